Source: an optimization exercise on an open RTL-to-GDS flow (aim: small area). Production flows keep margins and buffers that such runs may drop. Where RTL was checked, it was by simulation tests only, not by an equivalence proof against the original. Order is by start time. A run may have started before the one above it ended, and the first run may already hold edits. Some runs may be left out. An edit can pass the tests and still lose a function that they never use. For run 2, only the layout was checked, not whether the RTL still works.

## run.sh

```bash
#!/bin/bash
# synth_recipe.tcl (not shown) runs the flow's synth.tcl, then flattens the netlist and writes it again
# the make line also repeats each setting of config.mk as NAME=value (left out here)
make -C /OpenROAD-flow-scripts/flow DESIGN_CONFIG=/design/flow/config.mk WORK_HOME=/design/flow/orfs CLKGATE_MAP_FILE= SYNTH_SCRIPT=/design/flow/synth_recipe.tcl finish
```

## config.mk

```make
export PLATFORM = sky130hd
export DESIGN_NAME = card_driver
export DESIGN_NICKNAME = card_driver
export VERILOG_FILES = /design/flow/design.v
export SDC_FILE = /design/flow/constraint.sdc
export NUM_CORES = 4
export LEC_CHECK = 0
export ABC_AREA = 1
export CAP_MARGIN = 20
export CORE_MARGIN = 2
export CORE_UTILIZATION = 40
export SLEW_MARGIN = 20
```

## constraint.sdc

```tcl
create_clock -name core_clock -period 6.0 [get_ports {CLK}]
set_input_delay 1.2000 -clock core_clock [delete_from_list [all_inputs] [get_ports {CLK}]]
set_output_delay 1.2000 -clock core_clock [all_outputs]
set_load 0.01 [all_outputs]
```

## design.v

```verilog
`timescale 1 ns / 1 ns
`default_nettype none
module SPI_cont(
    input  wire       CLK,
    input  wire       RST,
    input  wire       TICK,
    input  wire       W_STB,
    input  wire [7:0] W_DATA,
    output wire       W_READY,
    output reg        R_STB,
    output reg  [7:0] R_DATA,
    output reg        MOSI,
    input  wire       MISO,
    output wire       SCLK    
);
reg receiving;
reg sending;
reg [3:0] period;
reg [7:0] WR_DATA;
reg [7:0] RD_DATA;
reg INT_SCLK;
always @(posedge CLK or posedge RST) if (RST) INT_SCLK <= 0; else INT_SCLK <= (W_STB) ? 1 : INT_SCLK ^ TICK;
assign SCLK = INT_SCLK & receiving;
assign W_READY = !sending;
always@(posedge CLK or posedge RST)
if(RST) begin       
  MOSI <= 1;
  receiving <= 0;   
  sending <= 0;
  WR_DATA <= 0;
  RD_DATA <= 0;
  R_STB <= 0;   
  R_DATA <= 0;
  period <= 0;
end else begin  
  R_STB <= 0;   
  R_DATA <= 0;
  if (W_STB) begin
    WR_DATA <= W_DATA;
    sending <= 1;
    period <= (8-1);    
  end else if (sending && TICK && (INT_SCLK==1)) begin  
    WR_DATA <= WR_DATA << 1; 
    period <= period - 1;    
    if(period[3]) begin  
      receiving <= 0;
      sending <= 0;
      MOSI <= 1;
      R_DATA <= RD_DATA;
      R_STB  <= 1;
    end else begin      
      receiving <= 1;
      MOSI <= WR_DATA[7];                                           
    end
  end else if (receiving && TICK && (INT_SCLK==0)) begin  
    RD_DATA <= { RD_DATA, MISO};
  end       
end
endmodule 
`timescale 1 ns / 1 ns
`default_nettype none
module card_driver
#(
  parameter ADDR_WIDTH=32,
  parameter LEN_WIDTH=24
  )
(
    input wire CLK,
    input wire RST,
    input  wire        WR_STB,
    input  wire [ADDR_WIDTH-1:0] WR_ADDR,
    input  wire [LEN_WIDTH-1:0] WR_LENGTH,
    output reg         WR_ACK,
    input  wire        WD_STB,
    input  wire  [7:0] WD_DATA,
    output reg         WD_ACK,
    input  wire        RD_STB,
    input  wire [ADDR_WIDTH-1:0] RD_ADDR,
    input  wire [LEN_WIDTH-1:0] RD_LENGTH,
       output reg         RD_ACK,
    output reg       RES_STB,
	output reg       RES_DEBUG,
    output reg [7:0] RES_DATA,
    input  wire      RES_BUSY,       
    output wire MOSI,
    input  wire MISO,
    output wire SCLK,
    output reg  CS
);        
parameter START_DIVIDER = 255;
parameter TRANSMISSION_DIVIDER = 0;  
localparam DIVIDER_WIDTH = 9; 
reg [DIVIDER_WIDTH-1:0] tickcounter;
wire TICK = tickcounter[DIVIDER_WIDTH-1];
reg [DIVIDER_WIDTH-1:0] divider_m1;
always @(posedge CLK or posedge RST) 
    if (RST) tickcounter <= START_DIVIDER-1; else tickcounter <= (TICK) ? divider_m1 : tickcounter-1;
reg [7:0] state;
reg W_STB;
reg [7:0] W_DATA; 
wire W_READY;
wire R_STB;
wire [7:0] R_DATA;
reg RES_DATA_IS_00;
reg RES_DATA_IS_01;
reg RES_DATA_IS_AA;
reg RES_DATA_IS_FF;
localparam SC_SIZE = 11;
reg [SC_SIZE:0] statecnt;  
reg [SC_SIZE:0] statecnt_wr;
reg [SC_SIZE:0] statecnt_rd;
reg [ADDR_WIDTH-1:0] shreg;
reg [LEN_WIDTH-1:0] len_counter;
always@(posedge CLK or posedge RST)    
if (RST) begin
    state <= 0;
    CS <= 1;
    W_STB <= 0;
    W_DATA <= 0; 
    RES_STB <= 0;
	RES_DEBUG <= 1;	
    RES_DATA <= 0;
    statecnt <= 0;
    statecnt_wr <= 0;    
    statecnt_rd <= 0;
    shreg <= 0;
	WR_ACK <= 0; 
	WD_ACK <= 0; 
	RD_ACK <= 0; 
    len_counter <= 0;
    divider_m1 <= START_DIVIDER-1;
    RES_DATA_IS_00 <= 0;
    RES_DATA_IS_01 <= 0;
    RES_DATA_IS_AA <= 0;
    RES_DATA_IS_FF <= 0;	
end else begin  
	CS <= 0; 
    W_STB <= 0;
    W_DATA <= 0; 
    RES_STB <= 0;
    RES_DATA <= 0;
	WR_ACK <= 0; 
	WD_ACK <= 0; 
	RD_ACK <= 0; 
	W_DATA <= 8'b11111111;
	RES_DEBUG <= 1;
	RES_DATA <= R_DATA;
	if (R_STB) begin  
	RES_DATA_IS_00 <= R_DATA==8'h00;
    RES_DATA_IS_01 <= R_DATA==8'h01;
    RES_DATA_IS_AA <= R_DATA==8'hAA;
    RES_DATA_IS_FF <= R_DATA==8'hFF;
	end
case(state)
  0:  begin                                                                                 CS<=1;  if (RES_BUSY==0) state <= 1; end
  1:  begin                                statecnt <= 15;  RES_STB <= 1; RES_DATA <= "S";  CS<=1;                   state <= 2; end
  2:  begin                        W_STB <= W_READY && !R_STB;                                  CS<=1;   if (R_STB)   state <=  3; end
  3:  begin                        W_STB <= W_READY && !R_STB;                                  CS<=1;   if (R_STB)   state <=  4; end
  4:  begin                        W_STB <= W_READY && !R_STB;                                  CS<=1;   if (R_STB)   state <=  5; end
  5:  begin                        W_STB <= W_READY && !R_STB;                                  CS<=1;   if (R_STB)   state <=  6; end
  6:  begin                        W_STB <= W_READY && !R_STB;                                  CS<=1;   if (R_STB)   state <=  7; end
  7:  begin                        W_STB <= W_READY && !R_STB;                                  CS<=1;   if (R_STB)   state <=  8; end
  8:  begin                        W_STB <= W_READY && !R_STB;                                  CS<=1;   if (R_STB)   state <=  9; end
  9:  begin                        W_STB <= W_READY && !R_STB;                                  CS<=1;   if (R_STB)   state <=  10; end
  10: begin                        W_STB <= W_READY && !R_STB;                                  CS<=1;   if (R_STB)   state <=  11; end
  11: begin                        W_STB <= W_READY && !R_STB;                                  CS<=1;   if (R_STB)   state <=  12; end
  12: begin W_DATA <= 8'b01000000; W_STB <= W_READY && !R_STB;                                           if (R_STB)   state <= 13; end  
  13: begin W_DATA <= 8'b00000000; W_STB <= W_READY && !R_STB;                                           if (R_STB)   state <= 14; end
  14: begin W_DATA <= 8'b00000000; W_STB <= W_READY && !R_STB;                                           if (R_STB)   state <= 15; end
  15: begin W_DATA <= 8'b00000000; W_STB <= W_READY && !R_STB;                                           if (R_STB)   state <= 16; end
  16: begin W_DATA <= 8'b00000000; W_STB <= W_READY && !R_STB;                                           if (R_STB)   state <= 17; end
  17: begin W_DATA <= 8'b10010101; W_STB <= W_READY && !R_STB;                                           if (R_STB)   state <= 19; end  
  18: begin                        W_STB <= W_READY && !R_STB;  RES_STB <= R_STB;    RES_DATA <= R_DATA; if (R_STB)   state <= 19; end
  19: begin statecnt <= statecnt-1;                                              if (RES_DATA_IS_01) state <= 20; else if (statecnt[SC_SIZE]) state <= 0 ; else state <= 18; end
  20: begin                        W_STB <= W_READY && !R_STB;  RES_STB <= R_STB;    RES_DATA <= R_DATA; if (R_STB)   state <= 21; end
  21:  begin statecnt <= 15;                                        if (RES_BUSY==0) state <= 23; end
  23: begin W_DATA <= 8'b01001000; W_STB <= W_READY && !R_STB;                                           if (R_STB)   state <= 24; end  
  24: begin W_DATA <= 8'b00000000; W_STB <= W_READY && !R_STB;                                           if (R_STB)   state <= 25; end
  25: begin W_DATA <= 8'b00000000; W_STB <= W_READY && !R_STB;                                           if (R_STB)   state <= 26; end
  26: begin W_DATA <= 8'b00000001; W_STB <= W_READY && !R_STB;                                           if (R_STB)   state <= 27; end
  27: begin W_DATA <= 8'b10101010; W_STB <= W_READY && !R_STB;                                           if (R_STB)   state <= 28; end  
  28: begin W_DATA <= 8'b10000111; W_STB <= W_READY && !R_STB;                                           if (R_STB)   state <= 29; end  
  29: begin                        W_STB <= W_READY && !R_STB;  RES_STB <= R_STB;    RES_DATA <= R_DATA; if (R_STB)   state <= 30; end
  30: begin statecnt <= statecnt-1;                                                if (RES_DATA_IS_01) state <= 31; else if (statecnt[SC_SIZE]) state <= 21 ; else state <= 29; end 
  31: begin                        W_STB <= W_READY && !R_STB;  RES_STB <= R_STB;    RES_DATA <= R_DATA; if (R_STB)   state <= 32; end 
  32: begin statecnt <= statecnt-1;                                                if (RES_DATA_IS_00) state <= 33; else if (statecnt[SC_SIZE]) state <= 21 ; else state <= 31; end 
  33: begin                        W_STB <= W_READY && !R_STB;  RES_STB <= R_STB;    RES_DATA <= R_DATA; if (R_STB)   state <= 34; end  
  34: begin statecnt <= statecnt-1;                                                if (RES_DATA_IS_00) state <= 35; else if (statecnt[SC_SIZE]) state <= 21 ; else state <= 33; end 
  35: begin                        W_STB <= W_READY && !R_STB;  RES_STB <= R_STB;    RES_DATA <= R_DATA; if (R_STB)   state <= 36; end 
  36: begin statecnt <= statecnt-1;                                                if (RES_DATA_IS_01) state <= 37; else if (statecnt[SC_SIZE]) state <= 21 ; else state <= 35; end 
  37: begin                        W_STB <= W_READY && !R_STB;  RES_STB <= R_STB;    RES_DATA <= R_DATA; if (R_STB)   state <= 38; end
  38: begin statecnt <= statecnt-1;                                                if (RES_DATA_IS_AA) state <= 39; else if (statecnt[SC_SIZE]) state <= 21 ; else state <= 37; end 
  39: begin CS<=1;                 W_STB <= W_READY && !R_STB;  RES_STB <= R_STB;    RES_DATA <= R_DATA; CS<=1; if (R_STB)   state <= 40; end
  40: begin statecnt <= 5;                                     if (RES_BUSY==0) state <= 42; end
  42: begin W_DATA <= 8'b01110111; W_STB <= W_READY && !R_STB;                                           if (R_STB)   state <= 43; end  
  43: begin W_DATA <= 8'b00000000; W_STB <= W_READY && !R_STB;                                           if (R_STB)   state <= 44; end
  44: begin W_DATA <= 8'b00000000; W_STB <= W_READY && !R_STB;                                           if (R_STB)   state <= 45; end
  45: begin W_DATA <= 8'b00000000; W_STB <= W_READY && !R_STB;                                           if (R_STB)   state <= 46; end
  46: begin W_DATA <= 8'b00000000; W_STB <= W_READY && !R_STB;                                           if (R_STB)   state <= 47; end
  47: begin                        W_STB <= W_READY && !R_STB;                                           if (R_STB)   state <= 48; end  
  48: begin                        W_STB <= W_READY && !R_STB;  RES_STB <= R_STB;    RES_DATA <= R_DATA; if (R_STB)   state <= 50; end
  50: begin statecnt <= statecnt-1;                                               if (RES_DATA_IS_01) state <= 51; else if (statecnt[SC_SIZE]) state <= 40 ; else if (RES_BUSY==0) state <= 48; end
  51: begin                        W_STB <= W_READY && !R_STB;  RES_STB <= R_STB;    RES_DATA <= R_DATA; if (R_STB)   state <= 52; end
  52: begin W_DATA <= 8'b01101001; W_STB <= W_READY && !R_STB;                                           if (R_STB)   state <= 53; end  
  53: begin W_DATA <= 8'b01000000; W_STB <= W_READY && !R_STB;                                           if (R_STB)   state <= 54; end
  54: begin W_DATA <= 8'b00000000; W_STB <= W_READY && !R_STB;                                           if (R_STB)   state <= 55; end
  55: begin W_DATA <= 8'b00000000; W_STB <= W_READY && !R_STB;                                           if (R_STB)   state <= 56; end
  56: begin W_DATA <= 8'b00000000; W_STB <= W_READY && !R_STB;                                           if (R_STB)   state <= 57; end
  57: begin                        W_STB <= W_READY && !R_STB;                                           if (R_STB)   state <= 58; end
  58: begin                        W_STB <= W_READY && !R_STB;  RES_STB <= R_STB;    RES_DATA <= R_DATA; if (R_STB)   state <= 59; end  
  59: begin statecnt <= statecnt-1 ;                                               if (RES_DATA_IS_00) state <= 60; else if (statecnt[SC_SIZE]) state <= 40; else if (RES_BUSY==0) state <= 58; end
  60: begin                        W_STB <= W_READY && !R_STB;  RES_STB <= R_STB;    RES_DATA <= R_DATA; CS<=1; if (R_STB)   state <= 61; end
  61: begin statecnt <= 5;                                                            if (RES_BUSY==0) state <= 62; end
  62: begin W_DATA <= 8'b01111011;         W_STB <= W_READY && !R_STB;                                           if (R_STB)   state <= 63; end   
  63: begin W_DATA <= 8'b00000000;         W_STB <= W_READY && !R_STB;                                           if (R_STB)   begin state <= 64; shreg <= shreg<<8;end end
  64: begin W_DATA <= 8'b00000000;         W_STB <= W_READY && !R_STB;                                           if (R_STB)   begin state <= 65; shreg <= shreg<<8;end end
  65: begin W_DATA <= 8'b00000000;         W_STB <= W_READY && !R_STB;                                           if (R_STB)   begin state <= 66; shreg <= shreg<<8;end end
  66: begin W_DATA <= 8'b00000000;         W_STB <= W_READY && !R_STB;                                           if (R_STB)   state <= 67; end
  67: begin W_DATA <= 8'b00000000;         W_STB <= W_READY && !R_STB;                                           if (R_STB)   state <= 68; end
  68: begin                                W_STB <= W_READY && !R_STB;  RES_STB <= R_STB;    RES_DATA <= R_DATA; if (R_STB)   state <= 69; end
  69: begin statecnt <= statecnt-1;                                                if (RES_DATA_IS_00) state <= 70; else if (statecnt[SC_SIZE]) state <= 61 ; else state <= 68; end
  70: begin                                W_STB <= W_READY && !R_STB;  RES_STB <= R_STB;    RES_DATA <= R_DATA; if (R_STB)   state <= 71; end
  71: begin CS<=1; divider_m1 <= TRANSMISSION_DIVIDER-1;       if (TICK) state <= 72; end
  72: begin CS<=1; if (WR_STB) state <= 80; else if (RD_STB) state <= 158; end
  80: begin                                                      RES_STB <= 1;        RES_DATA <= "z";     state <= 81; end   
  81: begin statecnt <= 15;  len_counter <= WR_LENGTH;                                                    if (RES_BUSY==0) state <= 82;  end
  82: begin                                W_STB <= W_READY && !R_STB;                       RES_DATA <= R_DATA; if (R_STB)   state <= 83; end
  83: begin                                                                              if (RES_DATA_IS_FF) state <= 110; else state <= 82; end
  110: begin statecnt <= 15; if (RES_BUSY==0) state <= 111; end
  111: begin W_DATA <= 8'b01011001;  W_STB <= W_READY && !R_STB;                                           if (R_STB)   state <= 112;  shreg <= WR_ADDR;  end  
  112: begin W_DATA <= shreg[31:24]; W_STB <= W_READY && !R_STB;                                           if (R_STB)   begin state <= 113; shreg <= shreg<<8;end end
  113: begin W_DATA <= shreg[31:24]; W_STB <= W_READY && !R_STB;                                           if (R_STB)   begin state <= 114; shreg <= shreg<<8;end end
  114: begin W_DATA <= shreg[31:24]; W_STB <= W_READY && !R_STB;                                           if (R_STB)   begin state <= 115; shreg <= shreg<<8;end end
  115: begin W_DATA <= shreg[31:24]; W_STB <= W_READY && !R_STB;                                           if (R_STB)   state <= 116; end
  116: begin                         W_STB <= W_READY && !R_STB;                                           if (R_STB)   begin state <= 117; len_counter <= len_counter-1; end; end
  117: begin                         W_STB <= W_READY && !R_STB;  RES_STB <= R_STB;    RES_DATA <= R_DATA; if (R_STB)   state <= 118; end
  118: begin statecnt <= statecnt-1;                                               if (RES_DATA_IS_00) state <= 119; else if (statecnt[SC_SIZE]) state <= 81 ; else state <= 117; end
  119: begin                         W_STB <= W_READY && !R_STB;  RES_STB <= R_STB;    RES_DATA <= R_DATA; if (R_STB)   state <= 124; end
  124:  begin                        W_STB <= W_READY && !R_STB;  RES_STB <= R_STB;    RES_DATA <= R_DATA; if (R_STB)   state <= 125; end
  125:  begin statecnt_wr <= 510;    W_STB <= W_READY && !R_STB;  RES_STB <= R_STB;    RES_DATA <= R_DATA; if (R_STB)   state <= 126; end       
  126:  begin                                                                      if (RES_DATA_IS_FF) state <= 131; else state <= 125; end  
  131: begin   W_DATA <= 8'b11111100; W_STB <= W_READY && !R_STB;  RES_STB <= R_STB;    RES_DATA <= R_DATA; if (R_STB)   state <= 132; end     
  132: begin shreg[31:24] <= WD_DATA;                             WD_ACK <= WD_STB;                      if (WD_STB)  state <= 133; end
  133: begin W_DATA <= shreg[31:24];  W_STB <= W_READY && !R_STB;                                        if (R_STB)   state <= 134; end
  134: begin statecnt_wr <=statecnt_wr-1;                      if (statecnt_wr[SC_SIZE]) state <= 135; else state <= 132; end 
  135: begin                         W_STB <= W_READY && !R_STB;  RES_STB <= R_STB;    RES_DATA <= R_DATA; if (R_STB)   state <= 136; end      
  136: begin                         W_STB <= W_READY && !R_STB;  RES_STB <= R_STB;    RES_DATA <= R_DATA; if (R_STB)   state <= 137; end          
  137: begin                         W_STB <= W_READY && !R_STB;  RES_STB <= R_STB;    RES_DATA <= R_DATA; if (R_STB)   state <= 138; end
  138: begin                         W_STB <= W_READY && !R_STB;  RES_STB <= R_STB;    RES_DATA <= R_DATA; if (R_STB)   begin state <= 139; len_counter <= len_counter -1; end; end    
  139: begin if (len_counter[LEN_WIDTH-1]) state <= 140; else state <= 125; end       
  140: begin                         W_STB <= W_READY && !R_STB;                       RES_DATA <= R_DATA; if (R_STB)   state <= 141; end
  141: begin                                                                       if (RES_DATA_IS_FF) state <= 145; else state <= 140; end
  145: begin W_DATA <= 8'b11111101; W_STB <= W_READY && !R_STB;  RES_STB <= R_STB;    RES_DATA <= R_DATA; if (R_STB)   state <= 146; end  
  146: begin statecnt <= 15;        W_STB <= W_READY && !R_STB;  RES_STB <= R_STB;    RES_DATA <= R_DATA; if (R_STB) state <= 147; end    
  147: begin                        W_STB <= W_READY && !R_STB;  RES_STB <= R_STB;    RES_DATA <= R_DATA; if (R_STB)   state <= 148; end
  148: begin statecnt <= statecnt-1;                                              if (RES_DATA_IS_00) state <= 149; else if (statecnt[SC_SIZE]) state <= 146 ; else state <= 147; end
  149: begin                        W_STB <= W_READY && !R_STB;  RES_STB <= R_STB;    RES_DATA <= R_DATA; if (R_STB)   state <= 150; end
  150: begin CS<=1;                                                                                               state <= 151; end 
  151: begin CS<=1;                         WR_ACK <= 1;                         RES_STB <= 1;        RES_DATA <= "Z";         state <= 152; end  
  152: begin CS<=1;                                                                                   state <= 72;  end
  158: begin                                                              RES_STB <= 1;        RES_DATA <= "o";        state <= 159;   end   
  159: begin len_counter <= RD_LENGTH;      statecnt <= 15; if (RES_BUSY==0) state <= 160; end
  160: begin                                W_STB <= W_READY && !R_STB;                       RES_DATA <= R_DATA; if (R_STB)   state <= 161; end
  161: begin                                                                              if (RES_DATA_IS_FF) state <= 162; else state <= 160; end
  162: begin W_DATA <= 8'b01010010;         W_STB <= W_READY && !R_STB;      shreg <= RD_ADDR;                    if (R_STB)   begin state <= 163; len_counter <= len_counter-1; end   end    
  163: begin W_DATA <= shreg[31:24];        W_STB <= W_READY && !R_STB;                                           if (R_STB)   begin state <= 164; shreg <= shreg<<8;end end
  164: begin W_DATA <= shreg[31:24];        W_STB <= W_READY && !R_STB;                                           if (R_STB)   begin state <= 165; shreg <= shreg<<8;end end
  165: begin W_DATA <= shreg[31:24];        W_STB <= W_READY && !R_STB;                                           if (R_STB)   begin state <= 166; shreg <= shreg<<8;end end
  166: begin W_DATA <= shreg[31:24];        W_STB <= W_READY && !R_STB;                                           if (R_STB)   state <= 167; end
  167: begin                                W_STB <= W_READY && !R_STB;                                           if (R_STB)   state <= 168; end
  168: begin                                W_STB <= W_READY && !R_STB;  RES_STB <= R_STB;    RES_DATA <= R_DATA; if (R_STB)   state <= 169; end   
  169: begin statecnt <= statecnt-1;                                               if (RES_DATA[7]==0) state <= 171; else if (statecnt[SC_SIZE]) state <= 159; else state <= 168; end
  171: begin statecnt <= 345;  statecnt_rd <= 510;                       RES_STB <= 1;        RES_DATA <= "#";  state <= 172;         end
  172: begin                                W_STB <= W_READY && !R_STB;                       RES_DATA <= R_DATA; if (R_STB)   state <= 173; end  
  173: begin                                                                              if (!RES_DATA_IS_FF) state <= 183; else state <= 172; end
  183: begin                                W_STB <= W_READY && !R_STB;  RES_STB <= R_STB;    RES_DATA <= R_DATA;  RES_DEBUG <= 0; if (R_STB)   state <= 184; end 
  184: begin statecnt_rd <=statecnt_rd-1;  RES_DEBUG <= 0; if (statecnt_rd[SC_SIZE]) state <= 185 ; else state <= 183; end
  185: begin                                W_STB <= W_READY && !R_STB;  RES_STB <= R_STB;          RES_DATA <= R_DATA; if (R_STB)   begin state <= 186; len_counter <= len_counter-1;end; end  
  186: begin                                W_STB <= W_READY && !R_STB;  RES_STB <= R_STB;          RES_DATA <= R_DATA; if (R_STB)   state <= 188; end  
  188: begin if (len_counter[LEN_WIDTH-1]) state <= 193; else state <= 171; end
  193: begin statecnt <= 15; if (RES_BUSY==0) state <= 194; end
  194: begin W_DATA <= 8'b01001100; W_STB <= W_READY && !R_STB;                                           if (R_STB)   state <= 195; end  
  195: begin W_DATA <= 8'b00000000; W_STB <= W_READY && !R_STB;                                           if (R_STB)   begin state <= 196; shreg <= shreg<<8;end end
  196: begin W_DATA <= 8'b00000000; W_STB <= W_READY && !R_STB;                                           if (R_STB)   begin state <= 197; shreg <= shreg<<8;end end
  197: begin W_DATA <= 8'b00000000; W_STB <= W_READY && !R_STB;                                           if (R_STB)   begin state <= 198; shreg <= shreg<<8;end end
  198: begin W_DATA <= 8'b00000000; W_STB <= W_READY && !R_STB;                                           if (R_STB)   state <= 199; end
  199: begin                        W_STB <= W_READY && !R_STB;                                           if (R_STB)   state <= 200; end
  200: begin                        W_STB <= W_READY && !R_STB;  RES_STB <= R_STB; RES_DATA <= R_DATA; if (R_STB)   state <= 201; end   
  201: begin statecnt <= statecnt-1;                                           if (RES_DATA[7]==0) state <= 202; else if (statecnt[SC_SIZE]) state <= 193; else state <= 200; end
  202: begin                        W_STB <= W_READY && !R_STB;                    RES_DATA <= R_DATA; if (R_STB)   state <= 203; end   
  203: begin CS<=1;                                                                                                state <= 204; end 
  204: begin CS<=1;                               RD_ACK <= 1;                 RES_STB <= 1;      RES_DATA <= "O";             state <= 205; end  
  205: begin CS<=1;                                                                                                state <= 72; end 
endcase
end
SPI_cont SPI(
.CLK(CLK), 
.RST(RST),
.TICK(TICK),
.W_STB(W_STB),
.W_DATA(W_DATA),
.W_READY(W_READY),
.R_STB(R_STB),
.R_DATA(R_DATA),
.MOSI(MOSI),
.MISO(MISO),
.SCLK(SCLK) 
);      
endmodule
```

==> results of run 1 <==
area by class of cell:
cell class	instances	area (um^2)	area share
Clock buffer	17	425	0.0296
Clock inverter	15	165	0.0115
Inverter	176	668	0.0465
Multi-Input combinational cell	1463	6810	0.474
Sequential cell	170	4270	0.297
Tap cell	390	488	0.0339
Timing Repair Buffer	158	1550	0.108
stage by stage:
stage	cells	hold slack, ns	cell area, um^2	setup slack [ns]
4_1_cts	2389	0.459	14400	2.50
5_1_grt	2389	0.482	14400	2.21
2_1_floorplan	1849	0.424	11900	0.213
3_5_place_dp	2357	0.448	13800	2.53
6_report	2389	0.457	14400	2.40
3_3_place_gp	2357	0.441	13800	2.61
per-layer routing:
| metal | up-vias | global-route usage | routed length (um) |
|---|---|---|---|
| met4 | 2 | 0.189 | 3020 |
| met1 | 6395 | 0.441 | 22100 |
| met5 | - | 0 | 13 |
| met3 | 153 | 0.0685 | 4340 |
| li1 | 6364 | - | - |
| met2 | 701 | 0.557 | 24200 |
final timing paths:
kind,to,slack [ns],cells past startpoint
setup reg to reg,len_counter[4]$_DFFE_PP0P_,2.40,12
hold / removal,tickcounter[0]$_DFF_PP0_,0.46,1
setup / recovery,len_counter[4]$_DFFE_PP0P_,2.40,12
min in group asynchronous,len_counter[17]$_DFFE_PP0P_,1.19,2
hold reg to reg,tickcounter[0]$_DFF_PP0_,0.46,1
max in group asynchronous,RES_DATA[0]$_DFF_PP0_,3.82,3
synth_stat cells (12+ instances only):
library cell,number
a21oi_1,67
o21ai_0,91
nand4_1,57
inv_1,161
nor2_1,309
a22o_1,14
dfrtp_1,160
buf_2,24
nand2_1,596
a31oi_1,14
a22oi_1,21
nor4_1,20
nand2_2,13
nor3_1,45
inv_2,12
nand3_1,93
nor2_2,18
registers in the layout, summed over array words and instances, names as in the netlist, 9 cells and up:
register / flops
shreg: 32
len_counter: 24
statecnt: 12
statecnt_rd: 12
statecnt_wr: 12
tickcounter: 9
critical path, cell delays in order (launching register included):
cell	delay [ns]
dfrtp_1	0.44
inv_1	0.14
nand2_2	0.10
nor2_2	0.61
buf_4	0.28
nand2_2	0.13
nand2_1	0.14
nor2_4	0.09
o22ai_2	0.76
inv_2	0.43
nand3_1	0.18
a21oi_1	0.06
a21oi_1	0.14
cell usage in the layout, fill, tap and decap left out, types with 15 or more instances in the layout:
master / Yosys / final
nand2_1: 596 / 596
nor2_1: 309 / 306
dfrtp_1: 160 / 160
inv_1: 161 / 160
clkdlybuf4s50_1: 0 / 142
nand3_1: 93 / 93
o21ai_0: 91 / 91
a21oi_1: 67 / 67
nand4_1: 57 / 57
nor3_1: 45 / 45
nor2_2: 18 / 21
a22oi_1: 21 / 21
nor4_1: 20 / 20
clkbuf_16: 0 / 17
buf_4: 3 / 15
cell families (layout without fill, tap and decap cells):
logic type | count (synthesis) | in the layout | synth area share
AOI/OAI and AO/OA | 268 | 268 | 0.136
muxes | 1 | 1 | 0.000944
and+or+nand+nor | 1178 | 1178 | 0.419
adders and majority gates | 6 | 6 | 0.00629
xor gates and xnor gates | 10 | 10 | 0.00734
DFF | 170 | 170 | 0.358
buffers and inverters | 216 | 366 | 0.0722
==> impl_metrics.toml, run 1 <==
[setup_path]
cp_data_arrival_time_ns = 3.98
worstReg2RegStart = "state[6]$_DFFE_PP0P_"
crit_required_ns = 6.38
critPathLaunchType = "register"
crit_fanout = 27
worstSetupPathType = "register to register"
cp-end-kind = "register"
startpoint = "state[6]$_DFFE_PP0P_"

[layout]
fillCellCount = 3001
antenna_cells = 0
final_util = 0.488
syn2layout_area_growth_pct = 20.5
post_route_cells_drive_above_1_share = 0.0645
final_nets = 2119

[die]
dieArea_um2 = 31200
die_h_um = 177
start_util = 0.405
io-pin-count = 143
fp-row-count = 63
design.core.area_um2 = 29500
die_w_um = 177

[placed_design]
hpwl_mm = 42.2
io_buffers = 142
routabilityCongestion = 1.11

[timing]
final.setup.tns_ns = 0
finClkSkew_ns = 0.00961
relSlewSlack = 0.290
worst_slew_pin_slew_ns = 1.06
rsz0062_at_grt = "no"
setup_viol = 0
hold_viol = 0
clock.fmax_ghz = 0.277
fin_crit_sh = 0.601
min_period_ns = 3.60
slew_violations = 0

[logic_synthesis]
synthCells = 1849
syn_area_um2 = 11900
yosysTopAreaCell = "dfrtp_1"
synth.top_cells.by_area = "dfrtp_1 34%, nand2_1 19%, nor2_1 9.7%, inv_1 5.1%, nand3_1 3.9%"
synth_seq_cells = 170
async_flop_share = 1.00
synth_fp_nets = 1982
synth_top_area_frac = 0.336
yosysUniqueCellTypes = 56
synth_edf_count = 0
synth-main-ff-cell = "dfrtp_1"
ys_seq_area_frac = 0.358
avgSynthCellArea_um2 = 6.45
ys_warn_count = 2

[global_routing]
grt-ovfl-total = 0
grt.total_usage = 0.348
grt_max_degree = 104
antenna_found_initial = 1
grt_pass1_wl_mm = 80.0
grt_pass1_vias = 13300

[clock_network]
clock-sinks = 170
clk_latency_ns = 0.46
cts_resized = 0
cts_tree = "done"
cts_max_level = 4
cts_hold_buf = 0
clock_tree.root_cell = "clkbuf_16"
path_clk_slew_ns = 0.08
cts_buffers = 17
cts_setup_buffers = 0
cts_buffer_depth = 2

[outcome]
outcome = "complete, no violations"

[routing]
wl_mm = 53.7
drt-pass1-iter-count = 7
viasPerCell = 5.70
initialDrtViolationCount = 1154
drtAntennaViolNets = 0
route.detailed.drc = 0
vias = 13600
wl_per_cell_um = 22.5

[min_path]
hold_path_class = "register to register"
worstHoldStart = "tickcounter[0]$_DFF_PP0_"

[flow_run]
cap_violations = 0
Power of run 1 is not shown: the default activity estimate is doubtful for this run.
==> run 2, diff against run 1 <==
==> design.v (replaced) <==
`timescale 1 ns / 1 ns
`default_nettype none
module SPI_cont(
    input  wire       CLK,
    input  wire       RST,
    input  wire       TICK,
    input  wire       W_STB,
    input  wire       LD,
    input  wire [7:0] LD_DATA,
    input  wire       POSTREQ,
    input  wire       HOLD,
    output wire       IDLE,
    output wire       POST,
    output wire       R_STB,
    output reg  [7:0] Q,
    output reg        MOSI,
    input  wire       MISO,
    output wire       SCLK
);
reg INT_SCLK;
reg recv;
reg [2:0] p;
wire first = !recv & p[1] & p[0];
assign R_STB = !recv & p[1] & !p[0];
assign POST  = !recv & !p[1] & p[0];
assign IDLE  = !recv & !p[1] & !p[0];
wire neg = (recv | first) & TICK & INT_SCLK & !W_STB;
wire pos = recv & TICK & !INT_SCLK;
assign SCLK = INT_SCLK & recv;
always @(posedge CLK) INT_SCLK <= W_STB | (INT_SCLK ^ TICK);
always @(posedge CLK or posedge RST)
if (RST) begin
  recv <= 0;
  p <= 3'd4;
  MOSI <= 1;
end else begin
  if (W_STB) p <= 3'd7;
  else if (neg) p <= p - 3'd1;
  else if (R_STB | POST) p <= {2'b10, R_STB ? POSTREQ : HOLD};
  if (neg) begin
    if (recv & (p == 3'd7)) begin
      recv <= 0;
      MOSI <= 1;
    end else begin
      recv <= 1;
      MOSI <= Q[7];
    end
  end
end
always @(posedge CLK)
  if (LD) Q <= LD_DATA;
  else if (pos) Q <= {Q[6:0], MISO};
endmodule
`timescale 1 ns / 1 ns
`default_nettype none
module card_driver
#(
  parameter ADDR_WIDTH=32,
  parameter LEN_WIDTH=24
  )
(
    input  wire CLK,
    input  wire RST,
    input  wire        WR_STB,
    input  wire [ADDR_WIDTH-1:0] WR_ADDR,
    input  wire [LEN_WIDTH-1:0] WR_LENGTH,
    output wire        WR_ACK,
    input  wire        WD_STB,
    input  wire  [7:0] WD_DATA,
    output reg         WD_ACK,
    input  wire        RD_STB,
    input  wire [ADDR_WIDTH-1:0] RD_ADDR,
    input  wire [LEN_WIDTH-1:0] RD_LENGTH,
    output wire        RD_ACK,
    output reg         RES_STB,
    output wire        RES_DEBUG,
    output wire  [7:0] RES_DATA,
    input  wire        RES_BUSY,
    output wire MOSI,
    input  wire MISO,
    output wire SCLK,
    output reg  CS
);
localparam [6:0]
  S0 = 7'd4,
  S1 = 7'd5,
  S2 = 7'd6,
  S3 = 7'd7,
  S4 = 7'd8,
  S5 = 7'd9,
  S6 = 7'd10,
  S7 = 7'd11,
  S8 = 7'd12,
  S9 = 7'd13,
  S10 = 7'd14,
  S11 = 7'd15,
  S12 = 7'd16,
  S13 = 7'd17,
  S14 = 7'd18,
  S15 = 7'd19,
  S16 = 7'd20,
  S17 = 7'd21,
  S18 = 7'd22,
  S20 = 7'd23,
  S21 = 7'd24,
  S23 = 7'd25,
  S24 = 7'd26,
  S25 = 7'd27,
  S26 = 7'd28,
  S27 = 7'd29,
  S28 = 7'd30,
  S29 = 7'd31,
  S31 = 7'd32,
  S33 = 7'd33,
  S35 = 7'd34,
  S37 = 7'd35,
  S39 = 7'd36,
  S40 = 7'd37,
  S42 = 7'd38,
  S43 = 7'd39,
  S44 = 7'd40,
  S45 = 7'd41,
  S46 = 7'd42,
  S47 = 7'd43,
  S48 = 7'd44,
  S51 = 7'd45,
  S52 = 7'd46,
  S53 = 7'd47,
  S54 = 7'd48,
  S55 = 7'd49,
  S56 = 7'd50,
  S57 = 7'd51,
  S58 = 7'd52,
  S60 = 7'd53,
  S61 = 7'd54,
  S62 = 7'd55,
  S63 = 7'd56,
  S64 = 7'd57,
  S65 = 7'd58,
  S66 = 7'd59,
  S67 = 7'd60,
  S68 = 7'd61,
  S70 = 7'd62,
  S71 = 7'd63,
  S72 = 7'd64,
  S80 = 7'd65,
  S81 = 7'd66,
  S82 = 7'd67,
  S110 = 7'd68,
  S111 = 7'd69,
  S112 = 7'd70,
  S113 = 7'd71,
  S114 = 7'd72,
  S115 = 7'd73,
  S116 = 7'd74,
  S117 = 7'd75,
  S119 = 7'd76,
  S124 = 7'd77,
  S125 = 7'd78,
  S131 = 7'd79,
  S132 = 7'd80,
  S133 = 7'd81,
  S135 = 7'd82,
  S136 = 7'd83,
  S137 = 7'd84,
  S138 = 7'd85,
  S140 = 7'd86,
  S145 = 7'd87,
  S146 = 7'd88,
  S147 = 7'd89,
  S149 = 7'd90,
  S150 = 7'd91,
  S151 = 7'd92,
  S152 = 7'd93,
  S158 = 7'd94,
  S159 = 7'd95,
  S160 = 7'd96,
  S162 = 7'd97,
  S163 = 7'd98,
  S164 = 7'd99,
  S165 = 7'd100,
  S166 = 7'd101,
  S167 = 7'd102,
  S168 = 7'd103,
  S171 = 7'd104,
  S172 = 7'd105,
  S183 = 7'd106,
  S185 = 7'd107,
  S186 = 7'd108,
  S193 = 7'd109,
  S194 = 7'd110,
  S195 = 7'd111,
  S196 = 7'd112,
  S197 = 7'd113,
  S198 = 7'd114,
  S199 = 7'd115,
  S200 = 7'd116,
  S202 = 7'd117,
  S203 = 7'd118,
  S204 = 7'd119,
  S205 = 7'd120;
reg [6:0] pc;
reg [9:0] cnt;              
reg [LEN_WIDTH-1:0] len;    
reg W_STB;
wire TICK = pc[6] | (&len[7:0]);
wire R_STB, POST, IDLE;
wire [7:0] Q;
wire IS_00 = Q == 8'h00;
wire IS_01 = Q == 8'h01;
wire IS_AA = Q == 8'hAA;
wire IS_FF = Q == 8'hFF;
wire neg   = cnt[9];
reg adv, jmp, xfer, rep, csn, ldc, lett, noreload, wdack, postreq, hold;
reg [6:0] T;
reg [7:0] txb;
reg cnt_dec, cnt_ld;
reg [9:0] cnt_val;
reg lendec, len_ldw, len_ldr;
always @* begin
  adv = 0; jmp = 0; T = S72; xfer = 0; rep = 0; csn = 0; ldc = 0; lett = 0; noreload = 0; wdack = 0;
  postreq = 0; hold = 0; txb = 8'hFF; cnt_dec = 0; cnt_ld = 0; cnt_val = 10'd15;
  lendec = 0; len_ldw = 0; len_ldr = 0;
  case (pc)
  S0: begin csn = 1; adv = !RES_BUSY; end
  S1: begin csn = 1; cnt_ld = 1; cnt_val = 10'd15; adv = 1; ldc = 1; lett = 1; txb = "S"; end
  S2: begin csn = 1; xfer = 1; adv = R_STB; end
  S3: begin csn = 1; xfer = 1; adv = R_STB; end
  S4: begin csn = 1; xfer = 1; adv = R_STB; end
  S5: begin csn = 1; xfer = 1; adv = R_STB; end
  S6: begin csn = 1; xfer = 1; adv = R_STB; end
  S7: begin csn = 1; xfer = 1; adv = R_STB; end
  S8: begin csn = 1; xfer = 1; adv = R_STB; end
  S9: begin csn = 1; xfer = 1; adv = R_STB; end
  S10: begin csn = 1; xfer = 1; adv = R_STB; end
  S11: begin csn = 1; xfer = 1; adv = R_STB; end
  S12: begin xfer = 1; txb = 8'h40; adv = R_STB; end
  S13: begin xfer = 1; txb = 8'h00; adv = R_STB; end
  S14: begin xfer = 1; txb = 8'h00; adv = R_STB; end
  S15: begin xfer = 1; txb = 8'h00; adv = R_STB; end
  S16: begin xfer = 1; txb = 8'h00; adv = R_STB; end
  S17: begin xfer = 1; txb = 8'h95; adv = R_STB; postreq = 1; end
  S18: begin xfer = 1; rep = 1; postreq = 1; adv = POST & IS_01; jmp = POST & !(IS_01) & neg; cnt_dec = POST; T = S0; end
  S20: begin xfer = 1; rep = 1; adv = R_STB; end
  S21: begin cnt_ld = 1; cnt_val = 10'd15; adv = !RES_BUSY; end
  S23: begin xfer = 1; txb = 8'h48; adv = R_STB; end
  S24: begin xfer = 1; txb = 8'h00; adv = R_STB; end
  S25: begin xfer = 1; txb = 8'h00; adv = R_STB; end
  S26: begin xfer = 1; txb = 8'h01; adv = R_STB; end
  S27: begin xfer = 1; txb = 8'hAA; adv = R_STB; end
  S28: begin xfer = 1; txb = 8'h87; adv = R_STB; end
  S29: begin xfer = 1; rep = 1; postreq = 1; adv = POST & IS_01; jmp = POST & !(IS_01) & neg; cnt_dec = POST; T = S21; end
  S31: begin xfer = 1; rep = 1; postreq = 1; adv = POST & IS_00; jmp = POST & !(IS_00) & neg; cnt_dec = POST; T = S21; end
  S33: begin xfer = 1; rep = 1; postreq = 1; adv = POST & IS_00; jmp = POST & !(IS_00) & neg; cnt_dec = POST; T = S21; end
  S35: begin xfer = 1; rep = 1; postreq = 1; adv = POST & IS_01; jmp = POST & !(IS_01) & neg; cnt_dec = POST; T = S21; end
  S37: begin xfer = 1; rep = 1; postreq = 1; adv = POST & IS_AA; jmp = POST & !(IS_AA) & neg; cnt_dec = POST; T = S21; end
  S39: begin csn = 1; xfer = 1; rep = 1; adv = R_STB; end
  S40: begin cnt_ld = 1; cnt_val = 10'd5; adv = !RES_BUSY; end
  S42: begin xfer = 1; txb = 8'h77; adv = R_STB; end
  S43: begin xfer = 1; txb = 8'h00; adv = R_STB; end
  S44: begin xfer = 1; txb = 8'h00; adv = R_STB; end
  S45: begin xfer = 1; txb = 8'h00; adv = R_STB; end
  S46: begin xfer = 1; txb = 8'h00; adv = R_STB; end
  S47: begin xfer = 1; adv = R_STB; end
  S48: begin xfer = 1; rep = 1; postreq = 1; adv = POST & IS_01; jmp = POST & !(IS_01) & neg; cnt_dec = POST; T = S40; hold = RES_BUSY & !(IS_01) & !neg; end
  S51: begin xfer = 1; rep = 1; adv = R_STB; end
  S52: begin xfer = 1; txb = 8'h69; adv = R_STB; end
  S53: begin xfer = 1; txb = 8'h40; adv = R_STB; end
  S54: begin xfer = 1; txb = 8'h00; adv = R_STB; end
  S55: begin xfer = 1; txb = 8'h00; adv = R_STB; end
  S56: begin xfer = 1; txb = 8'h00; adv = R_STB; end
  S57: begin xfer = 1; adv = R_STB; end
  S58: begin xfer = 1; rep = 1; postreq = 1; adv = POST & IS_00; jmp = POST & !(IS_00) & neg; cnt_dec = POST; T = S40; hold = RES_BUSY & !(IS_00) & !neg; end
  S60: begin csn = 1; xfer = 1; rep = 1; adv = R_STB; end
  S61: begin cnt_ld = 1; cnt_val = 10'd5; adv = !RES_BUSY; end
  S62: begin xfer = 1; txb = 8'h7B; adv = R_STB; end
  S63: begin xfer = 1; txb = 8'h00; adv = R_STB; end
  S64: begin xfer = 1; txb = 8'h00; adv = R_STB; end
  S65: begin xfer = 1; txb = 8'h00; adv = R_STB; end
  S66: begin xfer = 1; txb = 8'h00; adv = R_STB; end
  S67: begin xfer = 1; txb = 8'h00; adv = R_STB; end
  S68: begin xfer = 1; rep = 1; postreq = 1; adv = POST & IS_00; jmp = POST & !(IS_00) & neg; cnt_dec = POST; T = S61; end
  S70: begin xfer = 1; rep = 1; adv = R_STB; end
  S71: begin csn = 1; adv = TICK; end
  S72: begin csn = 1; adv = WR_STB; jmp = RD_STB; T = S158; end
  S80: begin adv = 1; ldc = 1; lett = 1; txb = "z"; end
  S81: begin cnt_ld = 1; cnt_val = 10'd15; adv = !RES_BUSY; len_ldw = 1; end
  S82: begin xfer = 1; postreq = 1; adv = POST & IS_FF; end
  S110: begin cnt_ld = 1; cnt_val = 10'd15; adv = !RES_BUSY; end
  S111: begin xfer = 1; txb = 8'h59; adv = R_STB; end
  S112: begin xfer = 1; txb = WR_ADDR[31:24]; adv = R_STB; end
  S113: begin xfer = 1; txb = WR_ADDR[23:16]; adv = R_STB; end
  S114: begin xfer = 1; txb = WR_ADDR[15:8]; adv = R_STB; end
  S115: begin xfer = 1; txb = WR_ADDR[7:0]; adv = R_STB; end
  S116: begin xfer = 1; lendec = 1; adv = R_STB; end
  S117: begin xfer = 1; rep = 1; postreq = 1; adv = POST & IS_00; jmp = POST & !(IS_00) & neg; cnt_dec = POST; T = S81; end
  S119: begin xfer = 1; rep = 1; adv = R_STB; end
  S124: begin xfer = 1; rep = 1; adv = R_STB; end
  S125: begin cnt_ld = 1; cnt_val = 10'd510; xfer = 1; rep = 1; postreq = 1; adv = POST & IS_FF; end
  S131: begin xfer = 1; txb = 8'hFC; rep = 1; adv = R_STB; end
  S132: begin adv = WD_STB; ldc = 1; txb = WD_DATA; wdack = WD_STB; end
  S133: begin xfer = 1; noreload = 1; postreq = 1; adv = POST & cnt[9]; jmp = POST & !(cnt[9]); T = S132; cnt_dec = POST; end
  S135: begin xfer = 1; rep = 1; adv = R_STB; end
  S136: begin xfer = 1; rep = 1; adv = R_STB; end
  S137: begin xfer = 1; rep = 1; adv = R_STB; end
  S138: begin xfer = 1; rep = 1; lendec = 1; postreq = 1; adv = POST & len[LEN_WIDTH-1]; jmp = POST & !(len[LEN_WIDTH-1]); T = S125; end
  S140: begin xfer = 1; postreq = 1; adv = POST & IS_FF; end
  S145: begin xfer = 1; txb = 8'hFD; rep = 1; adv = R_STB; end
  S146: begin cnt_ld = 1; cnt_val = 10'd15; xfer = 1; rep = 1; adv = R_STB; end
  S147: begin xfer = 1; rep = 1; postreq = 1; adv = POST & IS_00; jmp = POST & !(IS_00) & neg; cnt_dec = POST; T = S146; end
  S149: begin xfer = 1; rep = 1; adv = R_STB; end
  S150: begin csn = 1; adv = 1; end
  S151: begin csn = 1; adv = 1; ldc = 1; lett = 1; txb = "Z"; end
  S152: begin csn = 1; jmp = 1; T = S72; end
  S158: begin adv = 1; ldc = 1; lett = 1; txb = "o"; end
  S159: begin cnt_ld = 1; cnt_val = 10'd15; adv = !RES_BUSY; len_ldr = 1; end
  S160: begin xfer = 1; postreq = 1; adv = POST & IS_FF; end
  S162: begin xfer = 1; txb = 8'h52; lendec = 1; adv = R_STB; end
  S163: begin xfer = 1; txb = RD_ADDR[31:24]; adv = R_STB; end
  S164: begin xfer = 1; txb = RD_ADDR[23:16]; adv = R_STB; end
  S165: begin xfer = 1; txb = RD_ADDR[15:8]; adv = R_STB; end
  S166: begin xfer = 1; txb = RD_ADDR[7:0]; adv = R_STB; end
  S167: begin xfer = 1; adv = R_STB; end
  S168: begin xfer = 1; rep = 1; postreq = 1; adv = POST & !Q[7]; jmp = POST & !(!Q[7]) & neg; cnt_dec = POST; T = S159; end
  S171: begin cnt_ld = 1; cnt_val = 10'd510; adv = 1; ldc = 1; lett = 1; txb = "#"; end
  S172: begin xfer = 1; postreq = 1; adv = POST & !IS_FF; end
  S183: begin xfer = 1; rep = 1; postreq = 1; adv = POST & cnt[9]; cnt_dec = POST; end
  S185: begin xfer = 1; rep = 1; lendec = 1; adv = R_STB; end
  S186: begin xfer = 1; rep = 1; postreq = 1; adv = POST & len[LEN_WIDTH-1]; jmp = POST & !(len[LEN_WIDTH-1]); T = S171; end
  S193: begin cnt_ld = 1; cnt_val = 10'd15; adv = !RES_BUSY; end
  S194: begin xfer = 1; txb = 8'h4C; adv = R_STB; end
  S195: begin xfer = 1; txb = 8'h00; adv = R_STB; end
  S196: begin xfer = 1; txb = 8'h00; adv = R_STB; end
  S197: begin xfer = 1; txb = 8'h00; adv = R_STB; end
  S198: begin xfer = 1; txb = 8'h00; adv = R_STB; end
  S199: begin xfer = 1; adv = R_STB; end
  S200: begin xfer = 1; rep = 1; postreq = 1; adv = POST & !Q[7]; jmp = POST & !(!Q[7]) & neg; cnt_dec = POST; T = S193; end
  S202: begin xfer = 1; adv = R_STB; end
  S203: begin csn = 1; adv = 1; end
  S204: begin csn = 1; adv = 1; ldc = 1; lett = 1; txb = "O"; end
  S205: begin csn = 1; jmp = 1; T = S72; end
  default: ;
  endcase
end
assign WR_ACK = pc == S152;
assign RD_ACK = pc == S205;
assign RES_DEBUG = pc != S183;
assign RES_DATA = Q;
always @(posedge CLK or posedge RST)
if (RST) begin
  pc <= S0;
  CS <= 1;
  W_STB <= 0;
  RES_STB <= 0;
  WD_ACK <= 0;
end else begin
  if (adv) pc <= pc + 7'd1;
  else if (jmp) pc <= T;
  CS <= csn;
  W_STB <= xfer & IDLE;
  RES_STB <= (rep & R_STB) | lett;
  WD_ACK <= wdack;
end
always @(posedge CLK or posedge RST)
if (RST) len[7:0] <= 8'hFE;
else if (len_ldw) len[7:0] <= WR_LENGTH[7:0];
else if (len_ldr) len[7:0] <= RD_LENGTH[7:0];
else if ((lendec & R_STB) | !pc[6]) len[7:0] <= len[7:0] - 8'd1;
always @(posedge CLK)
if (len_ldw) len[LEN_WIDTH-1:8] <= WR_LENGTH[LEN_WIDTH-1:8];
else if (len_ldr) len[LEN_WIDTH-1:8] <= RD_LENGTH[LEN_WIDTH-1:8];
else if ((lendec & R_STB) | !pc[6]) len[LEN_WIDTH-1:8] <= len[LEN_WIDTH-1:8] - {{(LEN_WIDTH-9){1'b0}}, ~|len[7:0]};
always @(posedge CLK)
if (cnt_ld) cnt <= cnt_val;
else if (cnt_dec) cnt <= cnt - 10'd1;
SPI_cont SPI(
  .CLK(CLK),
  .RST(RST),
  .TICK(TICK),
  .W_STB(W_STB),
  .LD(ldc | (W_STB & !noreload)),
  .LD_DATA(txb),
  .POSTREQ(postreq),
  .HOLD(hold),
  .IDLE(IDLE),
  .POST(POST),
  .R_STB(R_STB),
  .Q(Q),
  .MOSI(MOSI),
  .MISO(MISO),
  .SCLK(SCLK)
);
endmodule
==> flow/run.sh (new file) <==
#!/bin/bash
# Layout flow: the standard flow (standard.sh), with two changes:
#  - synthesis maps the logic with flow/abc_area.script (the same Yosys steps
#    and registers as the standard synthesis; only ABC's mapping script differs)
#  - port buffers are sky130_fd_sc_hd__buf_1 cells
# Each step's full output goes to a log file in this folder.
set -euo pipefail
W=$PWD
rm -rf "$W/scripts_alt"
cp -r "$FLOW_HOME/scripts" "$W/scripts_alt"
cp "$W/flow/abc_area.script" "$W/scripts_alt/abc_area.script"
bash standard.sh "SCRIPTS_DIR=$W/scripts_alt" synth > "$W/run_synth.log" 2>&1
bash standard.sh "BUFFER_PORTS_ARGS=-buffer_cell sky130_fd_sc_hd__buf_1" finish > "$W/run_finish.log" 2>&1
==> flow/abc_area.script (new file) <==
strash; &get -n; &dch -f; &nf -R 1000; &put
==> standard.sh (new file) <==
#!/bin/bash
# synth_recipe.tcl (not shown) runs the flow's synth.tcl, then flattens the netlist and writes it again
# the make line also repeats each setting of config.mk as NAME=value (left out here)
make -C /OpenROAD-flow-scripts/flow DESIGN_CONFIG=/design/flow/config.mk WORK_HOME=/design/flow/orfs CLKGATE_MAP_FILE= SYNTH_SCRIPT=/design/flow/synth_recipe.tcl "${@:-finish}"
--- a/config.mk
+++ b/config.mk
@@ -9,4 +9,4 @@
 export CAP_MARGIN = 20
 export CORE_MARGIN = 2
-export CORE_UTILIZATION = 40
+export CORE_UTILIZATION = 60
 export SLEW_MARGIN = 20
removed: run.sh
==> run 2 against run 1 <==
  * Wire length shrank 62%
  * Clock skew grew 0.0029 ns
  * Synthesized cell count shrank 63%
  * Core utilization grew 25 points
  * Flip-flop and latch count shrank 111
  * Setup slack lost 1.1 ns
  * Non-clock buffer count shrank 14
  * First-iteration DRC count shrank 14%
  * Synthesized area shrank 57%
  * Final area shrank 58%
  * Critical path type unchanged
==> impl_metrics.toml, run 2 <==
[logic_synthesis]
syn_area_um2 = 5170
avgSynthCellArea_um2 = 7.55
synthTopCellsByCount = "107 x nor2_1, 86 x nand2_1, 66 x o21ai_0, 48 x a21oi_1, 34 x edfxtp_1"
synth_edf_count = 34
synth.most_common_cell = "nor2_1"
synth_top_area_frac = 0.197
ys_warn_count = 2
async_flop_share = 0.407
synth_fp_nets = 824
synth.top_cells.by_area = "edfxtp_1 20%, nor2_1 7.8%, o21ai_0 6.4%, dfrtp_1 6.3%, nand2_1 6.2%"
synthCells = 685
yosysUniqueCellTypes = 51
synth_seq_cells = 59
yosysTopAreaCell = "edfxtp_1"
synth-main-ff-cell = "edfxtp_1"
ys_seq_area_frac = 0.320

[setup_path]
worstReg2RegStart = "pc[6]$_DFFE_PP0P_"
critPathLaunchType = "register"
crit_fanout = 15
crit_required_ns = 6.22
cp-endpoint = "pc[3]$_DFFE_PP0P_"
r2r-end = "pc[3]$_DFFE_PP0P_"
cp-end-kind = "register"
startpoint = "pc[6]$_DFFE_PP0P_"
reg2reg_slack_ns = 1.33
worstSetupPathType = "register to register"
cp_data_arrival_time_ns = 4.88
reg2reg_depth = 12

[min_path]
hold_path_class = "register to register"
worstHoldStart = "len[7]$_DFFE_PP1P_"

[routing]
route.detailed.drc = 0
drt-pass1-iter-count = 8
vias = 6716
initialDrtViolationCount = 990
wl_per_cell_um = 21.6
drtAntennaViolNets = 0
wl_mm = 20.6
viasPerCell = 7.07

[global_routing]
grt_pass1_vias = 6332
grt.total_usage = 0.426
grt-ovfl-total = 0
grt_pass1_wl_mm = 32.4
grt_max_degree = 50
antenna_found_initial = 0

[timing]
slew_violations = 0
clock.fmax_ghz = 0.214
finClkSkew_ns = 0.0125
final.setup.tns_ns = 0
worst_slew_pin_slew_ns = 1.02
rsz0062_at_grt = "no"
fin_crit_sh = 0.778
setup_slack_ns = 1.33
hold_viol = 0
relSlewSlack = 0.315
min_period_ns = 4.67
setup_viol = 0

[layout]
top_regs = "len (24), cnt (10), SPI.Q (8)"
layout_commonest_cell = "buf_1"
largest_register_ff_count = 24
post_route_cells_drive_above_1_share = 0.0355
syn2layout_area_growth_pct = 18.1
instances_no_fill = 950
final_nets = 979
antenna_cells = 0
layout_common_cells = "142 x buf_1, 106 x nor2_1, 86 x nand2_1"
regMostFlops = "len"

[die]
die_h_um = 96.8
io-pin-count = 143
dieArea_um2 = 9380
fp-row-count = 33
design.core.area_um2 = 8300
die_w_um = 96.8
start_util = 0.623

[clock_network]
cts_setup_buffers = 0
clock-sinks = 59
path_clk_slew_ns = 0.08
cts_tree = "done"
clock_tree.root_cell = "clkbuf_8"
cts_max_level = 3
cts_hold_buf = 0
clk_latency_ns = 0.34
cts_resized = 0
cts_buffer_depth = 2
cts_buffers = 9

[placed_design]
io_buffers = 142
placed_cells = 934
pre_cts_ws_ns = 1.68
hpwl_mm = 14.6
routabilityCongestion = 1.16

[outcome]
outcome = "complete, no violations"

[flow_run]
cap_violations = 0
## run 2: cell count changes in the layout (fill, tap and decap cells not counted), sizes merged, moves of 67 or more
cell | before | now
inv | 184 | 1
nand3 | 95 | 28
nand2 | 609 | 86
buf | 16 | 144
nor2 | 330 | 107
dfrtp | 160 | 13
clkdlybuf4s50 | 142 | 0
## run 2: cells by family (layout without fill, tap and decap cells)
kind of cell | count (synthesis) | in the layout | synth area share
flops | 59 | 59 | 0.320
simple gates | 352 | 352 | 0.328
fa+ha+maj | 12 | 12 | 0.0290
compound gates | 214 | 214 | 0.257
buf+inv | 17 | 177 | 0.0123
mux | 4 | 4 | 0.00823
xor+xnor | 27 | 27 | 0.0457
## run 2: per-layer routing
metal / global-route usage / vias up / part of all wire
li1: - / 2969 / -
met1: 0.506 / 2948 / 0.35
met2: 0.710 / 647 / 0.46
met3: 0.0853 / 152 / 0.11
met4: 0.256 / 0 / 0.076
met5: 0 / - / 0
## run 2: layout make-up
class,instances,area [um^2]
Multi-Input combinational cell,609,3460
Fill cell,641,2190
Sequential cell,59,1660
Timing Repair Buffer,144,548
Tap cell,105,131
Clock buffer,9,124
Clock inverter,7,124
Inverter,17,63.8
## run 2: worst min path at each step
stage,slack (ns),cells past startpoint,endpoint
final,0.51,2,len[7]$_DFFE_PP1P_
after global routing,0.53,2,len[7]$_DFFE_PP1P_
after CTS,0.51,2,len[7]$_DFFE_PP1P_
after detailed placement,0.50,2,len[7]$_DFFE_PP1P_
after global placement,0.49,2,len[7]$_DFFE_PP1P_
after floorplan,0.47,2,len[5]$_DFFE_PP1P_
## run 2: per-stage QoR
step | hold slack (ns) | area (um^2) | util
detailed placement | 0.499 | 5860 | 0.706
floorplan | 0.473 | 5170 | -
CTS | 0.509 | 6110 | 0.736
global placement | 0.487 | 5860 | 0.706
finish | 0.511 | 6110 | 0.736
global route | 0.526 | 6110 | 0.736
## run 2: critical path, stage by stage (launching register included)
cell and delay (ns):
dfrtp_1 0.57, clkinv_1 0.35, nand3_1 0.57, o21ai_0 0.33, or2_0 0.35, nor4_1 0.33, nand3b_1 0.16, nor3_1 0.22
nor3_1 0.09, nor2_1 0.17, and3_1 0.48, o211ai_1 0.48, mux2_1 0.45
Power of run 2 is not shown: the default activity estimate is doubtful for this run.
==> run 3, diff against run 2 <==
--- a/design.v
+++ b/design.v
@@ -68,5 +68,5 @@
     input  wire        WD_STB,
     input  wire  [7:0] WD_DATA,
-    output reg         WD_ACK,
+    output wire        WD_ACK,
     input  wire        RD_STB,
     input  wire [ADDR_WIDTH-1:0] RD_ADDR,
@@ -346,4 +346,5 @@
 assign RD_ACK = pc == S205;
 assign RES_DEBUG = pc != S183;
+assign WD_ACK = (pc == S133) & IDLE & !W_STB;
 assign RES_DATA = Q;
 always @(posedge CLK or posedge RST)
@@ -351,15 +352,12 @@
   pc <= S0;
   CS <= 1;
-  W_STB <= 0;
   RES_STB <= 0;
-  WD_ACK <= 0;
 end else begin
   if (adv) pc <= pc + 7'd1;
   else if (jmp) pc <= T;
   CS <= csn;
-  W_STB <= xfer & IDLE;
   RES_STB <= (rep & R_STB) | lett;
-  WD_ACK <= wdack;
 end
+always @(posedge CLK) W_STB <= xfer & IDLE;
 always @(posedge CLK or posedge RST)
 if (RST) len[7:0] <= 8'hFE;
==> flow/run.sh (replaced) <==
#!/bin/bash
# Layout flow: the standard flow (standard.sh), with these changes:
#  - synthesis maps the logic with flow/abc_area.script (the same Yosys steps
#    and registers as the standard synthesis; only ABC's mapping script differs)
#  - port buffers are sky130_fd_sc_hd__buf_1 cells
#  - clock tree: small clock buffers and no dummy loads
# Each step's full output goes to a log file in this folder.
set -euo pipefail
W=$PWD
rm -rf "$W/scripts_alt"
cp -r "$FLOW_HOME/scripts" "$W/scripts_alt"
cp "$W/flow/abc_area.script" "$W/scripts_alt/abc_area.script"
bash standard.sh "SCRIPTS_DIR=$W/scripts_alt" synth > "$W/run_synth.log" 2>&1
bash standard.sh \
  "BUFFER_PORTS_ARGS=-buffer_cell sky130_fd_sc_hd__buf_1" \
  "CTS_ARGS=-sink_clustering_enable -repair_clock_nets -dont_use_dummy_load -buf_list {sky130_fd_sc_hd__clkbuf_2 sky130_fd_sc_hd__clkbuf_4}" \
  finish > "$W/run_finish.log" 2>&1
--- a/config.mk
+++ b/config.mk
@@ -9,4 +9,4 @@
 export CAP_MARGIN = 20
 export CORE_MARGIN = 2
-export CORE_UTILIZATION = 60
+export CORE_UTILIZATION = 45
 export SLEW_MARGIN = 20
==> run 3 against run 2 <==
  * Final cell count up 4.3%
  * Critical path depth up 2
  * Critical path type unchanged
  * Worst hold slack worse by 0.020 ns
  * Final area down 1.9%
  * Synthesized area down 0.48%
==> impl_metrics.toml, run 3 <==
[setup_path]
reg2reg_depth = 14
path_delay_family = "simple AND/OR/NAND/NOR gates"
slowest_stage = "nand3b_1"
worstSetupPathType = "register to register"
slowest_delay_ns = 0.68
crit_top_cell = "nand2_1"
cp_cell_sequence = "nand3b_1 -> nor2_1 -> nor4_1 -> nand2_1 -> a211oi_1 -> nand4_1 -> or4_1 -> nand2_1 -> nand4_1 -> or3_1 -> a2111oi_2 -> buf_4 -> nand2_1 -> o31ai_1"
cp_num_buf_inv = 1
crit_fanout = 19
critPathLaunchType = "register"
cp_data_arrival_time_ns = 4.98
crit_required_ns = 6.32
r2r-end = "pc[6]$_DFFE_PP0P_"
worstReg2RegStart = "pc[4]$_DFFE_PP0P_"
cp-end-kind = "register"
reg2reg_slack_ns = 1.34

[logic_synthesis]
synth_edf_count = 34
syn_area_um2 = 5150
async_flop_share = 0.379
ys_seq_area_frac = 0.316
synthCells = 690
synth-main-ff-cell = "edfxtp_1"
ys_warn_count = 2
yosysUniqueCellTypes = 52
synth_seq_cells = 58
yosysTopAreaCell = "edfxtp_1"
avgSynthCellArea_um2 = 7.46
synth.most_common_cell = "nor2_1"
synth.top_cells.by_area = "edfxtp_1 20%, nor2_1 8.2%, o21ai_0 6.4%, nand2_1 6.3%, dfstp_2 5.6%"
synth_fp_nets = 830
synth_top_area_frac = 0.198
synthTopCellsByCount = "113 x nor2_1, 87 x nand2_1, 66 x o21ai_0, 53 x a21oi_1"

[clock_network]
clk_latency_ns = 0.43
cts_max_level = 3
cts_buffer_depth = 2
cts_tree = "done"
cts_setup_buffers = 0
path_clk_slew_ns = 0.09
cts_buffers = 9
clock-sinks = 58
cts_hold_buf = 0
clock_tree.root_cell = "clkbuf_4"
cts_resized = 0

[timing]
setup_viol = 0
slew_violations = 0
fin_crit_sh = 0.777
rsz0062_at_grt = "no"
finClkSkew_ns = 0.0456
min_period_ns = 4.66
worst_slew_pin_slew_ns = 1.04
relSlewSlack = 0.304
clock.fmax_ghz = 0.214
final.setup.tns_ns = 0
hold_viol = 0

[routing]
drtAntennaViolNets = 0
wl_mm = 19.7
drt-pass1-iter-count = 7
vias = 6447
wl_per_cell_um = 19.9
viasPerCell = 6.51
initialDrtViolationCount = 931
route.detailed.drc = 0

[layout]
fillCellCount = 1132
regMostFlops = "len"
syn2layout_area_growth_pct = 16.4
antenna_cells = 0
layout_commonest_cell = "buf_1"
top_regs = "len (24), cnt (10), SPI.Q (8)"
multi_input_area_um2 = 3470
final_util = 0.531
post_route_cells_drive_above_1_share = 0.0354
seqCellArea_um2 = 1630
largest_register_ff_count = 24
final_nets = 990
layout_common_cells = "142 x buf_1, 112 x nor2_1, 86 x nand2_1"

[die]
design.core.area_um2 = 11300
die_w_um = 111
io-pin-count = 143
fp-row-count = 39
start_util = 0.457
die_h_um = 111
dieArea_um2 = 12300

[min_path]
whs_endpoint = "SPI.MOSI$_DFFE_PP1P_"
worstHoldStart = "SPI.MOSI$_DFFE_PP1P_"
worstHoldPathCells = 2
hold_path_class = "register to register"

[outcome]
outcome = "complete, no violations"

[global_routing]
grt.total_usage = 0.313
antenna_found_initial = 0
grt_pass1_vias = 6091
grt_pass1_wl_mm = 31.1
grt_max_degree = 47
grt-ovfl-total = 0

[flow_run]
cap_violations = 0

[placed_design]
io_buffers = 142
routabilityCongestion = 1.01
hpwl_mm = 14.9
-- run 3: changes by cell type after synthesis, sizes merged, moves of 4 or more --
cell    delta
a211oi     -5
a21oi      +5
a22oi      -5
a31oi      -5
nand3      +6
nand3b     -5
nor2       +6
nor4       -4
o21a       -4
o22ai      +7
-- run 3: tightest hold or removal path, cell delays in order (launching register included) --
cell and delay (ns):
dfstp_2 0.38, clkinv_1 0.04, a22oi_1 0.07
-- run 3: worst max-delay path by stage --
stage | from | endpoint | slack (ns) | cells after the start
2_1_floorplan | pc[4]$_DFFE_PP0P_ | pc[0]$_DFFE_PP0P_ | 0.80 | 13
3_3_place_gp | pc[0]$_DFFE_PP0P_ | pc[0]$_DFFE_PP0P_ | 1.61 | 15
3_5_place_dp | pc[0]$_DFFE_PP0P_ | pc[6]$_DFFE_PP0P_ | 1.51 | 16
4_1_cts | pc[0]$_DFFE_PP0P_ | pc[6]$_DFFE_PP0P_ | 1.48 | 16
5_1_grt | pc[0]$_DFFE_PP0P_ | pc[5]$_DFFE_PP0P_ | 0.99 | 16
6_report | pc[4]$_DFFE_PP0P_ | pc[6]$_DFFE_PP0P_ | 1.34 | 14
-- run 3: final cells by class --
cell class,count,area share
inverter,16,0.0100
multi-input combinational,616,0.580
sequential,58,0.271
clock buffer,9,0.0113
tap,143,0.0299
timing repair buffer,149,0.0978
-- run 3: logic make-up (layout without fill, tap and decap cells) --
kind of cell,count (synthesis),count (layout),synth area share
AOI/OAI and AO/OA,216,216,0.259
adders and majority gates,13,13,0.0316
xor gates and xnor gates,26,26,0.0443
and+or+nand+nor,358,358,0.332
DFF,58,58,0.316
buffers and inverters,16,174,0.0117
muxes,3,3,0.00632
-- run 3: layer usage --
layer  GRT usage  up-vias  wire length, um  share of wire
met5           0        -                0              0
met1       0.423     2965             8270           0.42
li1            -     2985                -              -
met3      0.0645       79             1850          0.094
met2       0.489      418             8840           0.45
met4       0.134        0              737          0.037
-- run 3: metrics by stage --
stage	hold slack (ns)	cell area (um^2)	setup WS, ns	std cells
5_1_grt	0.509	5990	0.993	991
4_1_cts	0.491	5990	1.48	991
3_3_place_gp	0.470	5920	1.61	982
6_report	0.492	5990	1.34	991
2_1_floorplan	0.473	5150	0.799	690
3_5_place_dp	0.477	5920	1.51	982
Power of run 3 is not shown: the default activity estimate is doubtful for this run.
==> run 4, diff against run 3 <==
==> run.sh (new file) <==
#!/bin/bash
# synth_recipe.tcl (not shown) runs the flow's synth.tcl, then flattens the netlist and writes it again
# the make line also repeats each setting of config.mk as NAME=value (left out here)
make -C /OpenROAD-flow-scripts/flow DESIGN_CONFIG=/design/flow/config.mk WORK_HOME=/design/flow/orfs CLKGATE_MAP_FILE= SYNTH_SCRIPT=/design/flow/synth_recipe.tcl finish
--- a/config.mk
+++ b/config.mk
@@ -10,3 +10,4 @@
 export CORE_MARGIN = 2
 export CORE_UTILIZATION = 45
+export CTS_BUF_LIST = sky130_fd_sc_hd__clkbuf_2 sky130_fd_sc_hd__clkbuf_4
 export SLEW_MARGIN = 20
removed: flow/run.sh
removed: flow/abc_area.script
removed: standard.sh
==> run 4 against run 3 <==
  * Synthesized area is 18% higher
  * Register-to-register slack better by 1.4 ns
  * Still clean
  * Highest routed layer is now met5
  * Count of clock-buffer cells in the layout is 1 higher
  * Global-route usage is 0.42 points higher
  * Clock skew is 0.028 ns lower
  * First-iteration DRC count is 18% lower
==> impl_metrics.toml, run 4 <==
[logic_synthesis]
synth.top_cells.by_area = "edfxtp_1 17%, nand2_1 17%, nor2_1 11%, inv_1 5.3%, dfstp_2 4.8%"
synth_edf_count = 34
yosysUniqueCellTypes = 53
synth_fp_nets = 1102
ys_warn_count = 2
syn_area_um2 = 6050
async_flop_share = 0.379
synth_seq_cells = 58
ys_seq_area_frac = 0.269
avgSynthCellArea_um2 = 6.29
synth_compound_area_frac = 0.140
post_synth_fa_ha_maj_area_fraction = 0.0269
synth.most_common_cell = "nand2_1"
synth-simple-area-share = 0.452
synthTopCellsByCount = "266 x nand2_1, 173 x nor2_1, 86 x inv_1, 56 x o21ai_0, 47 x nand3_1"
synth_top_family_by_area = "simple AND/OR/NAND/NOR gates"
synth_top_area_frac = 0.169
synth_mux_area_frac = 0.00186
synth-main-ff-cell = "edfxtp_1"
synthXorXnorAreaFrac = 0.0275
synthCells = 962
yosysTopAreaCell = "edfxtp_1"

[setup_path]
crit_required_ns = 4.80
worstSetupPathType = "register to primary output"
crit_fanout = 8
critPathLaunchType = "register"
cp-end-kind = "primary output"
cp_data_arrival_time_ns = 2.70
reg2reg_slack_ns = 2.77

[layout]
post_route_cells_drive_above_1_share = 0.0771
fillCellCount = 1302
regMostFlops = "len"
antenna_cells = 0
seqCellArea_um2 = 1630
layout_commonest_cell = "nand2_1"
syn2layout_area_growth_pct = 28.7
stdcell_area_um2 = 7780
multi_input_area_um2 = 3920
layout_common_cells = "266 x nand2_1, 173 x nor2_1, 142 x clkdlybuf4s50_1"
final_nets = 1237
largest_register_ff_count = 24
top_regs = "len (24), cnt (10), SPI.Q (8)"

[timing]
min_period_ns = 3.90
fin_crit_sh = 0.650
clock.fmax_ghz = 0.256
finClkSkew_ns = 0.0177
final.setup.tns_ns = 0
hold_viol = 0
setup_viol = 0
slew_violations = 0
worst_slew_pin_slew_ns = 1.03
relSlewSlack = 0.309
rsz0062_at_grt = "no"

[placed_design]
hpwl_mm = 18.0
io_buffers = 142
placed_area_um2 = 7580
routabilityCongestion = 1.04

[global_routing]
grt_pass1_vias = 6624
grt_pass1_wl_mm = 35.5
antenna_found_initial = 1
grt-ovfl-total = 0
grt_max_degree = 33
grt.total_usage = 0.317

[die]
design.core.area_um2 = 13200
io-pin-count = 143
fp-row-count = 42
die_w_um = 120
start_util = 0.458
dieArea_um2 = 14400
die_h_um = 120

[clock_network]
cts_resized = 0
cts_buffers = 9
cts_setup_buffers = 0
cts_max_level = 3
cts_buffer_depth = 2
cts_hold_buf = 0
cts_tree = "done"
clock_tree.root_cell = "clkbuf_4"
clk_latency_ns = 0.45
clock-sinks = 58
path_clk_slew_ns = 0.10

[routing]
drtAntennaViolNets = 0
wl_per_cell_um = 17.9
viasPerCell = 5.67
vias = 7240
initialDrtViolationCount = 764
wl_mm = 22.9
drt-pass1-iter-count = 6
route.detailed.drc = 0

[min_path]
hold_path_class = "register to register"

[outcome]
outcome = "complete, no violations"

[flow_run]
cap_violations = 0
[run 4: changes by cell type after synthesis, moves of 13 or more]
cell / change
nand2_1: +179
inv_1: +86
nor2_1: +60
nand4_1: +20
nor4_1: -18
a21oi_1: -16
a22oi_1: -16
clkinv_1: -16
nand3_2: +14
nand3_1: +13
nor2_2: +13
[run 4: critical path: stages (launching register included)]
cell and delay, ns:
dfrtp_1 0.43, inv_1 0.12, ha_1 0.38, nand2_1 0.20, nor2_1 0.23, inv_1 0.16
nor3_1 0.15, clkdlybuf4s50_1 0.59
[run 4: cell families after synthesis]
| kind of cell | count (synthesis) |
|---|---|
| xor+xnor | 19 |
| fa+ha+maj | 13 |
| simple gates | 610 |
| compound gates | 143 |
| mux | 1 |
| flops | 58 |
| buf+inv | 118 |
[run 4: area by class of cell]
type                            count  area share
Tap cell                          176      0.0283
Clock inverter                      6      0.0166
Clock buffer                       10     0.00965
Multi-Input combinational cell    786       0.504
Inverter                           98      0.0479
Sequential cell                    58       0.209
Timing Repair Buffer              144       0.185
[run 4: metal layers]
| layer | part of all wire | wire length [um] | global-route usage | up-vias |
|---|---|---|---|---|
| li1 | - | - | - | 3503 |
| met1 | 0.45 | 10300 | 0.447 | 3308 |
| met2 | 0.44 | 10000 | 0.479 | 363 |
| met3 | 0.081 | 1850 | 0.0623 | 64 |
| met4 | 0.034 | 773 | 0.121 | 2 |
| met5 | 0.00052 | 12 | 0 | - |
[run 4: per-stage QoR]
step	setup slack (ns)	utilization	std cells	hold slack, ns
finish	2.10	0.590	1278	0.513
global route	1.93	0.590	1278	0.533
CTS	2.11	0.590	1278	0.508
detailed placement	2.61	0.574	1262	0.492
global placement	2.70	0.574	1262	0.488
floorplan	3.38	-	962	0.464
[run 4: final timing paths]
| check | to | startpoint | cells after the start |
|---|---|---|---|
| worst max register to register | cnt[9]$_SDFFCE_PP0P_ | pc[2]$_DFFE_PP1P_ | 9 |
| worst min register to register | SPI.INT_SCLK$_DFF_P_ | SPI.INT_SCLK$_DFF_P_ | 2 |
| min in group asynchronous | len[0]$_DFFE_PP0P_ | RST | 2 |
| worst max-delay path | WD_ACK | pc[1]$_DFFE_PP0P_ | 7 |
| max in group asynchronous | pc[3]$_DFFE_PP0P_ | RST | 2 |
| worst min-delay path | SPI.INT_SCLK$_DFF_P_ | SPI.INT_SCLK$_DFF_P_ | 2 |
Power of run 4 is not shown: the default activity estimate is doubtful for this run.
==> run 5, diff against run 4 <==
==> flow/run.sh (new file) <==
#!/bin/bash
# Layout flow: the standard flow (standard.sh), with these changes:
#  - synthesis maps the logic with flow/abc_area.script (the same Yosys steps
#    and registers as the standard synthesis; only ABC's mapping script differs)
#  - port buffers are sky130_fd_sc_hd__buf_1 cells
#  - clock tree: small clock buffers and no dummy loads
# Each step's full output goes to a log file in this folder.
set -euo pipefail
W=$PWD
rm -rf "$W/scripts_alt"
cp -r "$FLOW_HOME/scripts" "$W/scripts_alt"
cp "$W/flow/abc_area.script" "$W/scripts_alt/abc_area.script"
bash standard.sh "SCRIPTS_DIR=$W/scripts_alt" synth > "$W/run_synth.log" 2>&1
bash standard.sh \
  "BUFFER_PORTS_ARGS=-buffer_cell sky130_fd_sc_hd__buf_1" \
  "CTS_ARGS=-sink_clustering_enable -repair_clock_nets -dont_use_dummy_load -root_buf sky130_fd_sc_hd__clkbuf_8 -buf_list sky130_fd_sc_hd__clkbuf_4" \
  finish > "$W/run_finish.log" 2>&1
==> flow/abc_area.script (new file) <==
strash; dch -f; amap; strash; dch -f; amap; strash; dch -f; amap; strash; dch -f; amap; strash; dch -f; amap
==> standard.sh (new file) <==
#!/bin/bash
# synth_recipe.tcl (not shown) runs the flow's synth.tcl, then flattens the netlist and writes it again
# the make line also repeats each setting of config.mk as NAME=value (left out here)
make -C /OpenROAD-flow-scripts/flow DESIGN_CONFIG=/design/flow/config.mk WORK_HOME=/design/flow/orfs CLKGATE_MAP_FILE= SYNTH_SCRIPT=/design/flow/synth_recipe.tcl "${@:-finish}"
--- a/config.mk
+++ b/config.mk
@@ -10,4 +10,3 @@
 export CORE_MARGIN = 2
 export CORE_UTILIZATION = 45
-export CTS_BUF_LIST = sky130_fd_sc_hd__clkbuf_2 sky130_fd_sc_hd__clkbuf_4
 export SLEW_MARGIN = 20
removed: run.sh
==> run 5 against run 4 <==
  * Via count shrank 12%
  * Flip-flop and latch count stayed put
  * Still clean on timing, DRC and antenna
  * Count of clock-buffer cells in the layout shrank 1
  * Core utilization is 4.2 points lower
==> impl_metrics.toml, run 5 <==
[routing]
viasPerCell = 6.42
wl_mm = 19.6
vias = 6366
drt-pass1-iter-count = 8
initialDrtViolationCount = 892
wl_per_cell_um = 19.7
route.detailed.drc = 0
drtAntennaViolNets = 0

[die]
die_h_um = 110
dieArea_um2 = 12100
start_util = 0.462
fp-row-count = 38
io-pin-count = 143
die_w_um = 110
design.core.area_um2 = 10900

[setup_path]
cp_data_arrival_time_ns = 5.27
cp-end-kind = "register"
crit_fanout = 27
crit_required_ns = 6.19
critPathLaunchType = "register"
r2r-end = "pc[6]$_DFFE_PP0P_"
reg2reg_depth = 18
worstReg2RegStart = "pc[4]$_DFFE_PP0P_"
reg2reg_slack_ns = 0.92
worstSetupPathType = "register to register"

[logic_synthesis]
synth_seq_cells = 58
ys_seq_area_frac = 0.323
synth_fp_nets = 829
synth_top_area_frac = 0.203
yosysTopAreaCell = "edfxtp_1"
synthCells = 689
async_flop_share = 0.379
synth.most_common_cell = "nor2_1"
synth.top_cells.by_area = "edfxtp_1 20%, nor2_1 10%, clkinv_1 6.1%, dfstp_2 5.7%, a21oi_1 5.7%"
avgSynthCellArea_um2 = 7.31
synthTopCellsByCount = "136 x nor2_1, 82 x clkinv_1, 57 x a21oi_1, 47 x o21ai_0, 42 x nand2_1"
yosysUniqueCellTypes = 41
synth_edf_count = 34
ys_warn_count = 2
synth-main-ff-cell = "edfxtp_1"
syn_area_um2 = 5030

[timing]
worst_slew_pin_slew_ns = 0.864
relSlewSlack = 0.420
hold_viol = 0
fin_crit_sh = 0.846
setup_viol = 0
rsz0062_at_grt = "no"
min_period_ns = 5.08
finClkSkew_ns = 0.0210
slew_violations = 0
final.setup.tns_ns = 0
clock.fmax_ghz = 0.197

[layout]
layout_common_cells = "142 x buf_1, 134 x nor2_1, 82 x clkinv_1"
seqCellArea_um2 = 1630
largest_register_ff_count = 24
post_route_cells_drive_above_1_share = 0.0399
layout_commonest_cell = "buf_1"
top_regs = "len (24), cnt (10), SPI.Q (8)"
regMostFlops = "len"
multi_input_area_um2 = 3110
syn2layout_area_growth_pct = 18.4
final_nets = 994
antenna_cells = 0
fillCellCount = 1091

[min_path]
whs_endpoint = "len[1]$_DFFE_PP1P_"
hold_path_class = "register to register"
worstHoldPathCells = 2
worstHoldStart = "len[1]$_DFFE_PP1P_"

[placed_design]
routabilityCongestion = 1.04
io_buffers = 142
hpwl_mm = 15.0

[global_routing]
grt_max_degree = 39
grt_pass1_vias = 5853
grt_pass1_wl_mm = 29.9
antenna_found_initial = 0
grt.total_usage = 0.322
grt-ovfl-total = 0

[clock_network]
cts_setup_buffers = 0
cts_resized = 0
cts_max_level = 3
cts_tree = "done"
clk_latency_ns = 0.35
cts_hold_buf = 0
clock_tree.root_cell = "clkbuf_8"
clock-sinks = 58
path_clk_slew_ns = 0.06
cts_buffers = 9
cts_buffer_depth = 2

[outcome]
outcome = "complete, no violations"

[flow_run]
cap_violations = 0
[run 5: area by class of cell]
cell class	count	area share
flip-flops and latches	58	0.273
well taps	140	0.0294
inverters	82	0.0516
repair buffers	154	0.105
multi-input cells	549	0.521
clock buffers	9	0.0208
[run 5: worst max-delay path: stages, from the launching register on]
cell and delay, ns:
dfrtp_1 0.43, clkinv_1 0.26, nor3_1 0.37, clkinv_1 0.64
nor2_2 0.26, buf_4 0.32, clkinv_1 0.54, nand2_1 0.36
nor2_1 0.09, o221ai_1 0.11, o21ai_0 0.13, o31ai_1 0.07
or4_1 0.20, nor4_1 0.06, buf_4 0.19, o211ai_1 0.19
clkinv_1 0.30, nor2_1 0.28, a222oi_1 0.13
[run 5: metal layers]
layer / GRT usage / part of all wire / vias to the layer above
met5: 0 / 0 / -
met4: 0.103 / 0.026 / 0
met3: 0.0765 / 0.10 / 53
met2: 0.488 / 0.44 / 364
met1: 0.450 / 0.43 / 2982
li1: - / - / 2967
[run 5: kinds of logic after synthesis]
logic type	share of synthesized area
buf+inv	0.0611
flops	0.323
simple gates	0.276
compound gates	0.308
fa+ha+maj	0.0323
[run 5: how the worst max path moves through the flow]
stage,from,end,slack (ns),cells after the start
after floorplan,pc[4]$_DFFE_PP0P_,pc[0]$_DFFE_PP0P_,1.39,15
after global placement,pc[4]$_DFFE_PP0P_,pc[6]$_DFFE_PP0P_,1.19,17
after detailed placement,pc[4]$_DFFE_PP0P_,pc[0]$_DFFE_PP0P_,1.07,17
after CTS,pc[4]$_DFFE_PP0P_,pc[5]$_DFFE_PP0P_,1.04,17
after global routing,pc[6]$_DFFE_PP0P_,pc[5]$_DFFE_PP0P_,0.35,17
final,pc[4]$_DFFE_PP0P_,pc[6]$_DFFE_PP0P_,0.92,18
[run 5: per-stage QoR]
stage                     utilization  cell area, um^2  cells  setup slack (ns)  hold WS, ns
after global routing            0.548             5960    992             0.352        0.531
after detailed placement        0.536             5840    983              1.07        0.507
after global placement          0.536             5840    983              1.19        0.499
after floorplan                     -             5030    689              1.39        0.466
final                           0.548             5960    992             0.923        0.517
after CTS                       0.548             5960    992              1.04        0.515
Power of run 5 is not shown: the default activity estimate is doubtful for this run.
==> run 6, diff against run 5 <==
--- a/design.v
+++ b/design.v
@@ -201,5 +201,5 @@
   S205 = 7'd120;
 reg [6:0] pc;
-reg [9:0] cnt;              
+reg [8:0] cnt;              
 reg [LEN_WIDTH-1:0] len;    
 reg W_STB;
@@ -211,18 +211,18 @@
 wire IS_AA = Q == 8'hAA;
 wire IS_FF = Q == 8'hFF;
-wire neg   = cnt[9];
+wire neg   = cnt[8];
 reg adv, jmp, xfer, rep, csn, ldc, lett, noreload, wdack, postreq, hold;
 reg [6:0] T;
 reg [7:0] txb;
 reg cnt_dec, cnt_ld;
-reg [9:0] cnt_val;
+reg [8:0] cnt_val;
 reg lendec, len_ldw, len_ldr;
 always @* begin
   adv = 0; jmp = 0; T = S72; xfer = 0; rep = 0; csn = 0; ldc = 0; lett = 0; noreload = 0; wdack = 0;
-  postreq = 0; hold = 0; txb = 8'hFF; cnt_dec = 0; cnt_ld = 0; cnt_val = 10'd15;
+  postreq = 0; hold = 0; txb = 8'hFF; cnt_dec = 0; cnt_ld = 0; cnt_val = 9'd15;
   lendec = 0; len_ldw = 0; len_ldr = 0;
   case (pc)
   S0: begin csn = 1; adv = !RES_BUSY; end
-  S1: begin csn = 1; cnt_ld = 1; cnt_val = 10'd15; adv = 1; ldc = 1; lett = 1; txb = "S"; end
+  S1: begin csn = 1; cnt_ld = 1; cnt_val = 15; adv = 1; ldc = 1; lett = 1; txb = "S"; end
   S2: begin csn = 1; xfer = 1; adv = R_STB; end
   S3: begin csn = 1; xfer = 1; adv = R_STB; end
@@ -243,5 +243,5 @@
   S18: begin xfer = 1; rep = 1; postreq = 1; adv = POST & IS_01; jmp = POST & !(IS_01) & neg; cnt_dec = POST; T = S0; end
   S20: begin xfer = 1; rep = 1; adv = R_STB; end
-  S21: begin cnt_ld = 1; cnt_val = 10'd15; adv = !RES_BUSY; end
+  S21: begin cnt_ld = 1; cnt_val = 15; adv = !RES_BUSY; end
   S23: begin xfer = 1; txb = 8'h48; adv = R_STB; end
   S24: begin xfer = 1; txb = 8'h00; adv = R_STB; end
@@ -256,5 +256,5 @@
   S37: begin xfer = 1; rep = 1; postreq = 1; adv = POST & IS_AA; jmp = POST & !(IS_AA) & neg; cnt_dec = POST; T = S21; end
   S39: begin csn = 1; xfer = 1; rep = 1; adv = R_STB; end
-  S40: begin cnt_ld = 1; cnt_val = 10'd5; adv = !RES_BUSY; end
+  S40: begin cnt_ld = 1; cnt_val = 5; adv = !RES_BUSY; end
   S42: begin xfer = 1; txb = 8'h77; adv = R_STB; end
   S43: begin xfer = 1; txb = 8'h00; adv = R_STB; end
@@ -273,5 +273,5 @@
   S58: begin xfer = 1; rep = 1; postreq = 1; adv = POST & IS_00; jmp = POST & !(IS_00) & neg; cnt_dec = POST; T = S40; hold = RES_BUSY & !(IS_00) & !neg; end
   S60: begin csn = 1; xfer = 1; rep = 1; adv = R_STB; end
-  S61: begin cnt_ld = 1; cnt_val = 10'd5; adv = !RES_BUSY; end
+  S61: begin cnt_ld = 1; cnt_val = 5; adv = !RES_BUSY; end
   S62: begin xfer = 1; txb = 8'h7B; adv = R_STB; end
   S63: begin xfer = 1; txb = 8'h00; adv = R_STB; end
@@ -285,7 +285,7 @@
   S72: begin csn = 1; adv = WR_STB; jmp = RD_STB; T = S158; end
   S80: begin adv = 1; ldc = 1; lett = 1; txb = "z"; end
-  S81: begin cnt_ld = 1; cnt_val = 10'd15; adv = !RES_BUSY; len_ldw = 1; end
+  S81: begin cnt_ld = 1; cnt_val = 15; adv = !RES_BUSY; len_ldw = 1; end
   S82: begin xfer = 1; postreq = 1; adv = POST & IS_FF; end
-  S110: begin cnt_ld = 1; cnt_val = 10'd15; adv = !RES_BUSY; end
+  S110: begin cnt_ld = 1; cnt_val = 15; adv = !RES_BUSY; end
   S111: begin xfer = 1; txb = 8'h59; adv = R_STB; end
   S112: begin xfer = 1; txb = WR_ADDR[31:24]; adv = R_STB; end
@@ -297,8 +297,8 @@
   S119: begin xfer = 1; rep = 1; adv = R_STB; end
   S124: begin xfer = 1; rep = 1; adv = R_STB; end
-  S125: begin cnt_ld = 1; cnt_val = 10'd510; xfer = 1; rep = 1; postreq = 1; adv = POST & IS_FF; end
+  S125: begin cnt_ld = 1; cnt_val = 511; xfer = 1; rep = 1; postreq = 1; adv = POST & IS_FF; end
   S131: begin xfer = 1; txb = 8'hFC; rep = 1; adv = R_STB; end
   S132: begin adv = WD_STB; ldc = 1; txb = WD_DATA; wdack = WD_STB; end
-  S133: begin xfer = 1; noreload = 1; postreq = 1; adv = POST & cnt[9]; jmp = POST & !(cnt[9]); T = S132; cnt_dec = POST; end
+  S133: begin xfer = 1; noreload = 1; postreq = 1; adv = POST & ~|cnt; jmp = POST & !(~|cnt); T = S132; cnt_dec = POST; end
   S135: begin xfer = 1; rep = 1; adv = R_STB; end
   S136: begin xfer = 1; rep = 1; adv = R_STB; end
@@ -307,5 +307,5 @@
   S140: begin xfer = 1; postreq = 1; adv = POST & IS_FF; end
   S145: begin xfer = 1; txb = 8'hFD; rep = 1; adv = R_STB; end
-  S146: begin cnt_ld = 1; cnt_val = 10'd15; xfer = 1; rep = 1; adv = R_STB; end
+  S146: begin cnt_ld = 1; cnt_val = 15; xfer = 1; rep = 1; adv = R_STB; end
   S147: begin xfer = 1; rep = 1; postreq = 1; adv = POST & IS_00; jmp = POST & !(IS_00) & neg; cnt_dec = POST; T = S146; end
   S149: begin xfer = 1; rep = 1; adv = R_STB; end
@@ -314,5 +314,5 @@
   S152: begin csn = 1; jmp = 1; T = S72; end
   S158: begin adv = 1; ldc = 1; lett = 1; txb = "o"; end
-  S159: begin cnt_ld = 1; cnt_val = 10'd15; adv = !RES_BUSY; len_ldr = 1; end
+  S159: begin cnt_ld = 1; cnt_val = 15; adv = !RES_BUSY; len_ldr = 1; end
   S160: begin xfer = 1; postreq = 1; adv = POST & IS_FF; end
   S162: begin xfer = 1; txb = 8'h52; lendec = 1; adv = R_STB; end
@@ -323,10 +323,10 @@
   S167: begin xfer = 1; adv = R_STB; end
   S168: begin xfer = 1; rep = 1; postreq = 1; adv = POST & !Q[7]; jmp = POST & !(!Q[7]) & neg; cnt_dec = POST; T = S159; end
-  S171: begin cnt_ld = 1; cnt_val = 10'd510; adv = 1; ldc = 1; lett = 1; txb = "#"; end
+  S171: begin cnt_ld = 1; cnt_val = 511; adv = 1; ldc = 1; lett = 1; txb = "#"; end
   S172: begin xfer = 1; postreq = 1; adv = POST & !IS_FF; end
-  S183: begin xfer = 1; rep = 1; postreq = 1; adv = POST & cnt[9]; cnt_dec = POST; end
+  S183: begin xfer = 1; rep = 1; postreq = 1; adv = POST & ~|cnt; cnt_dec = POST; end
   S185: begin xfer = 1; rep = 1; lendec = 1; adv = R_STB; end
   S186: begin xfer = 1; rep = 1; postreq = 1; adv = POST & len[LEN_WIDTH-1]; jmp = POST & !(len[LEN_WIDTH-1]); T = S171; end
-  S193: begin cnt_ld = 1; cnt_val = 10'd15; adv = !RES_BUSY; end
+  S193: begin cnt_ld = 1; cnt_val = 15; adv = !RES_BUSY; end
   S194: begin xfer = 1; txb = 8'h4C; adv = R_STB; end
   S195: begin xfer = 1; txb = 8'h00; adv = R_STB; end
@@ -359,17 +359,16 @@
   RES_STB <= (rep & R_STB) | lett;
 end
+wire [LEN_WIDTH-1:0] LENGTH = (WR_LENGTH & {LEN_WIDTH{WR_STB}}) | (RD_LENGTH & {LEN_WIDTH{RD_STB}});
 always @(posedge CLK) W_STB <= xfer & IDLE;
 always @(posedge CLK or posedge RST)
 if (RST) len[7:0] <= 8'hFE;
-else if (len_ldw) len[7:0] <= WR_LENGTH[7:0];
-else if (len_ldr) len[7:0] <= RD_LENGTH[7:0];
+else if (len_ldw | len_ldr) len[7:0] <= LENGTH[7:0];
 else if ((lendec & R_STB) | !pc[6]) len[7:0] <= len[7:0] - 8'd1;
 always @(posedge CLK)
-if (len_ldw) len[LEN_WIDTH-1:8] <= WR_LENGTH[LEN_WIDTH-1:8];
-else if (len_ldr) len[LEN_WIDTH-1:8] <= RD_LENGTH[LEN_WIDTH-1:8];
+if (len_ldw | len_ldr) len[LEN_WIDTH-1:8] <= LENGTH[LEN_WIDTH-1:8];
 else if ((lendec & R_STB) | !pc[6]) len[LEN_WIDTH-1:8] <= len[LEN_WIDTH-1:8] - {{(LEN_WIDTH-9){1'b0}}, ~|len[7:0]};
 always @(posedge CLK)
 if (cnt_ld) cnt <= cnt_val;
-else if (cnt_dec) cnt <= cnt - 10'd1;
+else if (cnt_dec) cnt <= cnt - 9'd1;
 SPI_cont SPI(
   .CLK(CLK),
--- a/config.mk
+++ b/config.mk
@@ -10,3 +10,4 @@
 export CORE_MARGIN = 2
 export CORE_UTILIZATION = 45
+export GPL_TIMING_DRIVEN = 0
 export SLEW_MARGIN = 20
==> run 6 against run 5 <==
  * Core utilization down 0.44 points
  * Synthesized cell count down 3.3%
  * Via count down 2.1%
  * Register-to-register slack about the same
  * Critical path depth down 2
  * Count of clock-buffer cells in the layout unchanged
  * Maximum frequency down 0.23%
  * Die area down 2.1%
  * Worst hold slack worse by 0.016 ns
  * Synthesized area down 2.2%
  * Flip-flop and latch count down 1
  * First-iteration DRC count down 5.3%
==> impl_metrics.toml, run 6 <==
[outcome]
outcome = "complete, no violations"

[logic_synthesis]
synth_edf_count = 33
yosysUniqueCellTypes = 44
yosysTopAreaCell = "edfxtp_1"
synth_seq_cells = 57
synth_top_area_frac = 0.201
avgSynthCellArea_um2 = 7.40
synthTopCellsByCount = "131 x nor2_1, 78 x clkinv_1, 47 x a21oi_1, 40 x nand2_1, 37 x o22ai_1"
synth.most_common_cell = "nor2_1"
synthCells = 666
async_flop_share = 0.386
synth-main-ff-cell = "edfxtp_1"
synth.top_cells.by_area = "edfxtp_1 20%, nor2_1 10%, clkinv_1 5.9%, dfstp_2 5.9%, dfrtp_1 5.6%"
ys_seq_area_frac = 0.324
ys_warn_count = 2
synth_fp_nets = 806
syn_area_um2 = 4930

[routing]
wl_mm = 18.6
initialDrtViolationCount = 845
vias = 6230
route.detailed.drc = 0
drtAntennaViolNets = 0
drt-pass1-iter-count = 7
viasPerCell = 6.46
wl_per_cell_um = 19.3

[timing]
setup_viol = 0
rsz0062_at_grt = "no"
clock.fmax_ghz = 0.197
min_period_ns = 5.09
slew_violations = 0
fin_crit_sh = 0.848
finClkSkew_ns = 0.0291
worst_slew_pin_slew_ns = 0.998
hold_viol = 0
relSlewSlack = 0.332

[die]
die_w_um = 109
fp-row-count = 38
design.core.area_um2 = 10700
io-pin-count = 143
start_util = 0.458
die_h_um = 109
dieArea_um2 = 11800

[clock_network]
cts_resized = 0
clk_latency_ns = 0.35
path_clk_slew_ns = 0.07
cts_hold_buf = 0
cts_buffers = 9
clock-sinks = 57
clock_tree.root_cell = "clkbuf_8"
cts_max_level = 3
cts_setup_buffers = 0
cts_buffer_depth = 2
cts_tree = "done"

[setup_path]
critPathLaunchType = "register"
cp-end-kind = "register"
cp_cell_sequence = "clkinv_1 -> nor3_1 -> clkinv_1 -> nor2_1 -> nor2_1 -> o21ai_0 -> nor3_1 -> nor4bb_1 -> a2111oi_0 -> nor2_1 -> a221oi_1 -> buf_2 -> clkinv_1 -> nor3_1 -> nor3b_1 -> a211oi_1"
crit_fanout = 19
crit_required_ns = 6.22
slowest_delay_ns = 0.71
slowest_stage = "clkinv_1"
cp_data_arrival_time_ns = 5.31
worstSetupPathType = "register to register"

[layout]
layout_commonest_cell = "buf_1"
largest_register_ff_count = 24
final_nets = 966
regMostFlops = "len"
syn2layout_area_growth_pct = 18.5
post_route_cells_drive_above_1_share = 0.0352
top_regs = "len (24), cnt (9), SPI.Q (8)"
antenna_cells = 0
layout_common_cells = "142 x buf_1, 131 x nor2_1, 78 x clkinv_1"
stdcell_area_um2 = 5840

[placed_design]
hpwl_mm = 14.2
placed_area_um2 = 5690
routabilityCongestion = 1.02
io_buffers = 142

[global_routing]
antenna_found_initial = 0
grt.total_usage = 0.316
grt_pass1_vias = 5643
grt_max_degree = 29
grt_pass1_wl_mm = 28.7
grt-ovfl-total = 0

[min_path]
hold_path_class = "register to register"

[flow_run]
cap_violations = 0
run 6: cell types whose count changed after synthesis, moves of 5 or more:
cell / delta
a22oi_1: +22
o22a_1: -5
o22ai_1: +5
a21oi_1: -10
o21ai_0: -12
nor2_1: -5
run 6: metal layers:
layer  track usage  share of wire
met5             0              0
met4        0.0971          0.028
met3        0.0885           0.11
met2         0.462           0.43
met1         0.451           0.43
run 6: worst paths after layout:
kind / start / to / slack [ns] / depth (start not counted)
max: pc[5]$_DFFE_PP0P_ / pc[3]$_DFFE_PP0P_ / 0.91 / 16
min: SPI.INT_SCLK$_DFF_P_ / SPI.INT_SCLK$_DFF_P_ / 0.50 / 1
max reg2reg: pc[5]$_DFFE_PP0P_ / pc[3]$_DFFE_PP0P_ / 0.91 / 16
min reg2reg: SPI.INT_SCLK$_DFF_P_ / SPI.INT_SCLK$_DFF_P_ / 0.50 / 1
max in group asynchronous: RST / SPI.recv$_DFFE_PP0P_ / 4.67 / 2
min in group asynchronous: RST / pc[0]$_DFFE_PP0P_ / 0.89 / 2
run 6: stage by stage:
step                TNS [ns]  std cells  hold slack (ns)   util  setup slack, ns
global route               0        964            0.531  0.543            0.491
finish                     0        964            0.501  0.543            0.911
detailed placement         0        953            0.492  0.529             1.08
CTS                        0        962            0.505  0.541             1.07
global placement      -22.87        948            0.478  0.524            -1.57
floorplan                  0        666            0.468      -             1.20
run 6: layout make-up:
type                       count  area [um^2]
fill                        1072         4910
multi-input combinational    531         3050
sequential                    57         1600
timing repair buffer         149          598
inverter                      78          293
tap                          140          175
clock buffer                   9          124
run 6: worst max-delay path, delay by kind of cell, from the launching register on:
family	cells	cell delay, ns
AO/OA/AOI/OAI	4	1.20
buffers and inverters	4	1.43
flip-flops	1	0.46
AND/OR/NAND/NOR	8	1.88
run 6: kinds of logic after synthesis:
| family | after synthesis | synth area share |
|---|---|---|
| AND/OR/NAND/NOR | 293 | 0.277 |
| AO/OA/AOI/OAI | 225 | 0.306 |
| buffers and inverters | 78 | 0.0594 |
| flip-flops | 57 | 0.324 |
| adder cells (fa/ha/maj) | 13 | 0.0330 |
Power of run 6 is not shown: the default activity estimate is doubtful for this run.
==> run 7, diff against run 6 <==
--- a/flow/run.sh
+++ b/flow/run.sh
@@ -14,4 +14,4 @@
 bash standard.sh \
   "BUFFER_PORTS_ARGS=-buffer_cell sky130_fd_sc_hd__buf_1" \
-  "CTS_ARGS=-sink_clustering_enable -repair_clock_nets -dont_use_dummy_load -root_buf sky130_fd_sc_hd__clkbuf_8 -buf_list sky130_fd_sc_hd__clkbuf_4" \
+  "CTS_ARGS=-sink_clustering_enable -repair_clock_nets -dont_use_dummy_load -root_buf sky130_fd_sc_hd__clkbuf_4 -buf_list sky130_fd_sc_hd__clkbuf_4" \
   finish > "$W/run_finish.log" 2>&1
--- a/config.mk
+++ b/config.mk
@@ -9,5 +9,5 @@
 export CAP_MARGIN = 20
 export CORE_MARGIN = 2
-export CORE_UTILIZATION = 45
+export CORE_UTILIZATION = 60
 export GPL_TIMING_DRIVEN = 0
 export SLEW_MARGIN = 20
==> run 7 against run 6 <==
  * Maximum frequency fell by 8.9%
  * Non-clock buffer count fell by 3
  * Clock skew rose by 0.012 ns
  * Via count rose by 2.6%
  * Setup slack got worse by 0.49 ns
  * Worst hold slack got worse by 0.0041 ns
  * Critical path type unchanged
  * Synthesized cell count did not move
  * Critical endpoint unchanged
==> impl_metrics.toml, run 7 <==
[die]
start_util = 0.609
design.core.area_um2 = 8090
die_w_um = 94.6
fp-row-count = 33
io-pin-count = 143
die_h_um = 94.6
dieArea_um2 = 8950

[setup_path]
worstReg2RegStart = "pc[5]$_DFFE_PP0P_"
cp_data_arrival_time_ns = 5.84
critPathLaunchType = "register"
worstSetupPathType = "register to register"
cp-end-kind = "register"
crit_required_ns = 6.26
reg2reg_slack_ns = 0.42
reg2reg_depth = 14
crit_fanout = 21
r2r-end = "pc[3]$_DFFE_PP0P_"

[logic_synthesis]
synth-main-ff-cell = "edfxtp_1"
syn_area_um2 = 4930
synth.most_common_cell = "nor2_1"
ys_warn_count = 2
avgSynthCellArea_um2 = 7.40
synth.top_cells.by_area = "edfxtp_1 20%, nor2_1 10%, clkinv_1 5.9%, dfstp_2 5.9%, dfrtp_1 5.6%"
synth_fp_nets = 806
synthCells = 666
yosysTopAreaCell = "edfxtp_1"
synth_seq_cells = 57
async_flop_share = 0.386
yosysUniqueCellTypes = 44
ys_seq_area_frac = 0.324
synth_top_area_frac = 0.201
synth_edf_count = 33
synthTopCellsByCount = "131 x nor2_1, 78 x clkinv_1, 47 x a21oi_1, 40 x nand2_1, 37 x o22ai_1"

[layout]
post_route_cells_drive_above_1_share = 0.0305
layout_commonest_cell = "buf_1"
top_regs = "len (24), cnt (9), SPI.Q (8)"
regMostFlops = "len"
final_nets = 963
syn2layout_area_growth_pct = 15.7
layout_common_cells = "142 x buf_1, 131 x nor2_1, 78 x clkinv_1"
fillCellCount = 712
antenna_cells = 0
multi_input_area_um2 = 3040
largest_register_ff_count = 24
seqCellArea_um2 = 1600

[flow_run]
cap_violations = 0

[global_routing]
antenna_found_initial = 0
grt_pass1_wl_mm = 27.8
grt_max_degree = 29
grt.total_usage = 0.397
grt_pass1_vias = 5758
grt-ovfl-total = 0

[clock_network]
cts_buffer_depth = 2
cts_max_level = 3
clk_latency_ns = 0.41
cts_hold_buf = 0
clock_tree.root_cell = "clkbuf_4"
cts_tree = "done"
clock-sinks = 57
cts_buffers = 9
path_clk_slew_ns = 0.08
cts_resized = 0
cts_setup_buffers = 0

[placed_design]
routabilityCongestion = 1.02
hpwl_mm = 14.0
io_buffers = 142

[timing]
min_period_ns = 5.58
finClkSkew_ns = 0.0410
hold_viol = 0
clock.fmax_ghz = 0.179
whs_ns = 0.497
worst_slew_pin_slew_ns = 1.10
slew_violations = 0
relSlewSlack = 0.266
setup_viol = 0
fin_crit_sh = 0.931
rsz0062_at_grt = "no"

[routing]
vias = 6390
viasPerCell = 6.90
route.detailed.drc = 0
drt-pass1-iter-count = 8
wl_mm = 18.3
initialDrtViolationCount = 746
wl_per_cell_um = 19.7
drtAntennaViolNets = 0

[min_path]
whs_endpoint = "SPI.INT_SCLK$_DFF_P_"
worstHoldPathCells = 1
hold_path_class = "register to register"
worstHoldStart = "SPI.INT_SCLK$_DFF_P_"

[outcome]
outcome = "complete, no violations"
[run 7: area by class of cell]
type                       count  area share
multi-input combinational    531       0.534
clock buffer                   9      0.0119
sequential                    57       0.280
inverter                      78      0.0514
tap                          105      0.0231
timing repair buffer         146      0.0997
[run 7: worst max-delay path by stage]
| stage | from | endpoint | slack [ns] | depth (start not counted) |
|---|---|---|---|---|
| CTS | pc[5]$_DFFE_PP0P_ | pc[3]$_DFFE_PP0P_ | 0.65 | 14 |
| global placement | pc[4]$_DFFE_PP0P_ | len[7]$_DFFE_PP1P_ | -0.86 | 7 |
| global route | pc[5]$_DFFE_PP0P_ | pc[3]$_DFFE_PP0P_ | 0.10 | 14 |
| finish | pc[5]$_DFFE_PP0P_ | pc[3]$_DFFE_PP0P_ | 0.42 | 14 |
| detailed placement | pc[5]$_DFFE_PP0P_ | pc[3]$_DFFE_PP0P_ | 0.69 | 14 |
| floorplan | pc[0]$_DFFE_PP0P_ | len[7]$_DFFE_PP1P_ | 1.20 | 9 |
[run 7: worst max-delay path, stage by stage, from the launching register on]
cell and delay (ns):
dfrtp_1 0.48, clkinv_1 0.25, nand3_1 0.73, nor2_1 0.31, a2111oi_0 0.99, or3_1 0.23
o21ai_0 0.07, a2111oi_0 0.33, nor2_1 0.08, a221oi_1 0.78, buf_2 0.32, clkinv_1 0.19
nor3_1 0.27, nor3b_1 0.33, a211oi_1 0.10
[run 7: cell families (layout without fill, tap and decap cells)]
family / Yosys count / in the layout / synth area share
AOI/OAI and AO/OA: 225 / 225 / 0.306
buffers and inverters: 78 / 233 / 0.0594
and+or+nand+nor: 293 / 293 / 0.277
DFF: 57 / 57 / 0.324
adders and majority gates: 13 / 13 / 0.0330
[run 7: layer usage]
metal  vias to the layer above  wire [um]  GRT usage
met5                         -          0          0
met4                         0        732      0.161
met3                        89       2150     0.0870
met2                       515       8630      0.672
met1                      2889       6730      0.490
li1                       2897          -          -
[run 7: through the flow]
stage                      util  cells  setup TNS (ns)  setup slack [ns]  area (um^2)
after floorplan               -    666               0              1.20         4930
after global placement    0.691    913           -5.82            -0.855         5590
after detailed placement  0.696    917               0             0.689         5630
after CTS                 0.704    926               0             0.651         5700
after global routing      0.704    926               0             0.104         5700
final                     0.704    926               0             0.417         5700
Power of run 7 is not shown: the default activity estimate is doubtful for this run.
==> run 8, diff against run 7 <==
--- a/flow/run.sh
+++ b/flow/run.sh
@@ -1,5 +1,6 @@
 #!/bin/bash
 # Layout flow: the standard flow (standard.sh), with these changes:
-#  - synthesis maps the logic with flow/abc_area.script (the same Yosys steps
+#  - synthesis maps the logic with flow/abc_area.script (ABC deep synthesis, then
+#    area mapping; the same Yosys steps
 #    and registers as the standard synthesis; only ABC's mapping script differs)
 #  - port buffers are sky130_fd_sc_hd__buf_1 cells
@@ -14,4 +15,4 @@
 bash standard.sh \
   "BUFFER_PORTS_ARGS=-buffer_cell sky130_fd_sc_hd__buf_1" \
-  "CTS_ARGS=-sink_clustering_enable -repair_clock_nets -dont_use_dummy_load -root_buf sky130_fd_sc_hd__clkbuf_4 -buf_list sky130_fd_sc_hd__clkbuf_4" \
+  "CTS_ARGS=-sink_clustering_enable -repair_clock_nets -dont_use_dummy_load -root_buf sky130_fd_sc_hd__clkbuf_8 -tree_buf sky130_fd_sc_hd__clkbuf_4 -buf_list sky130_fd_sc_hd__clkbuf_4" \
   finish > "$W/run_finish.log" 2>&1
==> flow/abc_area.script (replaced) <==
strash; &get -n; &deepsyn -T 60; &put; strash; dch -f; amap; strash; dch -f; amap; strash; dch -f; amap
--- a/config.mk
+++ b/config.mk
@@ -9,5 +9,6 @@
 export CAP_MARGIN = 20
 export CORE_MARGIN = 2
-export CORE_UTILIZATION = 60
+export CORE_UTILIZATION = 50
 export GPL_TIMING_DRIVEN = 0
+export SETUP_SLACK_MARGIN = 0.2
 export SLEW_MARGIN = 20
==> run 8 against run 7 <==
  * Still clean
  * Highest routed layer unchanged
  * Synthesized area decreased by 5.6%
  * Non-clock buffer count decreased by 4
  * Die area increased by 13%
==> impl_metrics.toml, run 8 <==
[routing]
route.detailed.drc = 0
initialDrtViolationCount = 793
drt-pass1-iter-count = 17
drtAntennaViolNets = 0
vias = 5883
wl_per_cell_um = 20.4
viasPerCell = 6.72
wl_mm = 17.9

[logic_synthesis]
synth_fp_nets = 753
yosysTopAreaCell = "edfxtp_1"
yosysUniqueCellTypes = 46
async_flop_share = 0.386
synth.most_common_cell = "nor2_1"
avgSynthCellArea_um2 = 7.59
synth-main-ff-cell = "edfxtp_1"
synth_edf_count = 33
synth_seq_cells = 57
syn_area_um2 = 4650
ys_seq_area_frac = 0.343
ys_warn_count = 2
synthTopCellsByCount = "112 x nor2_1, 82 x clkinv_1, 53 x nand2_1, 46 x o21ai_0"
synthCells = 613
synth.top_cells.by_area = "edfxtp_1 21%, nor2_1 9.0%, clkinv_1 6.6%, dfstp_2 6.2%, dfrtp_1 5.9%"
synth_top_area_frac = 0.213

[outcome]
outcome = "complete, no violations"

[clock_network]
cts_tree = "done"
cts_buffer_depth = 2
clk_latency_ns = 0.35
path_clk_slew_ns = 0.06
cts_max_level = 3
clock-sinks = 57
cts_buffers = 9
cts_setup_buffers = 0
cts_hold_buf = 0
clock_tree.root_cell = "clkbuf_8"
cts_resized = 0

[timing]
finClkSkew_ns = 0.0404
relSlewSlack = 0.338
final.setup.tns_ns = 0
min_period_ns = 5.42
fin_crit_sh = 0.903
rsz0062_at_grt = "no"
worst_slew_pin_slew_ns = 0.986
slew_violations = 0
clock.fmax_ghz = 0.185
setup_viol = 0
hold_viol = 0

[layout]
regMostFlops = "len"
instances_no_fill = 876
stdcell_area_um2 = 5480
antenna_cells = 0
final_nets = 907
top_regs = "len (24), cnt (9), SPI.Q (8)"
syn2layout_area_growth_pct = 17.8
layout_commonest_cell = "buf_1"
layout_common_cells = "142 x buf_1, 112 x nor2_1, 81 x clkinv_1"
post_route_cells_drive_above_1_share = 0.0353
largest_register_ff_count = 24

[global_routing]
grt.total_usage = 0.347
grt_max_degree = 25
grt_pass1_vias = 5342
antenna_found_initial = 0
grt_pass1_wl_mm = 27.3
grt-ovfl-total = 0

[flow_run]
cap_violations = 0

[die]
die_h_um = 100
start_util = 0.508
io-pin-count = 143
fp-row-count = 35
die_w_um = 100
design.core.area_um2 = 9150
dieArea_um2 = 10100

[placed_design]
hpwl_mm = 13.7
routabilityCongestion = 0.970
io_buffers = 142
placed_cells = 866
placed_area_um2 = 5330

[setup_path]
cp_data_arrival_time_ns = 5.60
crit_fanout = 10
cp-end-kind = "register"
crit_required_ns = 6.18
critPathLaunchType = "register"
worstSetupPathType = "register to register"

[min_path]
hold_path_class = "register to register"
run 8: changes by cell type in the layout (fill, tap and decap cells not counted), moves of 8 or more:
cell      before  now
o22ai_1       36   10
a21oi_1       47   28
nor2_1       131  112
nand2_1       40   53
o21ai_0       35   46
clkbuf_4       9    0
clkbuf_8       0    9
nand3_1       19   10
nor3_1        34   26
run 8: area by class of cell:
type                       count  area (um^2)
clock buffer                   9          124
fill                         887         3680
inverter                      82          312
multi-input combinational    474         2770
sequential                    57         1600
tap                          111          139
timing repair buffer         142          533
timing repair inverter         1         5.00
run 8: critical path, stage by stage (launching register included):
cell	delay, ns
dfrtp_1	0.62
clkinv_1	0.30
nand2_1	0.22
nor2_1	0.11
clkinv_1	0.21
o22ai_1	0.19
a211oi_1	0.51
o211ai_1	0.25
or4_1	0.52
nor4_1	0.36
a21oi_1	0.13
nor4_2	0.45
o21ai_0	0.32
nor2_1	0.27
clkinv_1	0.14
nor2_1	0.22
nor4b_1	0.32
a311oi_1	0.10
run 8: through the flow:
step	hold slack (ns)	worst slack, ns	util
after global routing	0.555	0.269	0.598
after global placement	0.520	0.603	0.582
after floorplan	0.488	1.97	-
final	0.530	0.582	0.598
after detailed placement	0.523	0.552	0.583
after CTS	0.530	0.531	0.596
run 8: final timing paths:
check,from,to,slack (ns),cells past startpoint
min in group asynchronous,RST,len[0]$_DFFE_PP0P_,0.88,2
min,SPI.MOSI$_DFFE_PP1P_,SPI.MOSI$_DFFE_PP1P_,0.53,1
max,pc[4]$_DFFE_PP0P_,pc[1]$_DFFE_PP0P_,0.58,17
max reg2reg,pc[4]$_DFFE_PP0P_,pc[1]$_DFFE_PP0P_,0.58,17
max in group asynchronous,RST,SPI.p[0]$_DFFE_PP0P_,4.69,2
min reg2reg,SPI.MOSI$_DFFE_PP1P_,SPI.MOSI$_DFFE_PP1P_,0.53,1
run 8: cells by family after synthesis:
logic type,share of synthesized area
buffers and inverters,0.0662
flip-flops,0.343
adder cells (fa/ha/maj),0.0350
AND/OR/NAND/NOR,0.245
AO/OA/AOI/OAI,0.311
run 8: layer usage:
| layer | global-route usage | wire (um) | vias to the layer above |
|---|---|---|---|
| li1 | - | - | 2650 |
| met4 | 0.130 | 700 | 0 |
| met3 | 0.0801 | 2020 | 79 |
| met2 | 0.544 | 7900 | 417 |
| met1 | 0.468 | 7240 | 2737 |
| met5 | 0 | 0 | - |
Power of run 8 is not shown: the default activity estimate is doubtful for this run.
==> run 9, diff against run 8 <==
==> flow/run.sh (replaced) <==
#!/bin/bash
# Layout flow: the standard flow (standard.sh), with these changes:
#  - synthesis: the same Yosys steps and registers as the standard synthesis,
#    except that adders are left to ABC (no ADDER_MAP_FILE) and ABC maps the
#    logic with flow/abc_area.script (deep synthesis, then area mapping)
#  - port buffers are sky130_fd_sc_hd__buf_1 cells
#  - clock tree: no dummy loads
# Each step's full output goes to a log file in this folder.
set -euo pipefail
W=$PWD
rm -rf "$W/scripts_alt"
cp -r "$FLOW_HOME/scripts" "$W/scripts_alt"
cp "$W/flow/abc_area.script" "$W/scripts_alt/abc_area.script"
bash standard.sh "SCRIPTS_DIR=$W/scripts_alt" "ADDER_MAP_FILE=" synth > "$W/run_synth.log" 2>&1
bash standard.sh \
  "BUFFER_PORTS_ARGS=-buffer_cell sky130_fd_sc_hd__buf_1" \
  "CTS_ARGS=-sink_clustering_enable -repair_clock_nets -dont_use_dummy_load -root_buf sky130_fd_sc_hd__clkbuf_8 -buf_list sky130_fd_sc_hd__clkbuf_4" \
  finish > "$W/run_finish.log" 2>&1
==> flow/abc_area.script (replaced) <==
strash; &get -n; &deepsyn -T 60; &put; strash; dch -f; amap; strash; dch -f; amap; strash; dch -f; amap; strash; &get -n; &deepsyn -T 60; &put; strash; dch -f; amap; strash; dch -f; amap; strash; dch -f; amap
==> run 9 against run 8 <==
  * Synthesized area shrank 6.8%
  * Worst hold slack worse by 0.0025 ns
  * Sequential share of layout area grew 1.6 points
  * Clock skew is 0.0057 ns lower
  * Largest cell class unchanged
  * Synthesized cell count decreased by 4.9%
  * Global-route usage grew 1.3 points
  * Setup slack worse by 0.083 ns
  * First-iteration DRC count is 9.5% lower
==> impl_metrics.toml, run 9 <==
[layout]
syn2layout_area_growth_pct = 19.9
layout_common_cells = "142 x buf_1, 101 x nor2_1, 72 x clkinv_1"
layout_commonest_cell = "buf_1"
top_regs = "len (24), cnt (9), SPI.Q (8)"
regMostFlops = "len"
largest_register_ff_count = 24
final_nets = 866
fillCellCount = 788
multi_input_area_um2 = 2490
seqCellArea_um2 = 1600
antenna_cells = 0
post_route_cells_drive_above_1_share = 0.0502

[placed_design]
routabilityCongestion = 1.02
hpwl_mm = 13.2
io_buffers = 142

[global_routing]
grt.total_usage = 0.360
grt_pass1_wl_mm = 27.0
grt-ovfl-total = 0
antenna_found_initial = 0
grt_pass1_vias = 5299
grt_max_degree = 25

[clock_network]
cts_setup_buffers = 0
clk_latency_ns = 0.36
clock-sinks = 57
cts_tree = "done"
cts_max_level = 3
cts_hold_buf = 0
cts_buffers = 9
path_clk_slew_ns = 0.08
cts_buffer_depth = 2
clock_tree.root_cell = "clkbuf_8"

[routing]
viasPerCell = 6.51
vias = 5485
initialDrtViolationCount = 718
wl_per_cell_um = 20.5
wl_mm = 17.2
route.detailed.drc = 0
drtAntennaViolNets = 0
drt-pass1-iter-count = 6

[logic_synthesis]
synth_fp_nets = 710
synthTopCellsByCount = "105 x nor2_1, 75 x clkinv_1, 57 x o21ai_0, 55 x nand2_1, 46 x a21oi_1"
ys_warn_count = 2
syn_area_um2 = 4330
synthCells = 583
yosysUniqueCellTypes = 44
async_flop_share = 0.386
synth.most_common_cell = "nor2_1"
avgSynthCellArea_um2 = 7.43
synth_top_area_frac = 0.229
synth.top_cells.by_area = "edfxtp_1 23%, nor2_1 9.1%, dfstp_2 6.7%, o21ai_0 6.6%, clkinv_1 6.5%"
synth_edf_count = 33
yosysTopAreaCell = "edfxtp_1"
ys_seq_area_frac = 0.368
synth_seq_cells = 57
synth-main-ff-cell = "edfxtp_1"

[setup_path]
cp_data_arrival_time_ns = 5.73
crit_required_ns = 6.23
cp-end-kind = "register"
crit_fanout = 10
worstSetupPathType = "register to register"
critPathLaunchType = "register"
reg2reg_slack_ns = 0.50
reg2reg_depth = 22
r2r-end = "pc[4]$_DFFE_PP0P_"
worstReg2RegStart = "pc[5]$_DFFE_PP0P_"

[timing]
setup_viol = 0
finClkSkew_ns = 0.0347
worst_slew_pin_slew_ns = 1.01
slew_violations = 0
hold_viol = 0
clock.fmax_ghz = 0.182
rsz0062_at_grt = "no"
min_period_ns = 5.50
final.setup.tns_ns = 0
fin_crit_sh = 0.917
relSlewSlack = 0.325

[die]
io-pin-count = 143
die_w_um = 97.1
die_h_um = 97.1
start_util = 0.522
dieArea_um2 = 9430
fp-row-count = 33
design.core.area_um2 = 8300

[min_path]
worstHoldPathCells = 2
whs_endpoint = "SPI.INT_SCLK$_DFF_P_"
hold_path_class = "register to register"
worstHoldStart = "SPI.INT_SCLK$_DFF_P_"

[outcome]
outcome = "complete, no violations"

[flow_run]
cap_violations = 0
## run 9: cell types whose count changed after synthesis, moves of 4 or more
cell      before  now
o21ai_0       46   57
nor4_1        16    6
o221ai_1       8    4
a41oi_1        0    5
a21oi_1       28   46
nor2_1       112  105
or3_1         14    4
clkinv_1      82   75
ha_1          13    0
o211ai_1       9    2
a222oi_1      11    6
## run 9: worst max-delay path: stages (launching register included)
cell,delay (ns)
dfrtp_1,0.54
clkinv_1,0.26
nand2_1,0.16
nor2_1,0.58
clkinv_1,0.34
nor2_2,0.47
nor2b_1,0.15
nor4_1,0.29
o211ai_1,0.21
nor2_1,0.23
a31o_1,0.16
nand2_1,0.09
nor2_1,0.12
a2111oi_0,0.07
or4b_1,0.51
a31oi_1,0.30
nand2_1,0.19
clkinv_1,0.12
o221ai_1,0.13
nor2_1,0.13
a22oi_1,0.11
nand2_1,0.12
a311oi_1,0.09
## run 9: cells by family after synthesis
logic type / count (synthesis) / share of synthesized area
AOI/OAI and AO/OA: 223 / 0.339
DFF: 57 / 0.368
buffers and inverters: 75 / 0.0650
and+or+nand+nor: 228 / 0.228
## run 9: stage by stage
step / instance area (um^2) / worst slack [ns] / cells / hold slack [ns] / util
after global routing: 5200 / 0.209 / 842 / 0.555 / 0.626
after detailed placement: 5040 / 0.353 / 833 / 0.513 / 0.608
after global placement: 5000 / -0.432 / 830 / 0.499 / 0.602
final: 5200 / 0.499 / 842 / 0.528 / 0.626
after CTS: 5170 / 0.264 / 842 / 0.520 / 0.623
after floorplan: 4330 / 1.66 / 583 / 0.462 / -
## run 9: layout make-up
class                           instances  area share
Inverter                               75      0.0556
Multi-Input combinational cell        451       0.479
Tap cell                              105      0.0253
Sequential cell                        57       0.307
Timing Repair Buffer                  145       0.108
Clock buffer                            9      0.0238
## run 9: what timing repair did
action / 4_1_cts / 5_1_grt
resized for setup: 0 / 8
endpoints found under the setup margin: 0 / 6
hold endpoints to repair: 0 / 0
## run 9: per-layer routing
layer	part of all wire	vias up	routed length [um]	track usage
met1	0.39	2522	6800	0.479
met5	0	-	0	0
met3	0.11	58	1910	0.0827
met2	0.46	402	7960	0.578
li1	-	2503	-	-
met4	0.033	0	566	0.126
## run 9: worst max-delay path by stage
stage	from	endpoint	slack, ns	cells after the start
finish	pc[5]$_DFFE_PP0P_	pc[4]$_DFFE_PP0P_	0.50	22
CTS	pc[0]$_DFFE_PP0P_	pc[4]$_DFFE_PP0P_	0.26	23
global route	pc[5]$_DFFE_PP0P_	pc[4]$_DFFE_PP0P_	0.21	21
floorplan	len[3]$_DFFE_PP1P_	len[23]$_DFFE_PP_	1.66	34
global placement	pc[1]$_DFFE_PP0P_	len[22]$_DFFE_PP_	-0.43	10
detailed placement	pc[0]$_DFFE_PP0P_	pc[4]$_DFFE_PP0P_	0.35	23
Power of run 9 is not shown: the default activity estimate is doubtful for this run.
==> run 10, diff against run 9 <==
--- a/design.v
+++ b/design.v
@@ -5,6 +5,7 @@
     input  wire       RST,
     input  wire       TICK,
-    input  wire       W_STB,
+    input  wire       XFER,
     input  wire       LD,
+    input  wire       NORELOAD,
     input  wire [7:0] LD_DATA,
     input  wire       POSTREQ,
@@ -21,9 +22,12 @@
 reg recv;
 reg [2:0] p;
-wire first = !recv & p[1] & p[0];
-assign R_STB = !recv & p[1] & !p[0];
-assign POST  = !recv & !p[1] & p[0];
-assign IDLE  = !recv & !p[1] & !p[0];
-wire neg = (recv | first) & TICK & INT_SCLK & !W_STB;
+wire W_STB = !recv & !p[2] & p[1];
+wire first = !recv & (p == 3'd7);
+assign R_STB = !recv & (p == 3'd6);
+assign POST  = !recv & (p == 3'd5);
+assign IDLE  = !recv & (p == 3'd4);
+wire w1 = !recv & (p == 3'd3);
+wire w2 = !recv & (p == 3'd2);
+wire neg = (recv | first) & TICK & INT_SCLK;
 wire pos = recv & TICK & !INT_SCLK;
 assign SCLK = INT_SCLK & recv;
@@ -35,6 +39,6 @@
   MOSI <= 1;
 end else begin
-  if (W_STB) p <= 3'd7;
-  else if (neg) p <= p - 3'd1;
+  if (w2) p <= 3'd7;
+  else if (neg | w1 | (IDLE & XFER)) p <= p - 3'd1;
   else if (R_STB | POST) p <= {2'b10, R_STB ? POSTREQ : HOLD};
   if (neg) begin
@@ -49,5 +53,5 @@
 end
 always @(posedge CLK)
-  if (LD) Q <= LD_DATA;
+  if (LD | (W_STB & !NORELOAD)) Q <= LD_DATA;
   else if (pos) Q <= {Q[6:0], MISO};
 endmodule
@@ -203,5 +207,4 @@
 reg [8:0] cnt;              
 reg [LEN_WIDTH-1:0] len;    
-reg W_STB;
 wire TICK = pc[6] | (&len[7:0]);
 wire R_STB, POST, IDLE;
@@ -346,5 +349,5 @@
 assign RD_ACK = pc == S205;
 assign RES_DEBUG = pc != S183;
-assign WD_ACK = (pc == S133) & IDLE & !W_STB;
+assign WD_ACK = (pc == S133) & IDLE;
 assign RES_DATA = Q;
 always @(posedge CLK or posedge RST)
@@ -360,5 +363,4 @@
 end
 wire [LEN_WIDTH-1:0] LENGTH = (WR_LENGTH & {LEN_WIDTH{WR_STB}}) | (RD_LENGTH & {LEN_WIDTH{RD_STB}});
-always @(posedge CLK) W_STB <= xfer & IDLE;
 always @(posedge CLK or posedge RST)
 if (RST) len[7:0] <= 8'hFE;
@@ -375,6 +377,7 @@
   .RST(RST),
   .TICK(TICK),
-  .W_STB(W_STB),
-  .LD(ldc | (W_STB & !noreload)),
+  .XFER(xfer),
+  .LD(ldc),
+  .NORELOAD(noreload),
   .LD_DATA(txb),
   .POSTREQ(postreq),
==> run 10 against run 9 <==
  * Global-route usage is 0.17 points lower
  * Synthesized area shrank 1.5%
  * Highest routed layer unchanged
  * First-iteration DRC count fell by 18%
  * Clock skew about the same
  * Maximum frequency decreased by 3.6%
  * Die area decreased by 1.5%
  * Synthesized cell count down 1.4%
  * Wire length fell by 3.0%
==> impl_metrics.toml, run 10 <==
[layout]
antenna_cells = 0
largest_register_ff_count = 24
final_nets = 855
syn2layout_area_growth_pct = 20.7
fillCellCount = 765
top_regs = "len (24), cnt (9), SPI.Q (8)"
post_route_cells_drive_above_1_share = 0.0675
layout_common_cells = "142 x buf_1, 86 x nor2_1, 60 x clkinv_1"
regMostFlops = "len"
layout_commonest_cell = "buf_1"

[die]
die_h_um = 96.4
dieArea_um2 = 9290
design.core.area_um2 = 8260
io-pin-count = 143
start_util = 0.517
die_w_um = 96.4
fp-row-count = 33

[placed_design]
pre_cts_ws_ns = -1.34
hpwl_mm = 12.9
routabilityCongestion = 1.02
io_buffers = 142

[logic_synthesis]
synth_seq_cells = 56
synth_top_area_frac = 0.232
synthCells = 575
synth_edf_count = 33
synth.top_cells.by_area = "edfxtp_1 23%, nor2_1 8.5%, dfstp_2 6.8%, a21oi_1 6.7%, o21ai_0 6.7%"
synthTopCellsByCount = "97 x nor2_1, 69 x clkinv_1, 58 x nand2_1, 57 x a21oi_1, 57 x o21ai_0"
syn_area_um2 = 4270
avgSynthCellArea_um2 = 7.42
async_flop_share = 0.393
yosysUniqueCellTypes = 45
synth_fp_nets = 702
synth-main-ff-cell = "edfxtp_1"
yosysTopAreaCell = "edfxtp_1"
synth.most_common_cell = "nor2_1"
ys_seq_area_frac = 0.369
ys_warn_count = 2

[global_routing]
grt_max_degree = 24
grt_pass1_wl_mm = 25.1
grt_pass1_vias = 4909
grt.total_usage = 0.358
grt-ovfl-total = 0
antenna_found_initial = 0

[min_path]
hold_path_class = "register to register"

[flow_run]
cap_violations = 0

[clock_network]
clock_tree.root_cell = "clkbuf_8"
cts_buffer_depth = 2
clock-sinks = 56
clk_latency_ns = 0.32
cts_buffers = 5
cts_tree = "done"
path_clk_slew_ns = 0.11
cts_max_level = 2

[routing]
drtAntennaViolNets = 0
route.detailed.drc = 0
vias = 5341
viasPerCell = 6.43
drt-pass1-iter-count = 5
wl_per_cell_um = 20.1
wl_mm = 16.7
initialDrtViolationCount = 592

[timing]
setup_viol = 0
min_period_ns = 5.71
hold_viol = 0
setup_slack_ns = 0.294
worst_slew_pin_slew_ns = 1.02
fin_crit_sh = 0.951
rsz0062_at_grt = "no"
relSlewSlack = 0.315
slew_violations = 0
finClkSkew_ns = 0.0344
clock.fmax_ghz = 0.175

[setup_path]
crit_required_ns = 6.07
cp_data_arrival_time_ns = 5.77
worstSetupPathType = "register to register"
crit_fanout = 15
critPathLaunchType = "register"
cp-end-kind = "register"

[outcome]
outcome = "complete, no violations"
-- run 10: cell types whose count changed in the layout (fill, tap and decap cells not counted), sizes merged, moves of 5 or more --
cell    delta
a221oi     -5
nor2       -8
a21oi     +11
o22ai      -6
clkinv     -6
-- run 10: cells by family (layout without fill, tap and decap cells) --
group	after synthesis	after routing	synth area share
simple gates	228	228	0.233
compound gates	222	222	0.337
buf+inv	69	220	0.0607
flops	56	56	0.369
-- run 10: routing by layer --
layer | up-vias | part of all wire | track usage
li1 | 2465 | - | -
met1 | 2507 | 0.40 | 0.485
met2 | 320 | 0.46 | 0.553
met3 | 49 | 0.11 | 0.0954
met4 | 0 | 0.032 | 0.129
met5 | - | 0 | 0
-- run 10: through the flow --
| stage | hold WS, ns | cell area [um^2] | std cells | TNS, ns | util |
|---|---|---|---|---|---|
| floorplan | 0.477 | 4270 | 575 | 0 | - |
| global placement | 0.493 | 4930 | 822 | -10.91 | 0.597 |
| detailed placement | 0.518 | 4940 | 822 | -11.92 | 0.598 |
| CTS | 0.524 | 5080 | 828 | 0 | 0.615 |
| global route | 0.550 | 5150 | 831 | 0 | 0.624 |
| finish | 0.532 | 5150 | 831 | 0 | 0.624 |
-- run 10: what timing repair did --
action | 4_1_cts | 5_1_grt
pin swaps | 1 | 1
setup buffers | 1 | 3
hold buffers | 0 | 0
setup endpoints to repair | 16 | 12
resized for setup | 24 | 14
gates cloned | 0 | 0
-- run 10: path summary, 6_finish.rpt --
kind	startpoint	endpoint	slack (ns)	depth (start not counted)
min in group asynchronous	RST	pc[1]$_DFFE_PP0P_	0.89	2
min	len[4]$_DFFE_PP1P_	len[4]$_DFFE_PP1P_	0.53	2
max in group asynchronous	RST	pc[6]$_DFFE_PP0P_	4.67	2
max reg2reg	pc[5]$_DFFE_PP0P_	SPI.Q[2]$_DFFE_PP_	0.29	20
min reg2reg	len[4]$_DFFE_PP1P_	len[4]$_DFFE_PP1P_	0.53	2
max	pc[5]$_DFFE_PP0P_	SPI.Q[2]$_DFFE_PP_	0.29	20
-- run 10: layout make-up --
type	instances	area, um^2	share of cell area
Tap cell	105	131	0.0255
Clock buffer	5	68.8	0.0134
Timing Repair Buffer	146	563	0.109
Inverter	69	283	0.0549
Sequential cell	56	1580	0.307
Multi-Input combinational cell	450	2520	0.490
-- run 10: worst max-delay path: stages, from the launching register on --
cell and delay, ns:
dfrtp_1 0.55, clkinv_2 0.31, nand2_1 0.20, nor2_1 0.49
clkinv_1 0.30, o32ai_2 0.31, a211oi_1 0.14, o21a_1 0.14
nor3_1 0.31, o211ai_1 0.28, nor2b_2 0.22, clkinv_1 0.13
o21ai_2 0.27, o21ai_0 0.29, nand3b_1 0.17, o21ai_0 0.22
nor2_1 0.26, o21ai_0 0.17, a221oi_1 0.29, o2111ai_1 0.24
o21a_1 0.18
Power of run 10 is not shown: the default activity estimate is doubtful for this run.

==> static timing again, ports no longer ideal <==
Ports are ideal in the flow. The routed layouts listed here were re-timed in OpenROAD. Step 1 (the two cells are an assumption about what drives the block):
set clk [get_ports {CLK}]
set_driving_cell -lib_cell sky130_fd_sc_hd__clkbuf_16 $clk
set_driving_cell -lib_cell sky130_fd_sc_hd__buf_2 [delete_from_list [all_inputs] $clk]
Step 2 moves the port delays by t, midway between the first and last clock arrival at a register: inputs arrive t later, outputs are due t later. That takes back most of the time a late clock gives input paths. Slacks: ideal / step 1 / step 2; pairs: ideal / step 1.
run	t, ns	setup slack, ns	latest minus earliest clock arrival (ns)	worst data-port slew with drivers (ns)
run 1	0.509	2.396 / 2.396 / 2.396	0.010 / 0.010	0.05
run 2	0.373	1.335 / 1.335 / 1.335	0.012 / 0.012	0.05
run 3	0.444	1.338 / 1.338 / 1.338	0.046 / 0.046	0.04
run 4	0.478	2.099 / 2.068 / 2.546	0.018 / 0.018	0.05
run 5	0.371	0.923 / 0.923 / 0.923	0.021 / 0.021	0.04
run 6	0.376	0.911 / 0.911 / 0.911	0.030 / 0.030	0.05
run 7	0.412	0.417 / 0.417 / 0.417	0.041 / 0.041	0.05
run 8	0.360	0.582 / 0.582 / 0.582	0.040 / 0.040	0.04
run 9	0.367	0.499 / 0.499 / 0.499	0.035 / 0.035	0.04
run 10	0.342	0.294 / 0.294 / 0.294	0.035 / 0.035	0.04
After both steps every run listed still meets setup and hold.
